Context: an optimization exercise on an open-source flow, tuned for small area and a short achievable clock period. The choices shown serve that exercise and are no tape-out recipe.
The RTL was checked by simulation tests, not by an equivalence proof against the original design.
Runs are listed by start time; runs that overlapped did not see each other's results, and the first one shown may already differ from the original design.
Some runs may be left out. An edit can pass the tests and still lose a function that they never use.
Power and IR drop assume default switching activity.

==> flow/config.mk <==
export PLATFORM = sky130hd
export DESIGN_NAME = processor
export DESIGN_NICKNAME = processor
export VERILOG_FILES = /design/flow/design.v
export SDC_FILE = /design/flow/constraint.sdc
export NUM_CORES = 4
export LEC_CHECK = 0
export CAP_MARGIN = 20
export CORE_MARGIN = 2
export CORE_UTILIZATION = 40
export SLEW_MARGIN = 20
==> flow/constraint.sdc <==
create_clock -name core_clock -period 12.5 [get_ports {clk}]
set_input_delay 2.5000 -clock core_clock [delete_from_list [all_inputs] [get_ports {clk}]]
set_output_delay 2.5000 -clock core_clock [all_outputs]
set_load 0.01 [all_outputs]
==> flow/design.v <==
module arithmetic_logic_unit (input [15:0] a, b,
							  input [3:0] opcode,
							  input [1:0] cz,
							  input clk, rst,
							  input c_in, z_in,
							  output reg [15:0] result,
							  output reg c_out, z_out);
	always@(*) begin	
	case(opcode)	
		4'b0000: 
			begin
			{c_out, result} = a + b;
			z_out = ~(|result);
			end
		4'b0001: 
			begin
			if (cz == 2'b00) 
				{c_out, result} = a + b;
			else if (cz == 2'b01)
				{c_out, result} = z_in ? (a + b) : 17'd0;
			else if (cz == 2'b10)
				{c_out, result} = c_in ? (a + b) : 17'd0;
			else
				{c_out, result} = a + {b[14:0], 1'b0};
			z_out = ~(|result);
			end
		4'b0010:
			begin
			if (cz == 2'b00) 
				result = ~(a & b);
			else if (cz == 2'b01)
				result = z_in ? (~(a & b)) : 16'h0000;
			else if (cz == 2'b10)
				result = c_in ? (~(a & b)) : 16'h0000;
			else
				result = 16'h0000;
			z_out = ~(|result);
			c_out = c_in;
			end
		4'b0100:
			begin
				result = a + b;
				z_out = z_in;
				c_out = c_in;
			end
		4'b0101:
			begin
				result = a + b;
				z_out = z_in;
				c_out = c_in;
			end
		4'b1000:
			begin
				result = a - b;
				z_out = ~(|result);
				c_out = c_in;
			end
		4'b1011:
			begin
				result = a + b;
				z_out = z_in;
				c_out = c_in;
			end
		default:
			begin
				result = a + b;
				z_out = z_in;
				c_out = c_in;
			end
	endcase
	end
endmodule
module controller (input [3:0] opcode, 	
				   output reg [1:0] choose_wb_data,
				   output reg pc_en, 
				   output reg reg_write_en,
				   output reg c_write_en,
				   output reg z_write_en,
					output reg loadz_choose,
				   output reg alu_choose,
				   output reg mem_write,
				   output reg mem_read, 
				   output reg branch_beq,
				   output reg jump_jal,
				   output reg jump_jlr, 
				   output reg jump_jri);
	always@(*) begin
		case (opcode)
			4'b0000 :  
			begin
				choose_wb_data = 2'b11; alu_choose = 0; branch_beq = 0; jump_jal = 0;
				jump_jri = 0; jump_jlr = 0; mem_write = 0; mem_read = 0; pc_en = 1; 
				reg_write_en = 1; c_write_en = 1; z_write_en = 1; loadz_choose = 0;
			end
			4'b0001 :  
			begin
				choose_wb_data = 2'b11; alu_choose = 1; branch_beq = 0; jump_jal = 0;
				jump_jri = 0; jump_jlr = 0; mem_write = 0; mem_read = 0; pc_en = 1;
				reg_write_en = 1; c_write_en = 1; z_write_en = 1; loadz_choose = 0;
			end
			4'b0010 :  
			begin
				choose_wb_data = 2'b11; alu_choose = 1; branch_beq = 0; jump_jal = 0;
				jump_jri = 0; jump_jlr = 0; mem_write = 0; mem_read = 0; pc_en = 1;
				reg_write_en = 1; c_write_en = 0; z_write_en = 1; loadz_choose = 0;
			end
			4'b0011 :  
			begin
				choose_wb_data = 2'b10; alu_choose = 0; branch_beq = 0; jump_jal = 0;
				jump_jri = 0; jump_jlr = 0; mem_write = 0; mem_read = 0; pc_en = 1; 
				reg_write_en = 1; c_write_en = 0; z_write_en = 1; loadz_choose = 0;
			end
			4'b0100 :  
			begin
				choose_wb_data = 2'b01; alu_choose = 0; branch_beq = 0; jump_jal = 0;
				jump_jri = 0; jump_jlr = 0; mem_write = 0; mem_read = 1; pc_en = 1;
				reg_write_en = 1; c_write_en = 0; z_write_en = 1; loadz_choose = 1;				
			end
			4'b0101 :  
			begin
				choose_wb_data = 2'b00; alu_choose = 0; branch_beq = 0; jump_jal = 0;
				jump_jri = 0; jump_jlr = 0; mem_write = 1; mem_read = 0; pc_en = 1; 
				reg_write_en = 0; c_write_en = 0; z_write_en = 0; loadz_choose = 0;
			end
			4'b1000 :  
			begin
				choose_wb_data = 2'b00; alu_choose = 1; branch_beq = 1; jump_jal = 0;
				jump_jri = 0; jump_jlr = 0; mem_write = 0; mem_read = 0; pc_en = 1; 
				reg_write_en = 0; c_write_en = 0; z_write_en = 0; loadz_choose = 0;
			end
			4'b1001 :  
			begin
				choose_wb_data = 2'b00; alu_choose = 1; branch_beq = 0; jump_jal = 1;
				jump_jri = 0; jump_jlr = 0; mem_write = 0; mem_read = 0; pc_en = 1; 
				reg_write_en = 1; c_write_en = 0; z_write_en = 0; loadz_choose = 0;
			end
			4'b1010 :  
			begin
				choose_wb_data = 2'b00; alu_choose = 0; branch_beq = 0; jump_jal = 0;
				jump_jri = 0; jump_jlr = 1; mem_write = 0; mem_read = 0; pc_en = 1; 
				reg_write_en = 1; c_write_en = 0; z_write_en = 0; loadz_choose = 0;
			end
			4'b1011 :  
			begin
				choose_wb_data = 2'b00; alu_choose = 0; branch_beq = 0; jump_jal = 0;
				jump_jri = 1; jump_jlr = 0; mem_write = 0; mem_read = 0; pc_en = 1; 
				reg_write_en = 0; c_write_en = 0; z_write_en = 0; loadz_choose = 0;			
			end
			default :
			begin 
				choose_wb_data = 2'b00; alu_choose = 0; branch_beq = 0; jump_jal = 0;
				jump_jri = 0; jump_jlr = 0; mem_write = 0; mem_read = 0; pc_en = 1; 
				reg_write_en = 0; c_write_en = 0; z_write_en = 0; loadz_choose = 0;
			end	
		endcase
	end
endmodule
module instruction_decoder (input [15:0] instruction, 
						    output [3:0] opcode,
						    output reg [2:0] reg_addr1,
						    output reg [2:0] reg_addr2,
						    output reg [2:0] reg_addr3,
						    output reg [1:0] cz,
						    output reg [15:0] immediate);
	assign opcode = instruction [15:12];
	always@(*) begin
	case (opcode)
		4'b0001, 4'b0010: 
			begin
				reg_addr3 = instruction [11:9];
				reg_addr2 = instruction [8:6];
				reg_addr1 = instruction [5:3];
				cz = instruction [1:0];
				immediate = 16'h0000;
			end
		4'b0000 :	
			begin
				reg_addr1 = 3'b000;
				reg_addr2 = instruction [8:6];
				reg_addr3 = instruction [11:9];
				cz = 2'b00;
				immediate = {{10{instruction [5]}},instruction [5:0]};
			end
		4'b0100 :
			begin
				reg_addr1 = 3'b000;
				reg_addr2 = instruction [8:6];
				reg_addr3 = instruction [11:9];
				cz = 2'b00;
				immediate = {{10{instruction[5]}},instruction [5:0]};
			end
		4'b0101, 4'b1000:	
			begin
				reg_addr1 = instruction [11:9];
				reg_addr2 = instruction [8:6];
				reg_addr3 = 3'b000;
				cz = 2'b00;
				immediate = {{10{instruction[5]}},instruction [5:0]};
			end
		4'b1010: 
			begin
				reg_addr1 = 3'b000;
				reg_addr2 = instruction [8:6];
				reg_addr3 = instruction [11:9];
				cz = 2'b00;
				immediate = {{10{instruction[5]}},instruction [5:0]};
			end
		4'b0011: 
			begin
				reg_addr1 = 3'b000;
				reg_addr2 = 3'b000;
				reg_addr3 = instruction [11:9];
				cz = 2'b00;
				immediate = {instruction [8:0], 7'b00000000};
			end
		4'b1001:  
			begin
				reg_addr1 = 3'b000;
				reg_addr2 = 3'b000;
				reg_addr3 = instruction [11:9];
				cz = 2'b00;
				immediate = {{7{instruction[5]}},instruction [8:0]};
			end
		4'b1011:  
			begin
				reg_addr1 = 3'b000;
				reg_addr2 = instruction [11:9];
				reg_addr3 = 3'b000;
				cz = 2'b00;
				immediate = {{7{instruction[5]}},instruction [8:0]};
			end
		default: 
			begin
				reg_addr1 = 3'b000;
				reg_addr2 = 3'b000;
				reg_addr3 = 3'b000;
				cz = 2'b00;
				immediate = 16'b0000;
			end		
	endcase
	end
endmodule
module register_file (input clk, 
						  input rst,
						  input pc_en, 
						  input [15:0] pc_new,  
						  input reg_write_en, 
						  input c_write_en,
						  input z_write_en,
						  input c_data,
						  input z_data,
						  input [2:0] reg_write_dest,  
						  input [15:0] reg_write_data,    
						  input [2:0] reg_read_addr_1,    
						  input [2:0] reg_read_addr_2, 
						  output [15:0] reg_read_data_1,  
						  output [15:0] reg_read_data_2,
						  output reg c_flag, 
						  output reg z_flag,
						  output [15:0] pc_current);
	reg [15:0] reg_array [0:7];  	
	always @ (posedge clk or posedge rst) begin  
		if (rst) begin  
			reg_array [0] <= 16'b0;  
			reg_array [1] <= 16'b0;  
			reg_array [2] <= 16'b0;  
			reg_array [3] <= 16'b0;  
			reg_array [4] <= 16'b0;  
			reg_array [5] <= 16'b0;  
			reg_array [6] <= 16'b0; 
			c_flag <= 1'b0;
			z_flag <= 1'b0;
		end  
		else begin  
			if (reg_write_en) begin 
				case (reg_write_dest)
					3'd0 :reg_array [0] <= reg_write_data;
					3'd1 :reg_array [1] <= reg_write_data;
					3'd2 :reg_array [2] <= reg_write_data;
					3'd3 :reg_array [3] <= reg_write_data;
					3'd4 :reg_array [4] <= reg_write_data;
					3'd5 :reg_array [5] <= reg_write_data;
					3'd6 :reg_array [6] <= reg_write_data;
				endcase		 
			end
			if (c_write_en)	c_flag <= c_data;
			if (z_write_en) 	z_flag <= z_data;
		end
	end 
	always@(posedge clk, posedge rst)   
		if (rst)
			reg_array[7] <= 16'd0;
		else if ((reg_write_en == 1) & (reg_write_dest == 3'd7))
			reg_array[7] <= reg_write_data;
		else if (pc_en == 1)
			reg_array[7] <= pc_new;
	assign pc_current = reg_array[7];
	assign reg_read_data_1 = reg_array [reg_read_addr_1];  
	assign reg_read_data_2 = reg_array [reg_read_addr_2];  
endmodule
module processor (input clk, rst,
                  output [15:0] imem_addr,
                  input  [15:0] imem_data,
                  output [15:0] dmem_addr,
                  output [15:0] dmem_wdata,
                  output dmem_we,
                  output dmem_re,
                  input  [15:0] dmem_rdata);
wire [15:0] pc;
wire [15:0] pc_inc;
wire [15:0] pc_next;
wire [15:0] instruction;
assign pc_inc = pc + 1;
assign imem_addr = pc;
assign instruction = imem_data;
wire [3:0] opcode;
wire [2:0] reg_read_addr1, reg_read_addr2, reg_write_addr3;
wire [1:0] cz;
wire [15:0] immediate;
instruction_decoder idec
	(instruction,
	 opcode,
	 reg_read_addr1, 
	 reg_read_addr2,
	 reg_write_addr3, 
	 cz,
	 immediate);  
wire [1:0] choose_wb_data;
wire pc_en, reg_write_en, c_write_en, z_write_en, alu_choose, loadz_choose;
wire mem_write, mem_read, branch_beq, jump_jal, jump_jlr, jump_jri;
controller cnt 
	(opcode, 
	 choose_wb_data,
	 pc_en, 
	 reg_write_en, 
	 c_write_en,
	 z_write_en,
	 loadz_choose,
	 alu_choose, 
	 mem_write, 
	 mem_read, 
	 branch_beq, 
	 jump_jal,
	 jump_jlr,
	 jump_jri);
wire cout, zout, zout2, cin, zin;
wire [15:0] reg_read_data1, reg_read_data2;
reg [15:0] reg_write_data;
register_file rf  
	(clk, 
	 rst,
	 pc_en, 
	 pc_next,  
	 reg_write_en,
	 c_write_en,
	 z_write_en,
	 cout,
	 zout2,	 
	 reg_write_addr3,  
	 reg_write_data,    
	 reg_read_addr1,    
	 reg_read_addr2, 
	 reg_read_data1,  
	 reg_read_data2,
	 cin, 
	 zin,
	 pc);
wire [15:0] alu_operand1, alu_operand2;
wire [15:0] alu_result;
assign alu_operand1 = alu_choose ? reg_read_data1 : immediate;
assign alu_operand2 = reg_read_data2;
assign zout2 = loadz_choose ? ~(|reg_write_data) : zout;
arithmetic_logic_unit alu 
	(alu_operand1, 
	 alu_operand2,
	 opcode,
	 cz,
	 clk, 
	 rst,
	 cin, 
	 zin,
	 alu_result,
	 cout, 
	 zout);
wire [15:0] mem_access_addr, mem_write_data, mem_read_data;
assign mem_access_addr = alu_result;
assign mem_write_data = reg_read_data1;
assign dmem_addr = mem_access_addr;
assign dmem_wdata = mem_write_data;
assign dmem_we = mem_write;
assign dmem_re = mem_read;
assign mem_read_data = (mem_read == 1'b1) ? dmem_rdata : 16'd0;
always@(*)
begin
	case (choose_wb_data)
		2'b00 : reg_write_data = pc_inc;
		2'b01 : reg_write_data = mem_read_data;
		2'b10 : reg_write_data = {immediate, 7'd0};
		2'b11 : reg_write_data = alu_result;
		default : reg_write_data = alu_result;
	endcase
end
reg [15:0] jump_result;
wire [15:0] pc_plus_imm;
assign pc_plus_imm = pc + immediate;
always@(*)
begin
	if (jump_jri | jump_jlr)
		jump_result = alu_result;
	else if (jump_jal)
		jump_result = pc_plus_imm;
	else if (branch_beq)
		jump_result = zout ? pc_plus_imm : pc_inc;
	else
		jump_result = pc_inc;
end
assign pc_next = (jump_jri | jump_jlr | jump_jal | branch_beq) ? jump_result : pc_inc;
endmodule
==> flow/run.sh <==
#!/bin/bash
# synth_recipe.tcl (not shown) runs the flow's synth.tcl, then flattens the netlist and writes it again
# the make line also repeats each setting of config.mk as NAME=value (left out here)
make -C /OpenROAD-flow-scripts/flow DESIGN_CONFIG=/design/flow/config.mk WORK_HOME=/design/flow/orfs CLKGATE_MAP_FILE= SYNTH_SCRIPT=/design/flow/synth_recipe.tcl finish
==> metrics.md, run 1 <==
| Metric | Value |
|---|---|
| Yosys Warn Count | 6 |
| Number of flops mapped to enable cells by yosys | 0 |
| Drt wl/cell | 26.4 um |
| Period Utilization, post-route | 0.961 |
| Worst Path Required | 10000 ps |
| Max-slew headroom | 0.208 |
| Most frequent cells in the layout | 322 x nand2_1, 180 x nor2_1, 168 x a21oi_1, 140 x o21ai_0, 130 x dfrtp_1 |
| Global route overflow | 0 |
| Crit path kind | in -> out |
| Clk slew on worst S/H paths | 60 ps |
| Clock Skew | 9.84 ps |
| Detailed Place HPWL | 45000 um |
| Top FF cell, synth | dfrtp_1 |
| Final Worst Setup Slack | 485 ps |
| Pwr Density | 250 nW/um2 |
| Vias in the first global route | 13495 |
| Number of DRC markers in iteration 0 | 1585 |
| Busiest grt layer | met2 |
| Worst-Skew Late Latency | 440 ps |
| Static leakage | 0.00626 uW |
| Fillcell total | 3129 |
| All-Layer GR Usage | 0.355 |
| Post-placement setup slack | 503 ps |
| Max VDD drop | 0.000157 V |
| Vias | 14166 |
| Pre-Repair DR Iteration Count | 7 |
| Unrepaired setup endpoints after global routing | false |
| Setup violations, final | 0 |
| Multi-input logic area | 8680 um2 |
| Startpoint Class | input pin |
| Slew at the pin closest to its max-slew limit | 1190 ps |
| Clk root buf | clkbuf_16 |
| CP Capture Type | primary output |
| Initial antenna violation count | 0 |
| Via/cell ratio | 6.38 |
| Grt met1 use | 0.459 |
| CTS sink cnt | 130 |
| Peak Freq | 83.2 MHz |
| Layout area overhead | 15.5% |
| Die area | 32900 um2 |
| Number of max-cap violations | 0 |
| Sequential cell area | 3250 um2 |
| CTS Buf Count | 17 |
| GPL Wtd Cong | 1.01 |
| Met3 Use GR | 0.0688 |
| Routed wire length | 58500 um |
| CTS max path bufs | 2 |
| Sequential fraction of the synthesis area | 0.258 |
| Hold WC Path Type | reg -> reg |
| Pin count of the biggest net entering global routing | 69 |
| Syn Area/Cell | 7.13 um2 |
| Die span in y | 181 um |
| Std-Cell Core Area | 30800 um2 |
| Final Hold Fails | 0 |
| Max-slew violations | 0 |
| H-Tree Depth | 4 |
| Remaining DRCs | 0 |
| Boundary pin count | 84 |
| ANT nets after route | 0 |
| Nets@finish | 1918 |
| Share of cells above drive strength 1 | 0.0745 |
| First-pass GRT wire length | 87900 um |
| Cell row count | 64 |
| Syn Std Cell Area | 12600 um2 |
| Starting Density | 0.409 |
| Count of different cell masters after synthesis | 82 |
| Worst-path fanout max | 18 |
| FF+latch count, synth | 130 |
| Diodes inserted | 0 |
| CTS tree | done |
| Final core area utilization | 0.472 |
| Die width | 181 um |
| Async SR Flop Fraction | 1.00 |
| Most common cell after layout, fill and taps aside | nand2_1 |
| Met2 Resource Use GR | 0.559 |
| Data arrival, critical path | 9510 ps |
| Status | no timing/DRC/antenna violations |
| TNS Setup | 0 ps |
| Min Tclk post-route | 12010 ps |
| Port buffer count | 83 |
| Post-synthesis cell count | 1767 |
[stage by stage]
stage | total power, uW | cells | hold WS [ps] | instance area, um2
2_1_floorplan | 2110 | 1767 | 463 | 12600
3_3_place_gp | 3030 | 2186 | 490 | 13900
6_report | 3630 | 2221 | 518 | 14500
5_1_grt | 3850 | 2221 | 535 | 14500
3_5_place_dp | 3040 | 2187 | 500 | 13900
4_1_cts | 3570 | 2219 | 516 | 14500
[power breakdown]
group          internal, uW  switching (uW)
registers               598             260
clock network           301             212
logic                   866            1390
total                  1770            1870
[flip-flops by register name, indices dropped and copies added (netlist names)]
register	cells
rf.c_flag	1
rf.z_flag	1
rf.reg_array	128
[synth_stat cells, types with 7 or more instances]
master     number  share of area
a21oi_1       169          0.067
o21ai_1         7         0.0028
a2111oi_0       7         0.0049
a311o_1         8         0.0064
and2_1          9         0.0045
nand3_1        73          0.029
mux2_2          8         0.0072
or3_1          12         0.0060
nor2_1        181          0.054
o22ai_1         7         0.0035
o31ai_1         9         0.0054
o21bai_1       12         0.0072
mux2i_1        14          0.011
a22oi_1        17          0.010
buf_2          10         0.0040
nor2b_1        13         0.0065
or2_2           7         0.0035
o21ai_0       140          0.056
a21o_1         24          0.014
nor3_1         33          0.013
a31oi_1        19         0.0094
inv_1          69          0.021
o21a_1         14         0.0083
ha_1           68          0.068
clkbuf_1       89          0.027
a221oi_1       31          0.022
a211oi_1       15         0.0089
o221ai_1       11         0.0076
nand4_1        13         0.0065
nand2_1       323          0.096
xnor2_1        38          0.026
buf_1          12         0.0036
xor2_1         10         0.0070
dfrtp_1       130           0.26
and3_1         16         0.0079
nand2b_1       15         0.0075
o211ai_1       13         0.0077
[area by class of cell]
type                    instances  area share
clock buffers                  18      0.0302
repair buffers                140      0.0864
flip-flops and latches        130       0.224
inverters                      70      0.0184
well taps                     396      0.0341
multi-input cells            1453       0.597
clock inverters                14      0.0106
[metal layers]
layer	wire length, um	vias up
li1	-	6452
met1	23900	6760
met2	26100	796
met3	4980	158
met4	3480	0
met5	0	-
[critical path: stages]
cell and delay (ps):
clkdlybuf4s50_1 550, inv_1 120, ha_1 310, nor2_1 410
nor2_8 120, a22oi_2 900, buf_4 350, nand2_1 70
a21oi_1 120, a21oi_1 60, o211ai_1 430, nand2_1 100
o21ai_0 270, ha_1 470, o21ai_0 230, o21ai_0 250
nand3_1 160, o31ai_2 440, a21o_1 230, xnor2_1 140
o221ai_1 360, o21bai_1 280, clkdlybuf4s50_1 620
[cell families (layout without fill, tap and decap cells)]
kind of cell | Yosys count | in the layout | share of synthesized area
and+or+nand+nor | 730 | 730 | 0.256
AOI/OAI and AO/OA | 579 | 579 | 0.299
buffers and inverters | 184 | 242 | 0.0576
DFF | 130 | 130 | 0.258
adders and majority gates | 72 | 72 | 0.0739
xor gates and xnor gates | 48 | 48 | 0.0334
muxes | 24 | 24 | 0.0219
[worst paths after layout]
path                                          from            endpoint  slack (ps)  cells past startpoint
worst max register to register  rf.reg_array[7][0]  rf.reg_array[7][2]        6110                     20
max in group asynchronous                      rst  rf.reg_array[7][0]        8580                      3
worst min-delay path            rf.reg_array[4][5]  rf.reg_array[4][5]         520                      2
min in group asynchronous                      rst  rf.reg_array[5][8]        2530                      2
worst max-delay path                 imem_data[13]       dmem_addr[11]         490                     23
worst min register to register  rf.reg_array[4][5]  rf.reg_array[4][5]         520                      2
[what timing repair did]
action                                  CTS  global route
hold buffers                              0             0
resized for setup                         0             1
setup buffers                             0             2
endpoints found under the setup margin    0             2
==> run 2: changes to the inputs <==
==> flow/design.v (replaced) <==
module processor (input clk, rst,
                  output [15:0] imem_addr,
                  input  [15:0] imem_data,
                  output [15:0] dmem_addr,
                  output [15:0] dmem_wdata,
                  output dmem_we,
                  output dmem_re,
                  input  [15:0] dmem_rdata);
wire [15:0] ir = imem_data;
wire [3:0] op = ir[15:12];
wire [2:0] fa = ir[11:9];
wire [2:0] fb = ir[8:6];
wire [2:0] fc = ir[5:3];
wire [1:0] cz = ir[1:0];
wire op_adi  = (op == 4'b0000);
wire op_add  = (op == 4'b0001);
wire op_nand = (op == 4'b0010);
wire op_lhi  = (op == 4'b0011);
wire op_lw   = (op == 4'b0100);
wire op_sw   = (op == 4'b0101);
wire op_beq  = (op == 4'b1000);
wire op_jal  = (op == 4'b1001);
wire op_jlr  = (op == 4'b1010);
wire op_jri  = (op == 4'b1011);
reg  [15:0] pc;
reg  [111:0] rf;
reg  [6:0] vld;
reg  cf, zf;
wire [2:0] pa = (op[3] | op[2]) ? fa : fc;
wire [2:0] qa = op_jri ? fa : fb;
reg [15:0] p, q;
integer j;
always @(*) begin
	p = 16'd0;
	q = 16'd0;
	for (j = 0; j < 7; j = j + 1) begin
		p = p | (rf[j*16 +: 16] & {16{(pa == j) & vld[j]}});
		q = q | (rf[j*16 +: 16] & {16{(qa == j) & vld[j]}});
	end
	p = p | (pc & {16{pa == 3'd7}});
	q = q | (pc & {16{qa == 3'd7}});
end
wire [15:0] imm = (op[3] & op[0]) ? {{7{ir[5]}}, ir[8:0]} : {{10{ir[5]}}, ir[5:0]};
wire xsel = op_add | op_nand | op_beq;
wire sh = op_add & (cz == 2'b11);
wire [15:0] x = xsel ? p : imm;
wire [15:0] y = sh ? {q[14:0], 1'b0} : q;
wire [16:0] sum = {1'b0, x} + {1'b0, y};
wire [15:0] s = sum[15:0];
wire [15:0] n = ~(x & y);
wire eq = (x == y);
wire cz_ok = (cz == 2'b00) | ((cz == 2'b01) & zf) | ((cz == 2'b10) & cf);
wire sel_s = op_adi | (op_add & (cz_ok | (cz == 2'b11)));
wire sel_n = op_nand & cz_ok;
wire [15:0] pc_inc = pc + 16'd1;
wire [15:0] pc_add = pc + imm;
wire [15:0] wd = (s & {16{sel_s}}) | (n & {16{sel_n}}) |
                 (dmem_rdata & {16{op_lw}}) |
                 ({ir[1:0], 14'd0} & {16{op_lhi}}) |
                 (pc_inc & {16{op_jal | op_jlr}});
wire wr_en = op_adi | op_add | op_nand | op_lhi | op_lw | op_jal | op_jlr;
wire wr7 = wr_en & (fa == 3'd7);
wire [15:0] pc_next = wr7 ? wd :
                      (op_jal | (op_beq & eq)) ? pc_add :
                      (op_jlr | op_jri) ? s : pc_inc;
always @(posedge clk)
	for (j = 0; j < 7; j = j + 1)
		if (wr_en & (fa == j)) rf[j*16 +: 16] <= wd;
always @(posedge clk or posedge rst)
	if (rst) begin
		vld <= 7'd0;
		pc <= 16'd0;
		cf <= 1'b0;
		zf <= 1'b0;
	end else begin
		for (j = 0; j < 7; j = j + 1)
			if (wr_en & (fa == j)) vld[j] <= 1'b1;
		pc <= pc_next;
		if (op_adi | op_add) cf <= sum[16] & sel_s;
		if (op_adi | op_add | op_nand | op_lw) zf <= ~|wd;
	end
assign imem_addr = pc;
assign dmem_addr = s;
assign dmem_wdata = p;
assign dmem_we = op_sw;
assign dmem_re = op_lw;
endmodule
==> run 2 against run 1 <==
Net effect:
- global-route usage fell by 9.9 points
- synthesized cell count decreased by 51%
- area after synthesis decreased by 27%
- clock-buffer cell count shrank 1
- clock power shrank 4%
- register-to-register slack better by 1400 ps
- first-iteration DRC count shrank 41%
- flip-flop and latch count grew 7
- routed wire length down 46%
- hold slack got worse by 21 ps
- cell count decreased by 45%
- power is 45% lower
- largest cell class unchanged
- highest routed layer unchanged
==> metrics.md, run 2 <==
| Metric | Value |
|---|---|
| Status | no timing/DRC/antenna violations |
| Worst hold stages | 1 (-1) |
| Global route overflow | 0 (unchanged) |
| Peak Freq | 91.3 MHz (+9.7%) |
| CP Capture Type | primary output |
| Setup violations, final | 0 (unchanged) |
| Count of different cell masters after synthesis | 82 (unchanged) |
| Reg-to-Reg End | rf[13] |
| Yosys Warn Count | 1 (-5) |
| Cell taking the most area after synthesis | edfxtp_1 |
| GPL Wtd Cong | 0.933 (-7.4%) |
| Max reg flops | 112 (-13%) |
| Routed wire length | 31500 um (-46%) |
| Data arrival, critical path | 8450 ps (-1060 ps) |
| H-Tree Depth | 4 (unchanged) |
| Top flop regs | rf x112, pc x16, vld x7 |
| Pin count of the biggest net entering global routing | 26 (-62%) |
| Min Tclk post-route | 10950 ps (-1060 ps) |
| Post_cts resized | 0 (unchanged) |
| Max-slew headroom | 0.236 (+0.0274) |
| Layout area overhead | 17.4% |
| Startpoint Class | input pin |
| Diodes inserted | 0 (unchanged) |
| Worst Path Required | 10000 ps (about the same) |
| Number of DRC markers in iteration 0 | 931 (-41%) |
| Top reg by flops | rf |
| Remaining DRCs | 0 (unchanged) |
| Setup Buffers After CTS | 0 (unchanged) |
| R2r startpoint | vld[4] |
| Placed Area | 10300 um2 (-26%) |
| Most common cell after layout, fill and taps aside | edfxtp_1 |
| Starting Density | 0.408 (about the same) |
| Top cells by area, synth | edfxtp_1 36%, dfrtp_1 6.8%, a22oi_1 5.4% |
| Max-slew violations | 0 (unchanged) |
| Hold WC Path Type | reg -> reg |
| Max VDD drop | 0.0000977 V (-38%) |
| Crit path kind | in -> out |
| Source of the worst hold timing path | vld[0] |
| Die span in y | 156 um (-14%) |
| Final Hold Fails | 0 (unchanged) |
| TNS Setup | 0 ps (unchanged) |
| Port buffer count | 83 (unchanged) |
| Static leakage | 0.00397 uW (-37%) |
| Cell row count | 55 (-14%) |
| Nets@finish | 995 (-48%) |
| Sequential cell area | 3990 um2 (+23%) |
| Async SR Flop Fraction | 0.182 (-0.818) |
| Initial antenna violation count | 0 (unchanged) |
| Syn Std Cell Area | 9250 um2 (-27%) |
| Post-Route M1 WL | 13300 um (-45%) |
| Sequential fraction of the synthesis area | 0.431 (+0.173) |
| Worst-Skew Late Latency | 430 ps (about the same) |
| Design Area, Final | 10900 um2 (-25%) |
| Clk root buf | clkbuf_16 |
| Pwr Density | 184 nW/um2 (-26%) |
| Clk slew on worst S/H paths | 60 ps (about the same) |
| Drt wl/cell | 25.7 um (-2.5%) |
| CP cell instances | clkdlybuf4s50_1, nand4b_4, mux2i_2, and4_1, a22o_1, a221oi_1, and3_1, mux2i_1, ha_1, a211oi_2, o21ai_1, a2111oi_1, o31ai_1, a21oi_1, xnor2_1, clkdlybuf4s50_1 |
| Buf/Inv on CP | 2 (-2) |
| Detailed Place HPWL | 22200 um (-51%) |
| FF+latch count, synth | 137 (+5.4%) |
| ANT nets after route | 0 (unchanged) |
| Final core area utilization | 0.480 (+0.00779) |
| CP peak stage delay | 1010 ps (+110 ps) |
| Worst path most repeated cell | clkdlybuf4s50_1 |
| Critical path's slowest cell | clkdlybuf4s50_1 |
| Number of max-cap violations | 0 (unchanged) |
| CTS tree | done |
| Worst-path fanout max | 19 (+1) |
| Vias in the first global route | 7463 (-45%) |
| Count leader, synth | edfxtp_1 |
| Clock Skew | 9.92 ps (+0.0846 ps) |
| Top sig layer | met4 |
| Synth top area share | 0.364 (+0.105) |
| All-Layer GR Usage | 0.257 (-0.0986) |
| Most frequent cells in the layout | 112 x edfxtp_1, 83 x clkdlybuf4s50_1, 66 x a22oi_1, 45 x nand2_1, 44 x nor2_1 |
| Unrepaired setup endpoints after global routing | false |
| Die width | 156 um (-14%) |
| Multi-input logic area | 4880 um2 (-44%) |
| Boundary pin count | 84 (unchanged) |
| Post-synthesis cell count | 862 (-51%) |
| Fillcell total | 2057 (-34%) |
| CTS max path bufs | 2 (unchanged) |
| Vias | 7913 (-44%) |
| First-pass GRT wire length | 46100 um (-48%) |
| Reg-to-reg slack, setup | 7510 ps (+1400 ps) |
| CTS sink cnt | 137 (+5.4%) |
| Share of cells above drive strength 1 | 0.129 (+0.0542) |
| Syn Area/Cell | 10.7 um2 (+50%) |
| Reg2reg path depth | 12 (-40%) |
| Std-Cell Core Area | 22600 um2 (-27%) |
| Worst path depth | 16 (-30%) |
| Wire length on met3 | 3040 um (-39%) |
| Top FF cell, synth | edfxtp_1 |
| Via/cell ratio | 6.46 (+1.3%) |
| Top delay family on crit path | compound AO/OA/AOI/OAI gates |
| Routed wl met2 | 14000 um (-47%) |
| Hold_buf cts | 0 (unchanged) |
| CTS Buf Count | 17 (unchanged) |
| Number of flops mapped to enable cells by yosys | 112 (+112) |
| Die area | 24300 um2 (-26%) |
| Commonest cells post-synth | 112 x edfxtp_1, 66 x a22oi_1, 47 x nor2_1 |
| Period Utilization, post-route | 0.876 (-0.0851) |
| WHS Endpoint | vld[0] |
| Slew at the pin closest to its max-slew limit | 1150 ps (-41.1 ps) |
| Pre-Repair DR Iteration Count | 8 (+1) |
==> run 2: cell count changes after synthesis, sizes merged, moves of 13 or more <==
cell	before	now
o21ai	148	25
nand2	323	49
dfrtp	130	25
edfxtp	0	112
a22o	6	31
nor3	33	20
inv	69	25
a22oi	18	66
a21oi	170	40
nor2	183	48
ha	68	33
clkbuf	89	23
nand3	73	29
xnor2	38	22
==> run 2: power by group <==
part	internal (uW)	switching (uW)	leakage, uW
Sequential	551	98.4	0.00132
Combinational	380	475	0.00237
Clock	293	200	0.000276
Total	1220	774	0.00397
==> run 2: worst max-delay path by stage <==
stage,from,end,slack (ps)
floorplan,imem_data[15],dmem_addr[13],3880
global placement,imem_data[12],dmem_addr[13],1620
detailed placement,imem_data[12],dmem_addr[13],1600
CTS,imem_data[12],dmem_addr[13],1580
global route,imem_data[12],dmem_addr[13],1040
finish,imem_data[12],dmem_addr[13],1550
==> run 2: cell type report <==
type | instances | area share
inverters | 25 | 0.00864
flip-flops and latches | 137 | 0.367
clock buffers | 17 | 0.0392
well taps | 285 | 0.0328
multi-input cells | 646 | 0.450
clock inverters | 15 | 0.0139
repair buffers | 100 | 0.0883
==> run 2: kinds of logic after synthesis <==
logic type / count (synthesis) / share of synthesized area
flops: 137 / 0.431
buf+inv: 79 / 0.0434
simple gates: 238 / 0.147
mux: 45 / 0.0553
compound gates: 288 / 0.237
fa+ha+maj: 34 / 0.0468
xor+xnor: 41 / 0.0396
==> run 2: metrics by stage <==
step | total power [uW] | hold WS, ps | std cells | setup slack, ps
after global placement | 1490 | 486 | 1193 | 1620
final | 2000 | 497 | 1225 | 1550
after floorplan | 1150 | 446 | 862 | 3880
after detailed placement | 1490 | 484 | 1193 | 1600
after global routing | 2090 | 540 | 1225 | 1040
after CTS | 1990 | 499 | 1225 | 1580
==> run 2: metal layers <==
metal	track usage	up-vias
met2	0.405	496
met1	0.346	3772
li1	-	3558
met3	0.0467	87
met5	0	-
met4	0.114	0
==> run 3: changes to the inputs <==
==> flow/design.v (replaced) <==
module agu (input [15:0] q, input [5:0] imm, output [16:0] s);
	reg [6:0] lo;
	reg [5:0] g, p, gg, pp;
	reg [10:0] ones, zeros;
	integer l, i, m;
	always @(*) begin
		g = q[5:0] & imm;
		p = q[5:0] ^ imm;
		gg = g;
		pp = p;
		for (l = 0; l < 3; l = l + 1)
			for (i = 0; i < 6; i = i + 1)
				if ((i >> l) & 1) begin
					m = ((i >> l) << l) - 1;
					gg[i] = gg[i] | (pp[i] & gg[m]);
					pp[i] = pp[i] & pp[m];
				end
		lo = {gg[5], p ^ {gg[4:0], 1'b0}};
		ones[0] = 1'b1;
		zeros[0] = 1'b1;
		for (i = 0; i < 10; i = i + 1) begin
			ones[i+1] = ones[i] & q[6+i];
			zeros[i+1] = zeros[i] & ~q[6+i];
		end
	end
	wire inc = lo[6] & ~imm[5];
	wire dec = ~lo[6] & imm[5];
	assign s[5:0] = lo[5:0];
	assign s[15:6] = q[15:6] ^ (({10{inc}} & ones[9:0]) | ({10{dec}} & zeros[9:0]));
	assign s[16] = imm[5] ? ~(dec & zeros[10]) : (inc & ones[10]);
endmodule
module processor (input clk, rst,
                  output [15:0] imem_addr,
                  input  [15:0] imem_data,
                  output [15:0] dmem_addr,
                  output [15:0] dmem_wdata,
                  output dmem_we,
                  output dmem_re,
                  input  [15:0] dmem_rdata);
wire [15:0] ir = imem_data;
wire [3:0] op = ir[15:12];
wire [2:0] fa = ir[11:9];
wire [2:0] fb = ir[8:6];
wire [2:0] fc = ir[5:3];
wire [1:0] cz = ir[1:0];
wire op_adi  = (op == 4'b0000);
wire op_add  = (op == 4'b0001);
wire op_nand = (op == 4'b0010);
wire op_lhi  = (op == 4'b0011);
wire op_lw   = (op == 4'b0100);
wire op_sw   = (op == 4'b0101);
wire op_beq  = (op == 4'b1000);
wire op_jal  = (op == 4'b1001);
wire op_jlr  = (op == 4'b1010);
wire op_jri  = (op == 4'b1011);
function [16:0] add16(input [15:0] a, input [15:0] b, input ci);
	reg [15:0] g, p, gg, pp;
	integer l, i, m;
	begin
		g = a & b;
		p = a ^ b;
		gg = g;
		pp = p;
		gg[0] = g[0] | (p[0] & ci);
		for (l = 0; l < 4; l = l + 1)
			for (i = 0; i < 16; i = i + 1)
				if ((i >> l) & 1) begin
					m = ((i >> l) << l) - 1;
					gg[i] = gg[i] | (pp[i] & gg[m]);
					pp[i] = pp[i] & pp[m];
				end
		add16 = {gg[15], p ^ {gg[14:0], ci}};
	end
endfunction
function [15:0] rf_read(input [2:0] a, input [111:0] rf, input [6:0] vld, input [15:0] pc);
	integer j;
	begin
		rf_read = pc & {16{a == 3'd7}};
		for (j = 0; j < 7; j = j + 1)
			rf_read = rf_read | (rf[j*16 +: 16] & {16{(a == j) & vld[j]}});
	end
endfunction
reg  [15:0] pc;
reg  [111:0] rf;
reg  [6:0] vld;
reg  cf, zf;
wire pc_rd = op_jal | op_jlr;
wire [2:0] pa = pc_rd ? 3'd7 : (op[3] | op[2]) ? fa : fc;
wire [15:0] p = rf_read(pa, rf, vld, pc);
wire [15:0] q = rf_read(fb, rf, vld, pc);
wire [15:0] imm6 = {{10{ir[5]}}, ir[5:0]};
wire [15:0] imm9 = {{7{ir[5]}}, ir[8:0]};
wire [16:0] ag;
agu au (.q(q), .imm(ir[5:0]), .s(ag));
wire sh = op_add & (cz == 2'b11);
wire [15:0] x = p;
wire [15:0] y = op_jri ? imm9 : pc_rd ? 16'd0 : sh ? {q[14:0], 1'b0} : q;
wire [16:0] sum = add16(x, y, pc_rd);
wire [15:0] s = sum[15:0];
wire [15:0] n = ~(x & y);
wire eq = (x == y);
wire cz_ok = (cz == 2'b00) | ((cz == 2'b01) & zf) | ((cz == 2'b10) & cf);
wire sel_s = (op_add & (cz_ok | (cz == 2'b11))) | pc_rd;
wire sel_n = op_nand & cz_ok;
wire taken = op_jal | (op_beq & eq);
wire [16:0] pc_sum = add16(pc, taken ? (op[0] ? imm9 : imm6) : 16'd1, 1'b0);
wire [15:0] pc_seq = pc_sum[15:0];
wire [15:0] wd = (s & {16{sel_s}}) | (ag[15:0] & {16{op_adi}}) |
                 (n & {16{sel_n}}) |
                 (dmem_rdata & {16{op_lw}}) |
                 ({ir[1:0], 14'd0} & {16{op_lhi}});
wire wr_en = op_adi | op_add | op_nand | op_lhi | op_lw | op_jal | op_jlr;
wire wr7 = wr_en & (fa == 3'd7);
wire [15:0] pc_next = wr7 ? wd :
                      op_jlr ? ag[15:0] : op_jri ? s : pc_seq;
integer j;
always @(posedge clk)
	for (j = 0; j < 7; j = j + 1)
		if (wr_en & (fa == j)) rf[j*16 +: 16] <= wd;
always @(posedge clk or posedge rst)
	if (rst) begin
		vld <= 7'd0;
		pc <= 16'd0;
		cf <= 1'b0;
		zf <= 1'b0;
	end else begin
		for (j = 0; j < 7; j = j + 1)
			if (wr_en & (fa == j)) vld[j] <= 1'b1;
		pc <= pc_next;
		if (op_adi | op_add) cf <= op_adi ? ag[16] : (sum[16] & sel_s);
		if (op_adi | op_add | op_nand | op_lw) zf <= ~|wd;
	end
assign imem_addr = pc;
assign dmem_addr = ag[15:0];
assign dmem_wdata = p;
assign dmem_we = op_sw;
assign dmem_re = op_lw;
endmodule
--- a/flow/config.mk
+++ b/flow/config.mk
@@ -8,4 +8,5 @@
 export CAP_MARGIN = 20
 export CORE_MARGIN = 2
 export CORE_UTILIZATION = 40
+export SETUP_SLACK_MARGIN = 4
 export SLEW_MARGIN = 20
==> run 3 against run 2 <==
Net effect:
- final area is 2.9% higher
- flip-flop and latch count unchanged
- power fell by 8.5%
- hold slack gained 9.9 ps
- area after synthesis decreased by 4.9%
- combinational power down 14%
==> metrics.md, run 3 <==
| Metric | Value |
|---|---|
| Synth top area share | 0.383 (+0.0188) |
| Multi-input logic area | 4810 um2 (-1.6%) |
| CTS max path bufs | 2 (unchanged) |
| Startpoint Class | input pin |
| CTS tree | done |
| Share of cells above drive strength 1 | 0.197 (+0.0678) |
| All-Layer GR Usage | 0.277 (+0.0204) |
| Post-placement setup slack | 1600 ps (-6.67 ps) |
| Worst-Skew Late Latency | 430 ps (about the same) |
| Static leakage | 0.00435 uW (+9.6%) |
| TNS Setup | 0 ps (unchanged) |
| Worst hold stages | 2 (+1) |
| Slew at the pin closest to its max-slew limit | 1120 ps (-29.7 ps) |
| Peak Freq | 116 MHz (+27%) |
| Cell row count | 54 (-1.8%) |
| Routed wire length | 32900 um (+4.5%) |
| Pin count of the biggest net entering global routing | 25 (-3.8%) |
| Std-Cell Core Area | 21700 um2 (-4.2%) |
| Cell taking the most area after synthesis | edfxtp_1 |
| Nets@finish | 1042 (+4.7%) |
| Remaining DRCs | 0 (unchanged) |
| Post-Layout Cell Count | 1252 (+2.2%) |
| Clk slew on worst S/H paths | 60 ps (about the same) |
| Diodes inserted | 0 (unchanged) |
| Starting Density | 0.405 (-0.00307) |
| Most common cell after layout, fill and taps aside | edfxtp_1 |
| GPL Wtd Cong | 0.933 (about the same) |
| Setup violations, final | 0 (unchanged) |
| Clock Skew | 10.7 ps (+0.782 ps) |
| CP Capture Type | primary output |
| Max reg flops | 112 (unchanged) |
| Count leader, synth | edfxtp_1 |
| Worst-path fanout max | 6 (-13) |
| Reg-to-reg slack, setup | 5940 ps (-1570 ps) |
| Pwr Density | 164 nW/um2 (-11%) |
| ANT nets after route | 0 (unchanged) |
| Max VDD drop | 0.0000839 V (-14%) |
| Boundary pin count | 84 (unchanged) |
| Drt wl/cell | 26.3 um (+2.2%) |
| Unrepaired setup endpoints after global routing | true |
| Period Utilization, post-route | 0.692 (-0.184) |
| Hold_buf cts | 0 (unchanged) |
| Via/cell ratio | 6.48 (+0.38%) |
| WHS Endpoint | zf |
| Vias | 8118 (+2.6%) |
| Detailed Place HPWL | 22700 um (+2.5%) |
| Yosys Warn Count | 2 (+1) |
| Final Worst Setup Slack | 3850 ps (+2300 ps) |
| Number of DRC markers in iteration 0 | 1169 (+26%) |
| Max-slew headroom | 0.255 (+0.0190) |
| Commonest cells post-synth | 112 x edfxtp_1, 79 x nand2_1, 52 x a22oi_1, 52 x nor2_1, 48 x clkbuf_1 |
| Reg-to-Reg End | pc[14] |
| Vias in the first global route | 7701 (+3.2%) |
| Initial antenna violation count | 0 (unchanged) |
| Layout area overhead | 27.1% |
| Sequential cell area | 3990 um2 (unchanged) |
| Die area | 23200 um2 (-4.8%) |
| Number of max-cap violations | 0 (unchanged) |
| Global route overflow | 0 (unchanged) |
| Data arrival, critical path | 6150 ps (-2300 ps) |
| Most frequent cells in the layout | 112 x edfxtp_1, 78 x nand2_1, 65 x clkdlybuf4s50_1, 54 x buf_4, 52 x a22oi_1 |
| Status | no timing/DRC/antenna violations |
| Fillcell total | 1921 (-6.6%) |
| Port buffer count | 83 (unchanged) |
| Clk root buf | clkbuf_16 |
| Top reg by flops | rf |
| Hold WC Path Type | reg -> reg |
| R2r startpoint | vld[4] |
| Reg2reg path depth | 25 (+13) |
| Die span in y | 152 um (-2.4%) |
| Count of different cell masters after synthesis | 67 (-18%) |
| Worst Path Required | 10000 ps (about the same) |
| CTS Buf Count | 17 (unchanged) |
| Crit path kind | in -> out |
| Post-synthesis cell count | 848 (-1.6%) |
| CTS sink cnt | 137 (unchanged) |
| Sequential fraction of the synthesis area | 0.454 (+0.0223) |
| Die width | 152 um (-2.4%) |
| Syn Area/Cell | 10.4 um2 (-3.4%) |
| Pre-Repair DR Iteration Count | 7 (-1) |
| Source of the worst hold timing path | zf |
| First-pass GRT wire length | 48400 um (+5.0%) |
| H-Tree Depth | 4 (unchanged) |
| Top FF cell, synth | edfxtp_1 |
| Placed cell count | 1176 (-1.4%) |
| Async SR Flop Fraction | 0.182 (unchanged) |
| Min Tclk post-route | 8650 ps (-2300 ps) |
| Final Hold Fails | 0 (unchanged) |
| Syn Std Cell Area | 8790 um2 (-4.9%) |
| Top flop regs | rf x112, pc x16, vld x7 |
| FF+latch count, synth | 137 (unchanged) |
| Number of flops mapped to enable cells by yosys | 112 (unchanged) |
| Top cells by area, synth | edfxtp_1 38%, dfrtp_1 7.1%, ha_1 5.3% |
| Max-slew violations | 0 (unchanged) |
run 3: changes by cell type after synthesis, moves of 15 or more:
cell,previous run,this run
mux2_2,18,0
and3_1,27,10
nand2_1,45,79
mux2i_1,22,0
clkbuf_1,23,48
a21oi_1,40,25
a222oi_1,0,17
run 3: per-stage QoR:
step / instance area (um2) / hold WS, ps / utilization / total power (uW)
global route: 11200 / 520 / 0.515 / 1900
finish: 11200 / 506 / 0.515 / 1830
CTS: 10900 / 497 / 0.501 / 1780
detailed placement: 9940 / 483 / 0.459 / 1290
floorplan: 8800 / 445 / - / 991
global placement: 9920 / 484 / 0.457 / 1290
run 3: where the power goes:
part	switching (uW)	total [uW]	internal, uW
Clock	208	464	256
Combinational	405	735	330
Sequential	78.8	630	551
Total	692	1830	1140
run 3: worst max-delay path by stage:
stage	endpoint	cells past startpoint	slack, ps	from
global placement	pc[14]	26	1750	imem_data[12]
finish	dmem_addr[15]	21	3850	imem_data[7]
global route	dmem_addr[15]	18	3720	imem_data[7]
detailed placement	pc[14]	26	1600	imem_data[12]
floorplan	dmem_addr[15]	21	4020	imem_data[7]
CTS	pc[14]	26	3850	imem_data[13]
run 3: metal layers:
layer | vias up | share of wire | track usage
met1 | 3932 | 0.39 | 0.368
li1 | 3551 | - | -
met3 | 94 | 0.11 | 0.0540
met5 | - | 0 | 0
met2 | 541 | 0.46 | 0.440
met4 | 0 | 0.041 | 0.130
run 3: layout make-up:
type                    instances  share of cell area
clock inverters                12             0.00818
clock buffers                  20              0.0391
flip-flops and latches        137               0.357
inverters                      36              0.0121
repair buffers                145               0.122
well taps                     280              0.0314
multi-input cells             622               0.430
run 3: repair_timing:
item | 4_1_cts | 5_1_grt
pin swaps | 19 | 17
cloned | 0 | 2
setup endpoints to repair | 54 | 20
gates resized for setup | 97 | 42
setup buffers | 24 | 18
run 3: cell families (layout without fill, tap and decap cells):
| group | Yosys count | after routing | synth area share |
|---|---|---|---|
| DFF | 137 | 137 | 0.454 |
| and+or+nand+nor | 269 | 269 | 0.156 |
| buffers and inverters | 89 | 213 | 0.0416 |
| xor gates and xnor gates | 34 | 34 | 0.0339 |
| adders and majority gates | 49 | 49 | 0.0800 |
| AOI/OAI and AO/OA | 270 | 270 | 0.235 |
run 3: critical path, stage by stage:
cell and delay (ps):
buf_12 110, buf_4 130, nor4b_4 350, buf_4 200, buf_4 160, a22oi_1 90, nand3_1 130, a21oi_2 70
fa_2 340, inv_2 70, a21o_1 100, a21o_1 150, a21o_1 130, a21o_1 140, buf_4 110, ha_2 210
o2111a_2 270, nand4_2 190, o22ai_1 210, xor2_1 280, buf_2 190
==> run 4: changes to the inputs <==
--- a/flow/design.v
+++ b/flow/design.v
@@ -1,33 +1,59 @@
-module agu (input [15:0] q, input [5:0] imm, output [16:0] s);
-	reg [6:0] lo;
-	reg [5:0] g, p, gg, pp;
-	reg [10:0] ones, zeros;
-	integer l, i, m;
+module rd_agu (input [2:0] a,
+               input [111:0] rf,
+               input [6:0] vld,
+               input [15:0] pc,
+               input [5:0] imm,
+               output reg [15:0] q,
+               output [6:0] cl,
+               output [10:0] ones,
+               output [10:0] zeros);
+	integer j, i, k, m;
+	always @(*) begin
+		q = pc & {16{a == 3'd7}};
+		for (j = 0; j < 7; j = j + 1)
+			q = q | (rf[j*16 +: 16] & {16{(a == j) & vld[j]}});
+	end
+	reg [6:0] c;
+	reg [5:0] g, t;
+	reg term;
 	always @(*) begin
 		g = q[5:0] & imm;
-		p = q[5:0] ^ imm;
-		gg = g;
-		pp = p;
-		for (l = 0; l < 3; l = l + 1)
-			for (i = 0; i < 6; i = i + 1)
-				if ((i >> l) & 1) begin
-					m = ((i >> l) << l) - 1;
-					gg[i] = gg[i] | (pp[i] & gg[m]);
-					pp[i] = pp[i] & pp[m];
-				end
-		lo = {gg[5], p ^ {gg[4:0], 1'b0}};
-		ones[0] = 1'b1;
-		zeros[0] = 1'b1;
-		for (i = 0; i < 10; i = i + 1) begin
-			ones[i+1] = ones[i] & q[6+i];
-			zeros[i+1] = zeros[i] & ~q[6+i];
+		t = q[5:0] | imm;
+		c[0] = 1'b0;
+		for (i = 1; i < 7; i = i + 1) begin
+			c[i] = 1'b0;
+			for (k = 0; k < i; k = k + 1) begin
+				term = g[k];
+				for (m = k + 1; m < i; m = m + 1)
+					term = term & t[m];
+				c[i] = c[i] | term;
+			end
 		end
 	end
-	wire inc = lo[6] & ~imm[5];
-	wire dec = ~lo[6] & imm[5];
-	assign s[5:0] = lo[5:0];
-	assign s[15:6] = q[15:6] ^ (({10{inc}} & ones[9:0]) | ({10{dec}} & zeros[9:0]));
-	assign s[16] = imm[5] ? ~(dec & zeros[10]) : (inc & ones[10]);
+	reg [10:0] on, ze;
+	always @(*) begin
+		on[0] = 1'b1;
+		ze[0] = 1'b1;
+		for (i = 0; i < 10; i = i + 1) begin
+			on[i+1] = on[i] & q[6+i];
+			ze[i+1] = ze[i] & ~q[6+i];
+		end
+	end
+	assign cl = c;
+	assign ones = on;
+	assign zeros = ze;
+endmodule
+module rd (input [2:0] a,
+           input [111:0] rf,
+           input [6:0] vld,
+           input [15:0] pc,
+           output reg [15:0] d);
+	integer j;
+	always @(*) begin
+		d = pc & {16{a == 3'd7}};
+		for (j = 0; j < 7; j = j + 1)
+			d = d | (rf[j*16 +: 16] & {16{(a == j) & vld[j]}});
+	end
 endmodule
 module processor (input clk, rst,
                   output [15:0] imem_addr,
@@ -72,33 +98,32 @@
 		add16 = {gg[15], p ^ {gg[14:0], ci}};
 	end
 endfunction
-function [15:0] rf_read(input [2:0] a, input [111:0] rf, input [6:0] vld, input [15:0] pc);
-	integer j;
-	begin
-		rf_read = pc & {16{a == 3'd7}};
-		for (j = 0; j < 7; j = j + 1)
-			rf_read = rf_read | (rf[j*16 +: 16] & {16{(a == j) & vld[j]}});
-	end
-endfunction
 reg  [15:0] pc;
 reg  [111:0] rf;
 reg  [6:0] vld;
 reg  cf, zf;
 wire pc_rd = op_jal | op_jlr;
 wire [2:0] pa = pc_rd ? 3'd7 : (op[3] | op[2]) ? fa : fc;
-wire [15:0] p = rf_read(pa, rf, vld, pc);
-wire [15:0] q = rf_read(fb, rf, vld, pc);
+wire [15:0] p, q;
+wire [16:0] ag;
+rd rp (.a(pa), .rf(rf), .vld(vld), .pc(pc), .d(p));
+wire [6:0] ag_c;
+wire [10:0] ag_1, ag_0;
+rd_agu rq (.a(fb), .rf(rf), .vld(vld), .pc(pc), .imm(ir[5:0]), .q(q), .cl(ag_c), .ones(ag_1), .zeros(ag_0));
+wire ag_inc = ag_c[6] & ~ir[5];
+wire ag_dec = ~ag_c[6] & ir[5];
+assign ag[5:0] = q[5:0] ^ ir[5:0] ^ ag_c[5:0];
+assign ag[15:6] = q[15:6] ^ (({10{ag_inc}} & ag_1[9:0]) | ({10{ag_dec}} & ag_0[9:0]));
+assign ag[16] = ir[5] ? ~(ag_dec & ag_0[10]) : (ag_inc & ag_1[10]);
 wire [15:0] imm6 = {{10{ir[5]}}, ir[5:0]};
 wire [15:0] imm9 = {{7{ir[5]}}, ir[8:0]};
-wire [16:0] ag;
-agu au (.q(q), .imm(ir[5:0]), .s(ag));
 wire sh = op_add & (cz == 2'b11);
 wire [15:0] x = p;
 wire [15:0] y = op_jri ? imm9 : pc_rd ? 16'd0 : sh ? {q[14:0], 1'b0} : q;
 wire [16:0] sum = add16(x, y, pc_rd);
 wire [15:0] s = sum[15:0];
 wire [15:0] n = ~(x & y);
-wire eq = (x == y);
+wire eq = (p == q);
 wire cz_ok = (cz == 2'b00) | ((cz == 2'b01) & zf) | ((cz == 2'b10) & cf);
 wire sel_s = (op_add & (cz_ok | (cz == 2'b11))) | pc_rd;
 wire sel_n = op_nand & cz_ok;
==> flow/flow/run.sh (new file) <==
#!/bin/bash
# The standard layout, with plain buf_1 cells (instead of the delay
# buffers buffer_ports picks by default) as the port buffers.
set -euo pipefail
export BUFFER_PORTS_ARGS="-buffer_cell sky130_fd_sc_hd__buf_1"
bash standard.sh > standard_flow.log 2>&1
==> flow/standard.sh (new file) <==
#!/bin/bash
# synth_recipe.tcl (not shown) runs the flow's synth.tcl, then flattens the netlist and writes it again
# the make line also repeats each setting of config.mk as NAME=value (left out here)
make -C /OpenROAD-flow-scripts/flow DESIGN_CONFIG=/design/flow/config.mk WORK_HOME=/design/flow/orfs CLKGATE_MAP_FILE= SYNTH_SCRIPT=/design/flow/synth_recipe.tcl "${@:-finish}"
--- a/flow/config.mk
+++ b/flow/config.mk
@@ -7,6 +7,8 @@
 export LEC_CHECK = 0
 export CAP_MARGIN = 20
 export CORE_MARGIN = 2
-export CORE_UTILIZATION = 40
-export SETUP_SLACK_MARGIN = 4
+export CORE_UTILIZATION = 60
+export CTS_BUF_LIST = sky130_fd_sc_hd__clkbuf_8
+export SETUP_SLACK_MARGIN = 4.5
 export SLEW_MARGIN = 20
+export SYNTH_HIERARCHICAL = 1
removed: flow/run.sh
==> run 4 against run 3 <==
Net effect:
- cell count decreased by 5.4%
- area after synthesis increased by 5.7%
- power decreased by 4.0%
- die area decreased by 29%
- register-to-register slack improved by 760 ps
- final area decreased by 5.2%
- routed wire length increased by 8.3%
- via count increased by 8.8%
- core utilization increased by 18 points
- critical path type unchanged
- largest power group unchanged
==> metrics.md, run 4 <==
| Metric | Value |
|---|---|
| Starting Density | 0.613 (+0.208) |
| Vias in the first global route | 8315 (+8.0%) |
| Hold WC Path Type | reg -> reg |
| Number of max-cap violations | 0 (unchanged) |
| Top flop regs | rf x112, pc x16, vld x7 |
| Design Area, Final | 10600 um2 (-5.2%) |
| GPL Wtd Cong | 0.976 (+4.6%) |
| Unrepaired setup endpoints after global routing | false |
| Clk slew on worst S/H paths | 80 ps (+20 ps) |
| Gate power share | 0.427 (+0.025) |
| Max reg flops | 112 (unchanged) |
| Die span in y | 128 um (-16%) |
| CTS Buf Count | 17 (unchanged) |
| Hold_buf cts | 0 (unchanged) |
| Syn Std Cell Area | 9290 um2 (+5.7%) |
| Global route overflow | 0 (unchanged) |
| Min Tclk post-route | 8000 ps (-654 ps) |
| Placed Area | 9620 um2 (-3.2%) |
| Count leader, synth | a22oi_1 |
| FF+latch count, synth | 137 (unchanged) |
| Die area | 16500 um2 (-29%) |
| Pre-Repair DR Iteration Count | 9 (+2) |
| Top cells by area, synth | edfxtp_1 36%, a22oi_1 10%, dfrtp_1 6.7% |
| Pin count of the biggest net entering global routing | 29 (+16%) |
| Via/cell ratio | 7.46 (+15%) |
| Data arrival, critical path | 5500 ps (-650 ps) |
| CTS sink cnt | 137 (unchanged) |
| Std-Cell Core Area | 15100 um2 (-30%) |
| Die width | 128 um (-16%) |
| Yosys Warn Count | 9 (+7) |
| H-Tree Depth | 4 (unchanged) |
| Internal power | 999 uW (-12%) |
| Number of flops mapped to enable cells by yosys | 112 (unchanged) |
| Worst-path fanout max | 12 (+6) |
| Top reg by flops | rf |
| NetSw | 757 uW (+9.4%) |
| First-pass GRT wire length | 51500 um (+6.5%) |
| Peak Freq | 125 MHz (+8.2%) |
| Cell row count | 45 (-17%) |
| Commonest cells post-synth | 125 x a22oi_1, 112 x edfxtp_1, 62 x nand2_1 |
| ANT nets after route | 0 (unchanged) |
| Final Hold Fails | 0 (unchanged) |
| Initial antenna violation count | 0 (unchanged) |
| Syn Area/Cell | 10.5 um2 (+1.1%) |
| Static leakage | 0.00398 uW (-8.5%) |
| Share of cells above drive strength 1 | 0.171 (-0.0258) |
| Drt wl/cell | 30.1 um (+15%) |
| Max-slew headroom | 0.245 (-0.00935) |
| Period Utilization, post-route | 0.640 (-0.0523) |
| Top FF cell, synth | edfxtp_1 |
| Sequential Power Share | 0.360 (+0.016) |
| Detailed Place HPWL | 24300 um (+7.0%) |
| Post-synthesis cell count | 886 (+4.5%) |
| Slew at the pin closest to its max-slew limit | 1130 ps (+14.0 ps) |
| Clk root buf | clkbuf_8 |
| Async SR Flop Fraction | 0.182 (unchanged) |
| Final core area utilization | 0.700 (+0.185) |
| CP Capture Type | primary output |
| All-Layer GR Usage | 0.431 (+0.154) |
| Diodes inserted | 0 (unchanged) |
| Worst Path Required | 10000 ps (about the same) |
| Startpoint Class | input pin |
| CP peak stage delay | 360 ps (about the same) |
| Count of different cell masters after synthesis | 74 (+10%) |
| CTS tree | done |
| Crit path kind | in -> out |
| Boundary pin count | 84 (unchanged) |
| Status | no timing/DRC/antenna violations |
| Routed wire length | 35600 um (+8.3%) |
| CTS max path bufs | 2 (unchanged) |
| Port buffer count | 83 (unchanged) |
| Max-slew violations | 0 (unchanged) |
| Cell taking the most area after synthesis | edfxtp_1 |
| TNS Setup | 0 ps (unchanged) |
| Setup violations, final | 0 (unchanged) |
| Max VDD drop | 0.000145 V (+73%) |
| Clock Power Share | 0.213 (-0.041) |
| Number of DRC markers in iteration 0 | 1733 (+48%) |
| Vias | 8836 (+8.8%) |
| Critical path's slowest cell | maj3_1 |
| CP cell instances | buf_2, nor4bb_4, buf_4, a22o_1, a221oi_1, nand3_2, and2_1, maj3_1, a21o_4, nor2b_4, a22oi_1, xnor2_2, buf_1 |
| Switching Fraction | 0.431 (+0.0526) |
| Remaining DRCs | 0 (unchanged) |
| Layout area overhead | 14.1% |
| Most common cell after layout, fill and taps aside | a22oi_1 |
| Clock Skew | 16.1 ps (+5.43 ps) |
| Most frequent cells in the layout | 123 x a22oi_1, 112 x edfxtp_1, 75 x buf_1, 61 x nand2_1, 48 x buf_4 |
| Sequential fraction of the synthesis area | 0.429 (-0.0244) |
| Synth top area share | 0.362 (-0.0206) |
| Nets@finish | 1056 (+1.3%) |
| Worst-Skew Late Latency | 470 ps (+40 ps) |
| Pwr Density | 166 nW/um2 (+1.3%) |
run 4: kinds of logic (layout without fill, tap and decap cells):
kind of cell             Yosys count  count (layout)  share of synthesized area
flip-flops                       137             137                      0.429
multiplexers                      16              16                     0.0172
XOR/XNOR                          59              59                     0.0556
AO/OA/AOI/OAI                    302             302                      0.236
other                              2               3                   0.000808
adder cells (fa/ha/maj)           42              42                     0.0633
buffers and inverters             93             200                     0.0541
AND/OR/NAND/NOR                  235             237                      0.144
run 4: worst max-delay path: cells and delay by family:
family          cells  cell delay [ps]
fa+ha+maj           1              360
simple gates        4              760
compound gates      4             1090
buf+inv             3              580
xor+xnor            1              180
run 4: per-module statistics from Yosys (local to each module, per instance):
module,flops+latches,times used,cells inside
rd,0,1,103
rd_agu,0,1,165
processor,137,1,618
run 4: stage by stage:
stage / instances / setup slack, ps / power (uW) / hold WS (ps)
2_1_floorplan: 887 / 4780 / 1050 / 446
3_3_place_gp: 1110 / 3200 / 1280 / 500
3_5_place_dp: 1110 / 3040 / 1290 / 510
4_1_cts: 1153 / 4480 / 1680 / 530
5_1_grt: 1184 / 4430 / 1820 / 541
6_report: 1184 / 4500 / 1760 / 533
run 4: area by class of cell:
type	instances	area, um2
well taps	188	235
clock buffers	17	234
repair buffers	135	756
flip-flops and latches	137	3990
multi-input cells	659	5100
clock inverters	15	156
inverters	33	124
fillers	1164	4550
run 4: repair_timing:
item                                    4_1_cts  5_1_grt
resized for setup                            39       27
gates cloned                                  1        1
pin swaps                                     8       12
endpoints found under the setup margin       41       21
setup buffers                                10       29
run 4: final timing paths:
path | slack [ps] | startpoint | end | depth (start not counted)
max | 4500 | imem_data[8] | dmem_addr[10] | 13
min | 530 | vld[4] | vld[4] | 1
max reg2reg | 6700 | vld[1] | pc[14] | 23
min reg2reg | 530 | vld[4] | vld[4] | 1
max in group asynchronous | 10100 | rst | zf | 3
min in group asynchronous | 2070 | rst | cf | 3
run 4: metal layers:
metal | GRT usage | vias up | wire (um)
met3 | 0.128 | 216 | 5200
met1 | 0.566 | 4139 | 12800
met5 | 0 | - | 0
met2 | 0.660 | 849 | 15700
li1 | - | 3632 | -
met4 | 0.208 | 0 | 1920
run 4: power by group through the flow:
| stage | combinational, uW | clock (uW) | sequential [uW] |
|---|---|---|---|
| floorplan | 445 | 0 | 609 |
| detailed placement | 659 | 0 | 633 |
| global route | 799 | 393 | 632 |
| finish | 749 | 374 | 633 |
| global placement | 647 | 0 | 633 |
| CTS | 679 | 374 | 625 |
==> run 5: changes to the inputs <==
--- a/flow/design.v
+++ b/flow/design.v
@@ -31,15 +31,36 @@
 		end
 	end
 	reg [10:0] on, ze;
+	integer i3;
 	always @(*) begin
 		on[0] = 1'b1;
 		ze[0] = 1'b1;
-		for (i = 0; i < 10; i = i + 1) begin
-			on[i+1] = on[i] & q[6+i];
-			ze[i+1] = ze[i] & ~q[6+i];
+		for (i3 = 0; i3 < 10; i3 = i3 + 1) begin
+			on[i3+1] = on[i3] & q[6+i3];
+			ze[i3+1] = ze[i3] & ~q[6+i3];
 		end
 	end
-	assign cl = c;
+	reg [7:0] c6r;
+	reg [5:0] rg, rt;
+	reg c6s, tm;
+	integer j2, k2, m2;
+	always @(*) begin
+		for (j2 = 0; j2 < 8; j2 = j2 + 1) begin
+			rg = (j2 == 7 ? pc[5:0] : rf[j2*16 +: 6]) & imm;
+			rt = (j2 == 7 ? pc[5:0] : rf[j2*16 +: 6]) | imm;
+			c6r[j2] = 1'b0;
+			for (k2 = 0; k2 < 6; k2 = k2 + 1) begin
+				tm = rg[k2];
+				for (m2 = k2 + 1; m2 < 6; m2 = m2 + 1)
+					tm = tm & rt[m2];
+				c6r[j2] = c6r[j2] | tm;
+			end
+		end
+		c6s = c6r[7] & (a == 3'd7);
+		for (j2 = 0; j2 < 7; j2 = j2 + 1)
+			c6s = c6s | (c6r[j2] & (a == j2) & vld[j2]);
+	end
+	assign cl = {c6s, c[5:0]};
 	assign ones = on;
 	assign zeros = ze;
 endmodule
==> run 5 against run 4 <==
Net effect:
- hold slack worse by 3.5 ps
- die area is 3.8% higher
- critical path type unchanged
- global-route usage is 1.6 points lower
- still clean on timing, DRC and antenna
==> metrics.md, run 5 <==
| Metric | Value |
|---|---|
| Status | no timing/DRC/antenna violations |
| Final Total Pwr | 1740 uW (-0.83%) |
| Top flop regs | rf x112, pc x16, vld x7 |
| Cell taking the most area after synthesis | edfxtp_1 |
| Vias in the first global route | 8825 (+6.1%) |
| Top reg by flops | rf |
| Remaining DRCs | 0 (unchanged) |
| CP Capture Type | primary output |
| Async SR Flop Fraction | 0.182 (unchanged) |
| All-Layer GR Usage | 0.415 (-0.0159) |
| Via/cell ratio | 7.35 (-1.5%) |
| Routed wire length | 35600 um (about the same) |
| Max-slew violations | 0 (unchanged) |
| Detailed Place HPWL | 24800 um (+1.8%) |
| CTS tree | done |
| Sequential fraction of the synthesis area | 0.413 (-0.0164) |
| Pre-Repair DR Iteration Count | 10 (+1) |
| Number of max-cap violations | 0 (unchanged) |
| Number of DRC markers in iteration 0 | 1728 (-0.29%) |
| CTS max path bufs | 2 (unchanged) |
| Top cells by area, synth | edfxtp_1 35%, a22oi_1 9.9%, dfrtp_1 6.5% |
| Design Area, Final | 11000 um2 (+4.1%) |
| Peak Freq | 126 MHz (+0.47%) |
| Die area | 17100 um2 (+3.8%) |
| Layout area overhead | 14.2% |
| Commonest cells post-synth | 127 x a22oi_1, 112 x edfxtp_1, 60 x nand2_1 |
| Crit path kind | in -> out |
| Data arrival, critical path | 5460 ps (-40 ps) |
| Diodes inserted | 0 (unchanged) |
| Top FF cell, synth | edfxtp_1 |
| CTS sink cnt | 137 (unchanged) |
| Pwr Density | 158 nW/um2 (-4.7%) |
| Max VDD drop | 0.000103 V (-29%) |
| Slew at the pin closest to its max-slew limit | 1250 ps (+120 ps) |
| Yosys Warn Count | 9 (unchanged) |
| Drt wl/cell | 27.7 um (-7.9%) |
| ANT nets after route | 0 (unchanged) |
| Post-synthesis cell count | 969 (+9.4%) |
| Min Tclk post-route | 7960 ps (-37.7 ps) |
| Die span in y | 131 um (+1.9%) |
| First-pass GRT wire length | 52000 um (+0.91%) |
| Placed cell count | 1224 (+10%) |
| Period Utilization, post-route | 0.637 (-0.00302) |
| Starting Density | 0.610 (-0.00319) |
| Syn Std Cell Area | 9660 um2 (+4.0%) |
| Hold WC Path Type | reg -> reg |
| Worst-path fanout max | 16 (+4) |
| Synth top area share | 0.348 (-0.0138) |
| Reg-to-reg slack, setup | 6870 ps (+170 ps) |
| Static leakage | 0.00407 uW (+2.4%) |
| Startpoint Class | input pin |
| CTS Buf Count | 17 (unchanged) |
| Syn Area/Cell | 9.97 um2 (-4.9%) |
| Vias | 9447 (+6.9%) |
| Clock Skew | 19.8 ps (+3.62 ps) |
| Count of different cell masters after synthesis | 72 (-2.7%) |
| Pin count of the biggest net entering global routing | 28 (-3.4%) |
| Final Hold Fails | 0 (unchanged) |
| Post-Layout Cell Count | 1285 (+8.5%) |
| Count leader, synth | a22oi_1 |
| Hold_buf cts | 0 (unchanged) |
| Max reg flops | 112 (unchanged) |
| Port buffer count | 83 (unchanged) |
| Unrepaired setup endpoints after global routing | false |
| Max-slew headroom | 0.166 (-0.0795) |
| Std-Cell Core Area | 15800 um2 (+4.5%) |
| TNS Setup | 0 ps (unchanged) |
| Share of cells above drive strength 1 | 0.151 (-0.0201) |
| Boundary pin count | 84 (unchanged) |
| Setup violations, final | 0 (unchanged) |
| Number of flops mapped to enable cells by yosys | 112 (unchanged) |
| Initial antenna violation count | 0 (unchanged) |
| Clk root buf | clkbuf_8 |
| H-Tree Depth | 4 (unchanged) |
| Die width | 131 um (+1.9%) |
| Nets@finish | 1129 (+6.9%) |
| Most common cell after layout, fill and taps aside | a22oi_1 |
| FF+latch count, synth | 137 (unchanged) |
| Most frequent cells in the layout | 126 x a22oi_1, 112 x edfxtp_1, 73 x buf_1, 60 x nand2_1 |
| Global route overflow | 0 (unchanged) |
| Worst Path Required | 10000 ps (about the same) |
| Clk slew on worst S/H paths | 100 ps (+20 ps) |
| Worst-Skew Late Latency | 460 ps (about the same) |
| Cell row count | 46 (+2.2%) |
| GPL Wtd Cong | 0.995 (+1.9%) |
| Placed Area | 10100 um2 (+5.3%) |
==> run 5: repair_timing <==
action                                  4_1_cts  5_1_grt
setup buffers                                14       14
pin swaps                                     8        9
endpoints found under the setup margin       37       21
resized for setup                            32       29
==> run 5: final cells by class <==
| cell class | count | area, um2 |
|---|---|---|
| fillers | 1272 | 4800 |
| repair buffers | 137 | 761 |
| inverters | 38 | 143 |
| multi-input cells | 725 | 5430 |
| flip-flops and latches | 137 | 3990 |
| well taps | 216 | 270 |
| clock buffers | 17 | 234 |
| clock inverters | 15 | 201 |
==> run 5: worst paths after layout <==
check | startpoint | end | cells past startpoint
max | imem_data[7] | dmem_addr[5] | 12
min | vld[2] | vld[2] | 1
max reg2reg | vld[1] | zf | 20
min reg2reg | vld[2] | vld[2] | 1
max in group asynchronous | rst | pc[0] | 3
min in group asynchronous | rst | vld[6] | 3
==> run 5: per-stage QoR <==
stage                     utilization  hold slack (ps)  setup slack, ps
after global routing            0.697              526             4480
final                           0.697              529             4540
after floorplan                     -              446             4830
after CTS                       0.680              513             4530
after global placement          0.640              484             3540
after detailed placement        0.640              482             3310
==> run 5: report_power, final <==
group / internal (uW) / switching, uW / leakage, uW
logic: 273 / 455 / 0.00254
registers: 555 / 82.7 / 0.00132
clock network: 156 / 221 / 0.000214
total: 984 / 758 / 0.00407
==> run 5: modules after synthesis (local to each module, per instance) <==
module	cells	flip-flops and latches
rd_agu	248	0
processor	618	137
rd	103	0
==> run 5: layer usage <==
metal  GRT usage  routed length (um)  part of all wire
met5           0                   0                 0
met4       0.296                2890             0.081
met1       0.525               12600              0.35
met3      0.0778                4000              0.11
met2       0.645               16100              0.45
==> run 5: critical path: stages <==
cell      delay (ps)
clkbuf_4         190
nor4bb_4         190
buf_4            230
a22oi_2          280
a41oi_2          200
maj3_2           360
maj3_2           340
maj3_2           340
maj3_2           340
xnor2_2          150
xnor2_1          190
buf_2            160
==> run 5: cells by family (layout without fill, tap and decap cells) <==
logic type | count (synthesis) | count (layout) | share of synthesized area
mux | 16 | 16 | 0.0166
xor+xnor | 59 | 59 | 0.0535
buf+inv | 108 | 207 | 0.0542
fa+ha+maj | 49 | 49 | 0.0684
compound gates | 342 | 342 | 0.251
simple gates | 256 | 256 | 0.142
other cells | 2 | 3 | 0.000778
flops | 137 | 137 | 0.413
==> run 6: changes to the inputs <==
--- a/flow/design.v
+++ b/flow/design.v
@@ -40,27 +40,7 @@
 			ze[i3+1] = ze[i3] & ~q[6+i3];
 		end
 	end
-	reg [7:0] c6r;
-	reg [5:0] rg, rt;
-	reg c6s, tm;
-	integer j2, k2, m2;
-	always @(*) begin
-		for (j2 = 0; j2 < 8; j2 = j2 + 1) begin
-			rg = (j2 == 7 ? pc[5:0] : rf[j2*16 +: 6]) & imm;
-			rt = (j2 == 7 ? pc[5:0] : rf[j2*16 +: 6]) | imm;
-			c6r[j2] = 1'b0;
-			for (k2 = 0; k2 < 6; k2 = k2 + 1) begin
-				tm = rg[k2];
-				for (m2 = k2 + 1; m2 < 6; m2 = m2 + 1)
-					tm = tm & rt[m2];
-				c6r[j2] = c6r[j2] | tm;
-			end
-		end
-		c6s = c6r[7] & (a == 3'd7);
-		for (j2 = 0; j2 < 7; j2 = j2 + 1)
-			c6s = c6s | (c6r[j2] & (a == j2) & vld[j2]);
-	end
-	assign cl = {c6s, c[5:0]};
+	assign cl = c;
 	assign ones = on;
 	assign zeros = ze;
 endmodule
@@ -144,21 +124,23 @@
 wire [16:0] sum = add16(x, y, pc_rd);
 wire [15:0] s = sum[15:0];
 wire [15:0] n = ~(x & y);
-wire eq = (p == q);
+wire eq = ~|(x ^ y);
 wire cz_ok = (cz == 2'b00) | ((cz == 2'b01) & zf) | ((cz == 2'b10) & cf);
 wire sel_s = (op_add & (cz_ok | (cz == 2'b11))) | pc_rd;
 wire sel_n = op_nand & cz_ok;
 wire taken = op_jal | (op_beq & eq);
 wire [16:0] pc_sum = add16(pc, taken ? (op[0] ? imm9 : imm6) : 16'd1, 1'b0);
 wire [15:0] pc_seq = pc_sum[15:0];
-wire [15:0] wd = (s & {16{sel_s}}) | (ag[15:0] & {16{op_adi}}) |
-                 (n & {16{sel_n}}) |
-                 (dmem_rdata & {16{op_lw}}) |
-                 ({ir[1:0], 14'd0} & {16{op_lhi}});
+wire [15:0] v = (s & {16{sel_s | op_jri}} & ~{16{op_jlr}}) | (ag[15:0] & {16{op_adi | op_jlr}}) |
+                (n & {16{sel_n}}) |
+                (dmem_rdata & {16{op_lw}}) |
+                ({ir[1:0], 14'd0} & {16{op_lhi}});
+wire [15:0] wd = op_jlr ? pc_seq : v;
 wire wr_en = op_adi | op_add | op_nand | op_lhi | op_lw | op_jal | op_jlr;
-wire wr7 = wr_en & (fa == 3'd7);
-wire [15:0] pc_next = wr7 ? wd :
-                      op_jlr ? ag[15:0] : op_jri ? s : pc_seq;
+wire a7 = (fa == 3'd7);
+wire wr7 = wr_en & a7;
+wire use_v = (wr7 & ~op_jlr) | (op_jlr & ~a7) | op_jri;
+wire [15:0] pc_next = use_v ? v : pc_seq;
 integer j;
 always @(posedge clk)
 	for (j = 0; j < 7; j = j + 1)
@@ -174,7 +156,7 @@
 			if (wr_en & (fa == j)) vld[j] <= 1'b1;
 		pc <= pc_next;
 		if (op_adi | op_add) cf <= op_adi ? ag[16] : (sum[16] & sel_s);
-		if (op_adi | op_add | op_nand | op_lw) zf <= ~|wd;
+		if (op_adi | op_add | op_nand | op_lw) zf <= ~|v;
 	end
 assign imem_addr = pc;
 assign dmem_addr = ag[15:0];
==> flow/flow/run.sh (replaced) <==
#!/bin/bash
# The standard layout with three changes: plain buf_1 cells (instead of the
# delay buffers buffer_ports picks by default) as the port buffers, clkbuf_8
# clock buffers, and no dummy loads on the clock tree.
set -euo pipefail
export BUFFER_PORTS_ARGS="-buffer_cell sky130_fd_sc_hd__buf_1"
export CTS_ARGS="-sink_clustering_enable -repair_clock_nets -buf_list sky130_fd_sc_hd__clkbuf_8 -dont_use_dummy_load"
bash standard.sh > standard_flow.log 2>&1
--- a/flow/config.mk
+++ b/flow/config.mk
@@ -8,7 +8,6 @@
 export CAP_MARGIN = 20
 export CORE_MARGIN = 2
 export CORE_UTILIZATION = 60
-export CTS_BUF_LIST = sky130_fd_sc_hd__clkbuf_8
 export SETUP_SLACK_MARGIN = 4.5
 export SLEW_MARGIN = 20
 export SYNTH_HIERARCHICAL = 1
==> run 6 against run 5 <==
Net effect:
- still clean on timing, DRC and antenna
- routed wire length decreased by 8.5%
- hold slack got worse by 3.8 ps
- combinational power increased by 0.8%
- critical path type unchanged
==> metrics.md, run 6 <==
| Metric | Value |
|---|---|
| Status | no timing/DRC/antenna violations |
| FF+latch count, synth | 137 (unchanged) |
| Layout area overhead | 18.5% |
| CP peak stage delay | 580 ps (+220 ps) |
| CTS Buf Count | 17 (unchanged) |
| Top cells by area, synth | edfxtp_1 37%, a22oi_1 11%, dfrtp_1 7.0% |
| Global route overflow | 0 (unchanged) |
| Static leakage | 0.00397 uW (-2.6%) |
| CP Capture Type | primary output |
| H-Tree Depth | 4 (unchanged) |
| Buf/Inv on CP | 2 (-1) |
| CTS sink cnt | 137 (unchanged) |
| Number of flops mapped to enable cells by yosys | 112 (unchanged) |
| Final Total Pwr | 1620 uW (-7.0%) |
| WHS Endpoint | cf |
| Clk root buf | clkbuf_8 |
| Worst hold stages | 2 (+1) |
| Top delay family on crit path | compound AO/OA/AOI/OAI gates |
| R2r startpoint | vld[4] |
| Hold_buf cts | 0 (unchanged) |
| Startpoint Class | input pin |
| Port buffer count | 83 (unchanged) |
| Cell taking the most area after synthesis | edfxtp_1 |
| Syn Std Cell Area | 8990 um2 (-6.9%) |
| Remaining DRCs | 0 (unchanged) |
| Worst Path Required | 10000 ps (about the same) |
| Critical path's slowest cell | and4b_4 |
| Post-placement setup slack | 2370 ps (-944 ps) |
| GPL Wtd Cong | 1.01 (+2.0%) |
| TNS Setup | 0 ps (unchanged) |
| Count of different cell masters after synthesis | 76 (+5.6%) |
| Final Worst Setup Slack | 4610 ps (+65.3 ps) |
| Number of DRC markers in iteration 0 | 1478 (-14%) |
| Source of the worst hold timing path | cf |
| Top FF cell, synth | edfxtp_1 |
| Max-slew headroom | 0.353 (+0.187) |
| Std-Cell Core Area | 14600 um2 (-7.8%) |
| Clock Skew | 36.7 ps (+17.0 ps) |
| Final core area utilization | 0.730 (+0.0328) |
| Hold WC Path Type | reg -> reg |
| Via/cell ratio | 7.37 (+0.24%) |
| Reg-to-reg slack, setup | 6630 ps (-240 ps) |
| All-Layer GR Usage | 0.399 (-0.0162) |
| Most frequent cells in the layout | 126 x a22oi_1, 112 x edfxtp_1, 75 x buf_1, 73 x buf_4, 52 x nor2_1 |
| Pin count of the biggest net entering global routing | 26 (-7.1%) |
| Vias | 8526 (-9.7%) |
| Synth top area share | 0.374 (+0.0260) |
| Reg2reg path depth | 22 (+10%) |
| Worst-Skew Late Latency | 450 ps (about the same) |
| Unrepaired setup endpoints after global routing | false |
| Nets@finish | 1048 (-7.2%) |
| First-pass GRT wire length | 47800 um (-8.1%) |
| Starting Density | 0.616 (+0.00584) |
| Initial antenna violation count | 0 (unchanged) |
| CP cell instances | clkbuf_4, and4b_4, a22oi_2, a41oi_4, o21ai_1, a31oi_2, maj3_2, a21o_4, nor2b_4, a22oi_1, xnor2_1, buf_1 |
| Max VDD drop | 0.000108 V (+4.7%) |
| Placed cell count | 1074 (-12%) |
| Post-synthesis cell count | 844 (-13%) |
| Post-Layout Cell Count | 1157 (-10%) |
| Number of max-cap violations | 0 (unchanged) |
| Peak Freq | 127 MHz (+0.83%) |
| Slew at the pin closest to its max-slew limit | 969 ps (-283 ps) |
| Commonest cells post-synth | 128 x a22oi_1, 112 x edfxtp_1, 56 x nor2_1 |
| Routed wire length | 32600 um (-8.5%) |
| Die width | 126 um (-3.4%) |
| Clk slew on worst S/H paths | 60 ps (-40 ps) |
| Die area | 16000 um2 (-6.7%) |
| Boundary pin count | 84 (unchanged) |
| Top reg by flops | rf |
| Pwr Density | 152 nW/um2 (-3.6%) |
| Data arrival, critical path | 5390 ps (-70 ps) |
| CTS tree | done |
| Vias in the first global route | 7958 (-9.8%) |
| Reg-to-Reg End | rf[111] |
| Period Utilization, post-route | 0.631 (-0.00523) |
| Syn Area/Cell | 10.6 um2 (+6.8%) |
| ANT nets after route | 0 (unchanged) |
| Count leader, synth | a22oi_1 |
| Die span in y | 126 um (-3.4%) |
| Worst-path fanout max | 16 (unchanged) |
| CTS max path bufs | 2 (unchanged) |
| Cell row count | 44 (-4.3%) |
| Crit path kind | in -> out |
| Sequential fraction of the synthesis area | 0.444 (+0.0308) |
| Most common cell after layout, fill and taps aside | a22oi_1 |
| Yosys Warn Count | 9 (unchanged) |
| Share of cells above drive strength 1 | 0.223 (+0.0724) |
| Max-slew violations | 0 (unchanged) |
| Diodes inserted | 0 (unchanged) |
| Setup violations, final | 0 (unchanged) |
| Max reg flops | 112 (unchanged) |
| Detailed Place HPWL | 22000 um (-11%) |
| Async SR Flop Fraction | 0.182 (unchanged) |
| Min Tclk post-route | 7890 ps (-65.3 ps) |
| Final Hold Fails | 0 (unchanged) |
| Drt wl/cell | 28.2 um (+1.7%) |
| Top flop regs | rf x112, pc x16, vld x7 |
| Pre-Repair DR Iteration Count | 8 (-2) |
| Worst path depth | 12 (unchanged) |
[run 6: cell types whose count changed in the layout (fill, tap and decap cells not counted), moves of 8 or more]
cell | previous run | this run
a31oi_1 | 11 | 2
clkinv_8 | 8 | 0
a21oi_1 | 51 | 40
buf_4 | 52 | 73
mux2i_1 | 16 | 7
xor2_1 | 24 | 7
inv_1 | 36 | 27
nand2_1 | 60 | 42
ha_1 | 30 | 18
ha_4 | 0 | 10
o21ai_0 | 42 | 19
o211ai_1 | 13 | 5
[run 6: worst max-delay path by stage]
stage	start	endpoint
6_report	imem_data[8]	dmem_addr[15]
5_1_grt	imem_data[7]	dmem_addr[7]
4_1_cts	imem_data[7]	dmem_addr[15]
2_1_floorplan	imem_data[12]	rf[111]
3_3_place_gp	imem_data[13]	rf[31]
3_5_place_dp	imem_data[13]	rf[63]
[run 6: logic make-up after synthesis]
| logic type | after synthesis | synth area share |
|---|---|---|
| DFF | 137 | 0.444 |
| adders and majority gates | 42 | 0.0654 |
| muxes | 14 | 0.0159 |
| xor gates and xnor gates | 42 | 0.0409 |
| buffers and inverters | 84 | 0.0511 |
| other | 2 | 0.000836 |
| AOI/OAI and AO/OA | 281 | 0.227 |
| and+or+nand+nor | 242 | 0.155 |
[run 6: routing by layer]
layer  vias to the layer above  share of wire  GRT usage
li1                       3549              -          -
met4                         0          0.045      0.156
met5                         -              0     0.0248
met3                       137           0.14      0.119
met2                       724           0.46      0.622
met1                      4116           0.36      0.526
[run 6: what timing repair did]
| action | 4_1_cts | 5_1_grt |
|---|---|---|
| pin swaps | 25 | 27 |
| gates cloned | 2 | 2 |
| endpoints found under the setup margin | 149 | 101 |
| buffers inserted | 30 | 32 |
| gates resized for setup | 76 | 51 |
[run 6: worst reg2reg max path, cell delays in order, from the launching register on]
cell,delay [ps]
dfrtp_1,410
nor4bb_4,380
buf_4,230
a22o_1,150
a31oi_1,40
and4_1,320
inv_1,190
nor2_1,100
nor3_2,310
ha_4,280
nor4_4,300
a41oi_2,200
buf_4,190
nor4_4,460
ha_1,390
o21a_1,210
o211ai_1,280
a21oi_1,130
or3_1,410
a21oi_1,190
xnor2_1,170
mux2i_2,100
buf_4,170
[run 6: final cells by class]
class                   instances  area, um2
flip-flops and latches        137       3990
fillers                      1000       3940
inverters                      30        115
well taps                     184        230
clock buffers                  17        234
repair buffers                163        983
multi-input cells             626       5090
[run 6: power by group]
part           switching, uW  total, uW  leakage (uW)  internal [uW]
clock network            141        261      0.000122            120
registers               66.8        625       0.00132            558
logic                    440        734       0.00253            295
[run 6: per-stage QoR]
| stage | cell area [um2] | hold slack (ps) |
|---|---|---|
| 3_5_place_dp | 9350 | 505 |
| 4_1_cts | 10100 | 540 |
| 5_1_grt | 10600 | 553 |
| 3_3_place_gp | 9350 | 509 |
| 2_1_floorplan | 9000 | 446 |
| 6_report | 10600 | 525 |
[run 6: modules after synthesis (local to each module, per instance)]
module,copies in the design,flip-flops and latches
processor,1,137
rd_agu,1,0
rd,1,0
==> run 7: changes to the inputs <==
--- a/flow/design.v
+++ b/flow/design.v
@@ -1,21 +1,11 @@
-module rd_agu (input [2:0] a,
-               input [111:0] rf,
-               input [6:0] vld,
-               input [15:0] pc,
-               input [5:0] imm,
-               output reg [15:0] q,
-               output [6:0] cl,
-               output [10:0] ones,
-               output [10:0] zeros);
-	integer j, i, k, m;
-	always @(*) begin
-		q = pc & {16{a == 3'd7}};
-		for (j = 0; j < 7; j = j + 1)
-			q = q | (rf[j*16 +: 16] & {16{(a == j) & vld[j]}});
-	end
-	reg [6:0] c;
+module agu_carry (input [15:0] q,
+                  input [5:0] imm,
+                  output reg [6:0] c,
+                  output reg [10:0] ones,
+                  output reg [10:0] zeros);
 	reg [5:0] g, t;
 	reg term;
+	integer i, k, m;
 	always @(*) begin
 		g = q[5:0] & imm;
 		t = q[5:0] | imm;
@@ -30,19 +20,15 @@
 			end
 		end
 	end
-	reg [10:0] on, ze;
-	integer i3;
+	integer n;
 	always @(*) begin
-		on[0] = 1'b1;
-		ze[0] = 1'b1;
-		for (i3 = 0; i3 < 10; i3 = i3 + 1) begin
-			on[i3+1] = on[i3] & q[6+i3];
-			ze[i3+1] = ze[i3] & ~q[6+i3];
+		ones[0] = 1'b1;
+		zeros[0] = 1'b1;
+		for (n = 0; n < 10; n = n + 1) begin
+			ones[n+1] = ones[n] & q[6+n];
+			zeros[n+1] = zeros[n] & ~q[6+n];
 		end
 	end
-	assign cl = c;
-	assign ones = on;
-	assign zeros = ze;
 endmodule
 module rd (input [2:0] a,
            input [111:0] rf,
@@ -110,7 +96,8 @@
 rd rp (.a(pa), .rf(rf), .vld(vld), .pc(pc), .d(p));
 wire [6:0] ag_c;
 wire [10:0] ag_1, ag_0;
-rd_agu rq (.a(fb), .rf(rf), .vld(vld), .pc(pc), .imm(ir[5:0]), .q(q), .cl(ag_c), .ones(ag_1), .zeros(ag_0));
+rd rq (.a(fb), .rf(rf), .vld(vld), .pc(pc), .d(q));
+agu_carry agc (.q(q), .imm(ir[5:0]), .c(ag_c), .ones(ag_1), .zeros(ag_0));
 wire ag_inc = ag_c[6] & ~ir[5];
 wire ag_dec = ~ag_c[6] & ir[5];
 assign ag[5:0] = q[5:0] ^ ir[5:0] ^ ag_c[5:0];
==> run 7 against run 6 <==
Net effect:
- still clean on timing, DRC and antenna
- global-route usage increased by 1.1 points
- cell count increased by 2.6%
- clock skew decreased by 3.1 ps
- synthesized cell count decreased by 1.5%
- combinational power increased by 11%
- critical path type unchanged
- largest cell class unchanged
- highest routed layer unchanged
==> metrics.md, run 7 <==
| Metric | Value |
|---|---|
| Status | no timing/DRC/antenna violations |
| Vias | 8830 (+3.6%) |
| Most common cell after layout, fill and taps aside | a22oi_1 |
| CP Capture Type | primary output |
| Via/cell ratio | 7.44 (+0.95%) |
| Placed Area | 9230 um2 (-1.3%) |
| Max reg flops | 112 (unchanged) |
| Die area | 15900 um2 (-0.77%) |
| Top delay family on crit path | compound AO/OA/AOI/OAI gates |
| Post-synthesis cell count | 831 (-1.5%) |
| Static leakage | 0.00413 uW (+4.1%) |
| Layout area overhead | 23.4% |
| Crit path kind | in -> out |
| Vias in the first global route | 8107 (+1.9%) |
| Peak Freq | 123 MHz (-2.7%) |
| Final Hold Fails | 0 (unchanged) |
| Die span in y | 126 um (-0.39%) |
| Nets@finish | 1078 (+2.9%) |
| Global route overflow | 0 (unchanged) |
| Initial antenna violation count | 0 (unchanged) |
| Pin count of the biggest net entering global routing | 26 (unchanged) |
| CP cell instances | buf_6, and4b_2, buf_12, a22oi_1, nand4_1, buf_4, o21ai_0, o311ai_4, o31ai_4, a31oi_2, buf_4, nor2b_4, buf_6, a22oi_1, xnor2_1, buf_2 |
| Starting Density | 0.613 (-0.00257) |
| Most frequent cells in the layout | 140 x a22oi_1, 112 x edfxtp_1, 106 x buf_4, 69 x buf_1, 55 x nor2_1 |
| Diodes inserted | 0 (unchanged) |
| Top flop regs | rf x112, pc x16, vld x7 |
| Port buffer count | 83 (unchanged) |
| Sequential Power Share | 0.369 (-0.017) |
| Top FF cell, synth | edfxtp_1 |
| Number of flops mapped to enable cells by yosys | 112 (unchanged) |
| Top cells by area, synth | edfxtp_1 38%, a22oi_1 12%, dfrtp_1 7.0% |
| Buf/Inv on CP | 6 (+4) |
| Remaining DRCs | 0 (unchanged) |
| Worst-Skew Late Latency | 440 ps (about the same) |
| CTS Buf Count | 17 (unchanged) |
| ANT nets after route | 0 (unchanged) |
| Setup violations, final | 0 (unchanged) |
| Std-Cell Core Area | 14500 um2 (-0.38%) |
| Switching Fraction | 0.404 (+0.00388) |
| Startpoint Class | input pin |
| Sequential fraction of the synthesis area | 0.447 (+0.00355) |
| GPL Wtd Cong | 1.03 (+1.3%) |
| Clk slew on worst S/H paths | 60 ps (about the same) |
| Number of max-cap violations | 0 (unchanged) |
| CTS tree | done |
| Design Area, Final | 11000 um2 (+3.3%) |
| Period Utilization, post-route | 0.649 (+0.0175) |
| Min Tclk post-route | 8110 ps (+218 ps) |
| Max VDD drop | 0.0000918 V (-15%) |
| Met2 Resource Use GR | 0.634 (+0.0122) |
| NetSw | 687 uW (+6.0%) |
| Syn Area/Cell | 10.7 um2 (+0.76%) |
| CP peak stage delay | 400 ps (-180 ps) |
| Critical path's slowest cell | o21ai_0 |
| Clk root buf | clkbuf_8 |
| Yosys Warn Count | 9 (unchanged) |
| All-Layer GR Usage | 0.411 (+0.0115) |
| Data arrival, critical path | 5610 ps (+220 ps) |
| Clock Skew | 33.6 ps (-3.12 ps) |
| Detailed Place HPWL | 22200 um (+1.0%) |
| Count of different cell masters after synthesis | 75 (-1.3%) |
| Pwr Density | 154 nW/um2 (+1.5%) |
| Worst-path fanout max | 10 (-6) |
| Commonest cells post-synth | 146 x a22oi_1, 112 x edfxtp_1, 57 x nor2_1 |
| Hold WC Path Type | reg -> reg |
| Max-slew violations | 0 (unchanged) |
| Cell row count | 44 (unchanged) |
| Routed wire length | 35300 um (+8.4%) |
| H-Tree Depth | 4 (unchanged) |
| Synth top area share | 0.377 (+0.00299) |
| Number of DRC markers in iteration 0 | 1596 (+8.0%) |
| TNS Setup | 0 ps (unchanged) |
| Slew at the pin closest to its max-slew limit | 966 ps (-2.90 ps) |
| Met3 Use GR | 0.121 (+0.00171) |
| Clock Power Share | 0.153 (-0.008) |
| Grt met1 use | 0.520 (-0.00627) |
| Unrepaired setup endpoints after global routing | false |
| Drt wl/cell | 29.8 um (+5.6%) |
| Pre-Repair DR Iteration Count | 10 (+2) |
| Max-slew headroom | 0.338 (-0.0149) |
| Syn Std Cell Area | 8920 um2 (-0.79%) |
| First-pass GRT wire length | 48300 um (+1.1%) |
| Count leader, synth | a22oi_1 |
| Cell taking the most area after synthesis | edfxtp_1 |
| Top reg by flops | rf |
| Boundary pin count | 84 (unchanged) |
| Internal power | 1010 uW (+4.3%) |
| FF+latch count, synth | 137 (unchanged) |
| Die width | 126 um (-0.39%) |
| Gate power share | 0.478 (+0.025) |
| Share of cells above drive strength 1 | 0.268 (+0.0452) |
| Busiest grt layer | met2 |
| Async SR Flop Fraction | 0.182 (unchanged) |
| Worst Path Required | 10000 ps (about the same) |
| CTS max path bufs | 2 (unchanged) |
| CTS sink cnt | 137 (unchanged) |
==> run 7: changes by cell type after synthesis, moves of 4 or more <==
cell | previous run | this run
buf_6 | 9 | 13
buf_2 | 20 | 14
a22oi_1 | 128 | 146
and3_1 | 9 | 5
a22o_1 | 6 | 0
nand4_1 | 21 | 32
nand2_1 | 43 | 31
a221oi_1 | 7 | 2
inv_1 | 30 | 26
==> run 7: worst paths after layout <==
| kind | start | end | slack, ps | depth (start not counted) |
|---|---|---|---|---|
| setup / recovery | imem_data[7] | dmem_addr[13] | 4390 | 16 |
| max in group asynchronous | rst | pc[7] | 9960 | 2 |
| hold / removal | vld[4] | vld[4] | 520 | 1 |
| setup reg to reg | vld[3] | rf[95] | 6360 | 24 |
| hold reg to reg | vld[4] | vld[4] | 520 | 1 |
| min in group asynchronous | rst | zf | 2110 | 2 |
==> run 7: area by class of cell <==
| class | count | area [um2] |
|---|---|---|
| Clock buffer | 17 | 234 |
| Fill cell | 1022 | 3530 |
| Inverter | 26 | 103 |
| Multi-Input combinational cell | 620 | 5080 |
| Sequential cell | 137 | 3990 |
| Tap cell | 184 | 230 |
| Timing Repair Buffer | 203 | 1370 |
==> run 7: logic make-up after synthesis <==
group / after synthesis / share of synthesized area
muxes: 14 / 0.0160
adders and majority gates: 40 / 0.0634
buffers and inverters: 79 / 0.0543
AOI/OAI and AO/OA: 284 / 0.225
xor gates and xnor gates: 43 / 0.0422
and+or+nand+nor: 232 / 0.150
DFF: 137 / 0.447
other: 2 / 0.000842
==> run 7: Yosys stat by module (local to each module, per instance) <==
module,cell area [um2],copies in the design,flip-flops and latches
agu_carry,294,1,0
processor,7030,1,137
rd,798,2,0
==> run 7: repair_timing <==
item | CTS | global route
gates cloned | 3 | 3
setup buffers | 53 | 50
endpoints found under the setup margin | 157 | 96
hold buffers | 0 | 0
resized for setup | 87 | 68
pin swaps | 27 | 39
==> run 7: metal layers <==
metal | routed length (um) | vias to the layer above
met3 | 4840 | 236
met1 | 12200 | 4201
met5 | 0 | -
met4 | 2710 | 0
met2 | 15600 | 783
li1 | - | 3610
==> run 7: through the flow <==
| stage | std cells | utilization | hold WS [ps] | setup slack, ps | total power [uW] |
|---|---|---|---|---|---|
| 6_report | 1187 | 0.757 | 518 | 4390 | 1700 |
| 5_1_grt | 1187 | 0.757 | 543 | 4330 | 1750 |
| 4_1_cts | 1134 | 0.706 | 510 | 4490 | 1570 |
| 3_5_place_dp | 1061 | 0.635 | 473 | 2190 | 1220 |
| 3_3_place_gp | 1060 | 0.634 | 468 | 2440 | 1210 |
| 2_1_floorplan | 832 | - | 446 | 4520 | 1010 |
==> run 7: power groups by stage <==
stage | Combinational, uW | Sequential, uW | Clock, uW
after floorplan | 398 | 609 | 0
after global placement | 585 | 624 | 0
after detailed placement | 596 | 626 | 0
after CTS | 695 | 618 | 258
after global routing | 851 | 626 | 277
final | 812 | 628 | 260
==> run 8: changes to the inputs <==
--- a/flow/design.v
+++ b/flow/design.v
@@ -20,14 +20,20 @@
 			end
 		end
 	end
-	integer n;
+	reg [9:0] po, pz;
+	integer l2, n, r;
 	always @(*) begin
-		ones[0] = 1'b1;
-		zeros[0] = 1'b1;
-		for (n = 0; n < 10; n = n + 1) begin
-			ones[n+1] = ones[n] & q[6+n];
-			zeros[n+1] = zeros[n] & ~q[6+n];
-		end
+		po = q[15:6];
+		pz = ~q[15:6];
+		for (l2 = 0; l2 < 4; l2 = l2 + 1)
+			for (n = 0; n < 10; n = n + 1)
+				if ((n >> l2) & 1) begin
+					r = ((n >> l2) << l2) - 1;
+					po[n] = po[n] & po[r];
+					pz[n] = pz[n] & pz[r];
+				end
+		ones = {po, 1'b1};
+		zeros = {pz, 1'b1};
 	end
 endmodule
 module rd (input [2:0] a,
@@ -118,16 +124,17 @@
 wire taken = op_jal | (op_beq & eq);
 wire [16:0] pc_sum = add16(pc, taken ? (op[0] ? imm9 : imm6) : 16'd1, 1'b0);
 wire [15:0] pc_seq = pc_sum[15:0];
-wire [15:0] v = (s & {16{sel_s | op_jri}} & ~{16{op_jlr}}) | (ag[15:0] & {16{op_adi | op_jlr}}) |
+wire [15:0] v = (s & {16{sel_s | op_jri}}) | (ag[15:0] & {16{op_adi}}) |
                 (n & {16{sel_n}}) |
                 (dmem_rdata & {16{op_lw}}) |
                 ({ir[1:0], 14'd0} & {16{op_lhi}});
-wire [15:0] wd = op_jlr ? pc_seq : v;
+wire [15:0] wd = v;
 wire wr_en = op_adi | op_add | op_nand | op_lhi | op_lw | op_jal | op_jlr;
 wire a7 = (fa == 3'd7);
 wire wr7 = wr_en & a7;
-wire use_v = (wr7 & ~op_jlr) | (op_jlr & ~a7) | op_jri;
-wire [15:0] pc_next = use_v ? v : pc_seq;
+wire use_v = wr7 | op_jri;
+wire use_ag = op_jlr & ~a7;
+wire [15:0] pc_next = use_v ? v : use_ag ? ag[15:0] : pc_seq;
 integer j;
 always @(posedge clk)
 	for (j = 0; j < 7; j = j + 1)
@@ -143,7 +150,7 @@
 			if (wr_en & (fa == j)) vld[j] <= 1'b1;
 		pc <= pc_next;
 		if (op_adi | op_add) cf <= op_adi ? ag[16] : (sum[16] & sel_s);
-		if (op_adi | op_add | op_nand | op_lw) zf <= ~|v;
+		if (op_adi | op_add | op_nand | op_lw) zf <= ~|wd;
 	end
 assign imem_addr = pc;
 assign dmem_addr = ag[15:0];
--- a/flow/config.mk
+++ b/flow/config.mk
@@ -8,6 +8,6 @@
 export CAP_MARGIN = 20
 export CORE_MARGIN = 2
 export CORE_UTILIZATION = 60
-export SETUP_SLACK_MARGIN = 4.5
+export SETUP_SLACK_MARGIN = 4.2
 export SLEW_MARGIN = 20
 export SYNTH_HIERARCHICAL = 1
==> run 8 against run 7 <==
Net effect:
- highest routed layer unchanged
- via count is 6.7% lower
- sequential power hardly changed
- synthesized cell count up 1.4%
- clock-buffer cell count did not move
- hold slack worse by 7.9 ps
- still clean
- critical endpoint is now dmem_addr[12]
==> metrics.md, run 8 <==
| Metric | Value |
|---|---|
| Remaining DRCs | 0 (unchanged) |
| Peak Freq | 122 MHz (-0.96%) |
| Worst hold stages | 1 (unchanged) |
| Die span in y | 126 um (+0.44%) |
| Number of flops mapped to enable cells by yosys | 112 (unchanged) |
| Final Hold Fails | 0 (unchanged) |
| Std-Cell Core Area | 14600 um2 (+0.38%) |
| Top flop regs | rf x112, pc x16, vld x7 |
| Async SR Flop Fraction | 0.182 (unchanged) |
| Most common cell after layout, fill and taps aside | a22oi_1 |
| Nets@finish | 998 (-7.4%) |
| Number of DRC markers in iteration 0 | 1159 (-27%) |
| Share of cells above drive strength 1 | 0.147 (-0.121) |
| Reg-to-reg slack, setup | 6460 ps (+100 ps) |
| Hold_buf cts | 0 (unchanged) |
| Hold WC Path Type | reg -> reg |
| Starting Density | 0.617 (+0.00317) |
| Drt wl/cell | 28.7 um (-3.5%) |
| Synth Area in XOR/XNOR | 0.0396 (-0.00260) |
| Syn Std Cell Area | 9000 um2 (+0.90%) |
| CTS max path bufs | 2 (unchanged) |
| Worst-Skew Late Latency | 470 ps (+30 ps) |
| Max-slew headroom | 0.185 (-0.152) |
| Max-slew violations | 0 (unchanged) |
| Max VDD drop | 0.000138 V (+51%) |
| Sequential fraction of the synthesis area | 0.443 (-0.00398) |
| Startpoint Class | input pin |
| TNS Setup | 0 ps (unchanged) |
| WHS Endpoint | vld[6] |
| CTS tree | done |
| Port buffer count | 83 (unchanged) |
| Worst Path Required | 10000 ps (about the same) |
| CP cell instances | buf_2, and4bb_4, a22oi_1, nand4_1, a21oi_1, a211oi_2, o31ai_2, a31oi_4, nor2b_4, a22oi_1, xor2_2, inv_1, buf_1 |
| Min Tclk post-route | 8190 ps (+79.0 ps) |
| CP Capture Type | primary output |
| Slew at the pin closest to its max-slew limit | 1220 ps (+256 ps) |
| Pin count of the biggest net entering global routing | 28 (+7.7%) |
| Data arrival, critical path | 5690 ps (+80 ps) |
| Critical path's slowest cell | a21oi_1 |
| Static leakage | 0.00367 uW (-11%) |
| Diodes inserted | 0 (unchanged) |
| Crit path kind | in -> out |
| Vias in the first global route | 7653 (-5.6%) |
| Top reg by flops | rf |
| Clock Skew | 43.4 ps (+9.77 ps) |
| CTS Buf Count | 17 (unchanged) |
| Pwr Density | 157 nW/um2 (+1.8%) |
| Layout area overhead | 10.5% |
| Synth Area in Adders | 0.0629 (-0.000565) |
| Reg-to-Reg End | pc[15] |
| Worst path most repeated cell | a22oi_1 |
| Synth top area share | 0.374 (-0.00336) |
| Global route overflow | 0 (unchanged) |
| Routed wire length | 31800 um (-10%) |
| First-pass GRT wire length | 46500 um (-3.9%) |
| Clk slew on worst S/H paths | 70 ps (about the same) |
| Status | no timing/DRC/antenna violations |
| Final core area utilization | 0.682 (-0.0754) |
| Period Utilization, post-route | 0.655 (+0.00632) |
| Number of max-cap violations | 0 (unchanged) |
| Boundary pin count | 84 (unchanged) |
| Cell row count | 44 (unchanged) |
| Largest family of logic cells by synthesized area | compound AO/OA/AOI/OAI gates |
| Max reg flops | 112 (unchanged) |
| Detailed Place HPWL | 21900 um (-1.4%) |
| Post-synthesis mux area share | 0.0235 (+0.00751) |
| Buf/Inv on CP | 3 (-3) |
| Worst-path fanout max | 10 (unchanged) |
| Syn Area/Cell | 10.7 um2 (-0.54%) |
| Die width | 126 um (+0.44%) |
| Pre-Repair DR Iteration Count | 6 (-4) |
| H-Tree Depth | 4 (unchanged) |
| Most frequent cells in the layout | 143 x a22oi_1, 112 x edfxtp_1, 77 x buf_1, 42 x o21ai_0, 42 x nor2_1 |
| CP peak stage delay | 370 ps (-30 ps) |
| Cell taking the most area after synthesis | edfxtp_1 |
| Yosys Warn Count | 9 (unchanged) |
| Final hold slack | 510 ps (-7.89 ps) |
| GPL Wtd Cong | 1.05 (+2.1%) |
| Post-synthesis cell count | 843 (+1.4%) |
| Post-synthesis simple-gate area fraction | 0.152 (+0.00186) |
| Compound-cell area share of the yosys netlist | 0.222 (-0.00368) |
| Clk root buf | clkbuf_8 |
| FF+latch count, synth | 137 (unchanged) |
| Count of different cell masters after synthesis | 77 (+2.7%) |
| R2r startpoint | vld[4] |
| Commonest cells post-synth | 143 x a22oi_1, 112 x edfxtp_1, 49 x nor2_1 |
| CTS sink cnt | 137 (unchanged) |
| All-Layer GR Usage | 0.394 (-0.0170) |
| Fillcell total | 1129 (+10%) |
| Via/cell ratio | 7.45 (about the same) |
| Unrepaired setup endpoints after global routing | true |
| Vias | 8242 (-6.7%) |
| Initial antenna violation count | 0 (unchanged) |
| Top delay family on crit path | compound AO/OA/AOI/OAI gates |
| Count leader, synth | a22oi_1 |
| Die area | 16000 um2 (+0.88%) |
| ANT nets after route | 0 (unchanged) |
| Reg2reg path depth | 22 (-8.3%) |
| Source of the worst hold timing path | vld[6] |
| Top FF cell, synth | edfxtp_1 |
| Setup violations, final | 0 (unchanged) |
| Top cells by area, synth | edfxtp_1 37%, a22oi_1 12%, dfrtp_1 7.0% |
==> run 8: changes by cell type in the layout (fill, tap and decap cells not counted), sizes merged, moves of 8 or more <==
cell / delta
buf: -77
mux2i: +8
nand3: -9
nor2: -8
nor3: -8
o21ai: +17
o22ai: -9
xnor2: -12
==> run 8: worst max-delay path by stage <==
| stage | start | end | slack, ps | depth (start not counted) |
|---|---|---|---|---|
| 4_1_cts | imem_data[8] | dmem_addr[10] | 4200 | 12 |
| 3_3_place_gp | imem_data[8] | dmem_addr[8] | 3050 | 12 |
| 5_1_grt | imem_data[6] | dmem_addr[13] | 4180 | 13 |
| 2_1_floorplan | imem_data[12] | pc[15] | 4710 | 24 |
| 3_5_place_dp | imem_data[13] | pc[15] | 2720 | 22 |
| 6_report | imem_data[6] | dmem_addr[12] | 4310 | 13 |
==> run 8: cell type report <==
| class | count | area [um2] | area share |
|---|---|---|---|
| Tap cell | 184 | 230 | 0.0232 |
| Timing Repair Buffer | 120 | 609 | 0.0613 |
| Multi-Input combinational cell | 623 | 4780 | 0.481 |
| Sequential cell | 137 | 3990 | 0.401 |
| Inverter | 26 | 97.6 | 0.00981 |
| Clock buffer | 17 | 234 | 0.0235 |
==> run 8: repair_timing <==
item,in CTS,in global routing
setup buffers,14,11
gates cloned,0,1
endpoints found under the setup margin,52,19
pin swaps,5,6
gates resized for setup,37,17
==> run 8: power by group <==
part           internal [uW]  switching, uW  total, uW
Combinational            242            431        672
Sequential               559           67.4        627
Clock                    119            145        265
==> run 8: logic make-up after synthesis <==
logic type,after synthesis
AOI/OAI and AO/OA,290
xor gates and xnor gates,39
adders and majority gates,40
buffers and inverters,85
DFF,137
muxes,21
other,2
and+or+nand+nor,229
==> run 8: stage by stage <==
stage / worst slack, ps / area, um2 / total power, uW / std cells
floorplan: 4710 / 9000 / 1020 / 844
CTS: 4200 / 9760 / 1520 / 1095
finish: 4310 / 9940 / 1560 / 1107
global placement: 3050 / 9300 / 1230 / 1064
global route: 4180 / 9940 / 1630 / 1107
detailed placement: 2720 / 9310 / 1240 / 1064
==> run 8: routing by layer <==
metal	routed length, um	GRT usage
met5	0	0
met4	1870	0.201
met3	3900	0.0903
met2	14300	0.610
met1	11700	0.522
==> run 8: per-module statistics from Yosys (local to each module, per instance) <==
| module | times used | cell area [um2] |
|---|---|---|
| agu_carry | 1 | 285 |
| processor | 1 | 7110 |
| rd | 2 | 798 |
==> run 9: changes to the inputs <==
--- a/flow/config.mk
+++ b/flow/config.mk
@@ -7,7 +7,7 @@
 export LEC_CHECK = 0
 export CAP_MARGIN = 20
 export CORE_MARGIN = 2
-export CORE_UTILIZATION = 60
+export CORE_UTILIZATION = 70
 export SETUP_SLACK_MARGIN = 4.2
 export SLEW_MARGIN = 20
 export SYNTH_HIERARCHICAL = 1
==> run 9 against run 8 <==
Net effect:
- cell count fell by 1.3%
- clock skew fell by 20 ps
- combinational power fell by 0.7%
- critical path depth rose by 1
- register-to-register slack improved by 180 ps
- core utilization rose by 10 points
- first-iteration DRC count rose by 33%
- critical path type unchanged
- highest routed layer unchanged
==> metrics.md, run 9 <==
| Metric | Value |
|---|---|
| Hold WC Path Type | reg -> reg |
| Status | no timing/DRC/antenna violations |
| Top reg by flops | rf |
| Top sig layer | met4 |
| Unrepaired setup endpoints after global routing | false |
| Max-slew violations | 0 (unchanged) |
| Data arrival, critical path | 5840 ps (+150 ps) |
| Via/cell ratio | 7.78 (+4.6%) |
| Max reg flops | 112 (unchanged) |
| CTS tree | done |
| GPL Wtd Cong | 1.01 (-3.9%) |
| Vias | 8509 (+3.2%) |
| Routed wl met2 | 13800 um (-3.5%) |
| Placed Area | 9280 um2 (-0.30%) |
| Final hold slack | 527 ps (+16.6 ps) |
| Max VDD drop | 0.000138 V (-0.28%) |
| Count leader, synth | a22oi_1 |
| Diodes inserted | 0 (unchanged) |
| Post-Route M1 WL | 10500 um (-10%) |
| Yosys Warn Count | 9 (unchanged) |
| Period Utilization, post-route | 0.667 (+0.0119) |
| Nets@finish | 996 (-0.20%) |
| Clock Skew | 23.3 ps (-20.1 ps) |
| Remaining DRCs | 0 (unchanged) |
| Slew at the pin closest to its max-slew limit | 1130 ps (-94.5 ps) |
| Crit path kind | in -> out |
| Initial antenna violation count | 0 (unchanged) |
| FF+latch count, synth | 137 (unchanged) |
| Starting Density | 0.716 (+0.0991) |
| Final Worst Setup Slack | 4160 ps (-149 ps) |
| CTS sink cnt | 137 (unchanged) |
| Fillcell total | 816 (-28%) |
| Worst-Skew Late Latency | 460 ps (about the same) |
| Layout area overhead | 9.79% |
| Sequential cell area | 3990 um2 (unchanged) |
| Async SR Flop Fraction | 0.182 (unchanged) |
| Final core area utilization | 0.786 (+0.104) |
| Top cells by area, synth | edfxtp_1 37%, a22oi_1 12%, dfrtp_1 7.0% |
| Cell taking the most area after synthesis | edfxtp_1 |
| Commonest cells post-synth | 143 x a22oi_1, 112 x edfxtp_1, 49 x nor2_1 |
| Static leakage | 0.00366 uW (-0.25%) |
| Pin count of the biggest net entering global routing | 28 (unchanged) |
| Post-placement setup slack | 2610 ps (-110 ps) |
| Boundary pin count | 84 (unchanged) |
| Number of flops mapped to enable cells by yosys | 112 (unchanged) |
| Global route overflow | 0 (unchanged) |
| Die area | 13800 um2 (-14%) |
| Sequential fraction of the synthesis area | 0.443 (unchanged) |
| Worst-path fanout max | 16 (+6) |
| Port buffer count | 83 (unchanged) |
| Count of different cell masters after synthesis | 77 (unchanged) |
| Std-Cell Core Area | 12600 um2 (-14%) |
| Hold_buf cts | 0 (unchanged) |
| Number of max-cap violations | 0 (unchanged) |
| Post-synthesis cell count | 843 (unchanged) |
| Clk root buf | clkbuf_8 |
| Cell row count | 41 (-6.8%) |
| Number of DRC markers in iteration 0 | 1540 (+33%) |
| H-Tree Depth | 4 (unchanged) |
| Wire length on met3 | 4580 um (+17%) |
| Min Tclk post-route | 8340 ps (+149 ps) |
| Syn Std Cell Area | 9000 um2 (unchanged) |
| ANT nets after route | 0 (unchanged) |
| Routed wire length | 31600 um (-0.65%) |
| First-pass GRT wire length | 47100 um (+1.4%) |
| Top FF cell, synth | edfxtp_1 |
| Multi-input logic area | 4750 um2 (-0.78%) |
| Max-slew headroom | 0.248 (+0.0630) |
| CTS Buf Count | 17 (unchanged) |
| Pwr Density | 160 nW/um2 (+1.6%) |
| Share of cells above drive strength 1 | 0.141 (-0.00619) |
| CP Capture Type | primary output |
| TNS Setup | 0 ps (unchanged) |
| Clk slew on worst S/H paths | 70 ps (about the same) |
| All-Layer GR Usage | 0.451 (+0.0573) |
| Reg-to-reg slack, setup | 6640 ps (+180 ps) |
| Die width | 117 um (-7.2%) |
| Worst Path Required | 10000 ps (about the same) |
| Final Hold Fails | 0 (unchanged) |
| Vias in the first global route | 8147 (+6.5%) |
| Peak Freq | 120 MHz (-1.8%) |
| Syn Area/Cell | 10.7 um2 (unchanged) |
| CTS max path bufs | 2 (unchanged) |
| Most frequent cells in the layout | 143 x a22oi_1, 112 x edfxtp_1, 76 x buf_1, 47 x nor2_1, 41 x o21ai_0 |
| Top flop regs | rf x112, pc x16, vld x7 |
| Synth top area share | 0.374 (unchanged) |
| Most common cell after layout, fill and taps aside | a22oi_1 |
| Startpoint Class | input pin |
| Die span in y | 117 um (-7.2%) |
| Pre-Repair DR Iteration Count | 9 (+3) |
| Setup violations, final | 0 (unchanged) |
| Drt wl/cell | 28.9 um (+0.62%) |
| Design Area, Final | 9880 um2 (-0.68%) |
| Detailed Place HPWL | 22000 um (+0.54%) |
==> run 9: routing by layer <==
| metal | GRT usage | vias up |
|---|---|---|
| met5 | 0 | - |
| met4 | 0.301 | 0 |
| met3 | 0.144 | 247 |
| met2 | 0.678 | 894 |
| met1 | 0.559 | 3912 |
| li1 | - | 3456 |
==> run 9: where the power goes <==
| part | total (uW) | switching [uW] | leakage [uW] | internal [uW] |
|---|---|---|---|---|
| registers | 642 | 82.8 | 0.00131 | 559 |
| clock network | 269 | 149 | 0.000122 | 120 |
| logic | 667 | 425 | 0.00222 | 242 |
| total | 1580 | 658 | 0.00366 | 920 |
==> run 9: through the flow <==
stage                     instances  total power [uW]
after floorplan                 844              1020
after global placement         1055              1220
after detailed placement       1056              1240
after CTS                      1080              1520
after global routing           1093              1630
final                          1093              1580
==> run 9: final cells by class <==
| type | count | share of cell area |
|---|---|---|
| Clock buffer | 17 | 0.0237 |
| Inverter | 26 | 0.00988 |
| Multi-Input combinational cell | 623 | 0.481 |
| Sequential cell | 137 | 0.404 |
| Tap cell | 172 | 0.0218 |
| Timing Repair Buffer | 118 | 0.0602 |
==> run 9: worst paths after layout <==
path                               from             to  cells after the start
hold / removal                   vld[5]         vld[5]                      1
setup reg to reg                 vld[4]         pc[14]                     21
min in group asynchronous           rst         vld[6]                      2
hold reg to reg                  vld[5]         vld[5]                      1
max in group asynchronous           rst          pc[9]                      2
setup / recovery           imem_data[6]  dmem_addr[12]                     14
==> run 9: worst max-delay path: stages <==
cell and delay (ps):
buf_2 250, and4bb_4 380, a22oi_1 220, nand4_1 380
a21oi_2 330, a211oi_2 90, o31ai_2 320, a31oi_2 120
buf_4 180, nor2b_4 150, a22oi_1 240, xor2_1 410
inv_1 110, buf_1 150
==> run 9: repair_timing <==
item	in CTS	in global routing
gates cloned	0	1
setup buffers	7	11
endpoints found under the setup margin	39	18
resized for setup	40	20
pin swaps	3	8
==> run 9: cells by family (layout without fill, tap and decap cells) <==
group | after synthesis | count (layout) | share of synthesized area
buffers and inverters | 85 | 161 | 0.0558
adders and majority gates | 40 | 40 | 0.0629
AOI/OAI and AO/OA | 290 | 290 | 0.222
and+or+nand+nor | 229 | 230 | 0.152
DFF | 137 | 137 | 0.443
xor gates and xnor gates | 39 | 39 | 0.0396
muxes | 21 | 21 | 0.0235
other | 2 | 3 | 0.000835
==> run 9: modules after synthesis (local to each module, per instance) <==
module     times used  cell area [um2]
processor           1             7110
rd                  2              798
agu_carry           1              285

## re-timing with driven ports
The flow's constraints put no driver on any port. The routed layouts listed below were extracted and timed again, unchanged, in two steps. Step 1 sets driving cells, clkbuf_16 on the clock port and buf_2 on the other inputs (assumed; they add their load-dependent delay and slew). Step 2 times the ports against the registers' clock, not the clock port: input delays grow and output delays shrink by t, the midpoint of the rising clock arrivals with the driver on. a / b / c = ideal / step 1 / step 2; a / b = the first two.
run | shift t [ns] | slack for setup (ns) | worst register clock-pin slew, ns | worst slew at a driven data input, ns | cell pins on the clock port's net
run 1 | 0.480 | 0.485 / 0.459 / 0.459 | 0.07 / 0.07 | 0.08 | 1
run 2 | 0.466 | 1.548 / 1.523 / 1.523 | 0.06 / 0.06 | 0.04 | 1
run 3 | 0.475 | 3.849 / 3.762 / 3.630 | 0.07 / 0.07 | 0.13 | 1
run 4 | 0.506 | 4.503 / 4.472 / 4.296 | 0.10 / 0.10 | 0.06 | 1
run 5 | 0.492 | 4.541 / 4.515 / 4.274 | 0.10 / 0.10 | 0.04 | 1
run 6 | 0.470 | 4.606 / 4.582 / 4.212 | 0.09 / 0.09 | 0.04 | 1
run 7 | 0.455 | 4.388 / 4.340 / 4.126 | 0.09 / 0.09 | 0.05 | 1
run 8 | 0.488 | 4.309 / 4.283 / 4.117 | 0.09 / 0.09 | 0.06 | 1
run 9 | 0.482 | 4.160 / 4.139 / 3.979 | 0.08 / 0.08 | 0.05 | 1
After both steps every run listed still meets setup and hold. For run 6, which loses most, drivers alone change the setup slack by -0.024 ns; drivers and shift together by -0.394 ns.
